This design comes from an exercise in tuning for a short achievable clock period and few clock cycles on the open sky130 flow, not from production work.
Where RTL was checked, it was by simulation tests only, not by an equivalence proof against the original.
The runs stand in the order in which they began. Some may have run side by side, so a run need not build on the results above it, and the first need not be the original design.
The series may have gaps, and a smaller design here may also do less where the tests do not look.
No functional check of the RTL was part of run 1.
No activity file was given, so power comes from the tool's default toggle rates.

--- design/flow/flow/run.sh ---
#!/bin/bash
# Standard ORFS flow, but with repair_timing aiming well below the target
# period (larger setup margin); everything else as standard.sh.
set -euo pipefail
sed -e 's/SETUP_SLACK_MARGIN=[^ ]*/SETUP_SLACK_MARGIN=9/' standard.sh > my_standard.sh
bash my_standard.sh > flow_make.log 2>&1
--- design/flow/standard.sh ---
#!/bin/bash
# synth_recipe.tcl (not shown) runs the flow's synth.tcl, then flattens the netlist and writes it again
# the make line also repeats each setting of config.mk as NAME=value (left out here)
make -C /OpenROAD-flow-scripts/flow DESIGN_CONFIG=/design/flow/config.mk WORK_HOME=/design/flow/orfs CLKGATE_MAP_FILE= SYNTH_SCRIPT=/design/flow/synth_recipe.tcl "${@:-finish}"
--- design/flow/config.mk ---
export PLATFORM = sky130hd
export DESIGN_NAME = cpu
export DESIGN_NICKNAME = cpu
export VERILOG_FILES = /design/flow/design.v
export SDC_FILE = /design/flow/constraint.sdc
export NUM_CORES = 8
export LEC_CHECK = 0
export CAP_MARGIN = 30
export CORE_MARGIN = 2
export CORE_UTILIZATION = 40
export SETUP_SLACK_MARGIN = 4
export SLEW_MARGIN = 40
--- design/flow/constraint.sdc ---
create_clock -name core_clock -period 11.5 [get_ports {clk}]
set_input_delay 2.3000 -clock core_clock [delete_from_list [all_inputs] [get_ports {clk}]]
set_output_delay 2.3000 -clock core_clock [all_outputs]
set_load 0.01 [all_outputs]
--- design/flow/design.v ---
module control ( input [31:0] idata,     
                 output lui, output auipc, output jal, output jalr, output br,
                 output ld, output st, output opi, output op,
                 output wen,             
                 output usea,            
                 output useb,            
                 output useimm,          
                 output sub,             
                 output sra,             
                 output [2:0] f3,
                 output [4:0] rs1, output [4:0] rs2, output [4:0] rd
               );
    wire [6:0] opc = idata[6:0];
    assign f3  = idata[14:12];
    assign rs1 = idata[19:15];
    assign rs2 = idata[24:20];
    assign rd  = idata[11:7];
    assign lui   = opc == 7'b0110111;
    assign auipc = opc == 7'b0010111;
    assign jal   = opc == 7'b1101111;
    assign jalr  = opc == 7'b1100111;
    assign br    = opc == 7'b1100011 && f3[2:1] != 2'b01;
    assign ld    = opc == 7'b0000011;
    assign st    = opc == 7'b0100011;
    assign opi   = opc == 7'b0010011;
    assign op    = opc == 7'b0110011;
    assign wen    = (lui | auipc | jal | jalr | ld | opi | op) && rd != 5'd0;
    assign usea   = ~(lui | auipc | jal);
    assign useb   = op | br | st;
    assign useimm = ~op;
    assign sub    = op && f3 == 3'd0 && idata[30];
    assign sra    = (op | opi) && f3 == 3'd5 && idata[30];
endmodule
module imm_gen ( input [31:0] idata,      
                 output [31:0] imm,
                 output [31:0] timm
               );
    wire [6:0] opc = idata[6:0];
    wire [31:0] i_imm = {{20{idata[31]}}, idata[31:20]};
    wire [31:0] s_imm = {{20{idata[31]}}, idata[31:25], idata[11:7]};
    wire [31:0] u_imm = {idata[31:12], 12'd0};
    wire [31:0] b_imm = {{20{idata[31]}}, idata[7], idata[30:25], idata[11:8], 1'b0};
    wire [31:0] j_imm = {{12{idata[31]}}, idata[19:12], idata[20], idata[30:21], 1'b0};
    assign imm  = (opc == 7'b0100011) ? s_imm :
                  (opc[4:2] == 3'b101) ? u_imm : i_imm;
    assign timm = (opc[3:2] == 2'b11) ? j_imm :
                  (opc[4:2] == 3'b101) ? u_imm : b_imm;
endmodule
module fslot ( input [31:0] inst,
               input [31:0] pc,
               input [31:0] a,           
               input [31:0] b,           
               output lui, output auipc, output jal, output jalr, output br,
               output ld, output st,
               output wen,               
               output usea, output useb,
               output [4:0] rd,
               output [2:0] f3,
               output taken,             
               output [31:0] asum,       
               output [31:0] tgt,        
               output [31:0] pc4,
               output sel_sum,           
               output [31:0] ea, output [31:0] eb, output ecin,
               output [31:0] cval,       
               output [3:0] smask,       
               output [31:0] sdata       
             );
    wire opi, op, useimm, sub, sra;
    wire [4:0] rs1, rs2;
    wire [31:0] imm, timm;
    control dec (
        .idata(inst),
        .lui(lui), .auipc(auipc), .jal(jal), .jalr(jalr), .br(br),
        .ld(ld), .st(st), .opi(opi), .op(op),
        .wen(wen), .usea(usea), .useb(useb), .useimm(useimm),
        .sub(sub), .sra(sra), .f3(f3), .rs1(rs1), .rs2(rs2), .rd(rd)
    );
    imm_gen ig (.idata(inst), .imm(imm), .timm(timm));
    assign asum = a + imm;
    assign tgt  = pc + timm;
    assign pc4  = pc + 32'd4;
    wire beq, blt, bltu;
    cmp32 bc (.a(a), .b(b), .eq(beq), .lt(blt), .ltu(bltu));
    assign taken = f3[2] ? ((f3[1] ? bltu : blt) ^ f3[0]) : (beq ^ f3[0]);
    wire [31:0] bb = useimm ? imm : b;
    wire seq_, slt, sltu;
    cmp32 sc (.a(a), .b(bb), .eq(seq_), .lt(slt), .ltu(sltu));
    wire [4:0]  sh  = bb[4:0];
    wire [31:0] sll = a << sh;
    wire [63:0] sre = {{32{sra & a[31]}}, a} >> sh;
    reg  [31:0] aluv;
    always @(*) begin
        case (f3)
            3'd1: aluv = sll;
            3'd2: aluv = {31'd0, slt};
            3'd3: aluv = {31'd0, sltu};
            3'd4: aluv = a ^ bb;
            3'd5: aluv = sre[31:0];
            3'd6: aluv = a | bb;
            default: aluv = a & bb;
        endcase
    end
    assign sel_sum = (op | opi) && f3 == 3'd0;
    assign ea   = a;
    assign eb   = sub ? ~b : bb;
    assign ecin = sub;
    assign cval = (op | opi) ? aluv :
                  lui ? imm :
                  auipc ? tgt : pc4;
    assign smask = (f3 == 3'd0) ? (4'b0001 << asum[1:0]) :
                   (f3 == 3'd1) ? ((asum[1:0] == 2'd0) ? 4'b0011 :
                                   (asum[1:0] == 2'd2) ? 4'b1100 : 4'b0000) :
                   (f3 == 3'd2) ? ((asum[1:0] == 2'd0) ? 4'b1111 : 4'b0000) :
                   4'b0000;
    assign sdata = (f3[1:0] == 2'd0) ? {4{b[7:0]}} :
                   (f3[1:0] == 2'd1) ? {2{b[15:0]}} : b;
endmodule
module cmp32 ( input [31:0] a,
               input [31:0] b,
               output eq,
               output lt,      
               output ltu      
             );
    wire [31:0] g0 = a & ~b;
    wire [31:0] e0 = ~(a ^ b);
    wire [15:0] g1, e1;
    wire [7:0]  g2, e2;
    wire [3:0]  g3, e3;
    wire [1:0]  g4, e4;
    genvar i;
    generate
        for (i = 0; i < 16; i = i + 1) begin : l1
            if (i == 15) begin : top
                assign g1[i] = g0[30];
                assign e1[i] = e0[30];
            end else begin : mid
                assign g1[i] = g0[2*i+1] | (e0[2*i+1] & g0[2*i]);
                assign e1[i] = e0[2*i+1] & e0[2*i];
            end
        end
        for (i = 0; i < 8; i = i + 1) begin : l2
            assign g2[i] = g1[2*i+1] | (e1[2*i+1] & g1[2*i]);
            assign e2[i] = e1[2*i+1] & e1[2*i];
        end
        for (i = 0; i < 4; i = i + 1) begin : l3
            assign g3[i] = g2[2*i+1] | (e2[2*i+1] & g2[2*i]);
            assign e3[i] = e2[2*i+1] & e2[2*i];
        end
        for (i = 0; i < 2; i = i + 1) begin : l4
            assign g4[i] = g3[2*i+1] | (e3[2*i+1] & g3[2*i]);
            assign e4[i] = e3[2*i+1] & e3[2*i];
        end
    endgenerate
    wire glo  = g4[1] | (e4[1] & g4[0]);     
    wire elo  = e4[1] & e4[0];               
    wire ltlo = ~glo & ~elo;                 
    wire d31  = a[31] ^ b[31];
    assign eq  = elo & ~d31;
    assign ltu = d31 ? b[31] : ltlo;
    assign lt  = d31 ? a[31] : ltlo;
endmodule
module ldalign ( input [2:0] f3,
                 input [1:0] lo,
                 input [31:0] d,
                 output reg [31:0] v
               );
    always @(*) begin
        case (f3)
            3'd0: case (lo)
                    2'd0: v = {{24{d[7]}},  d[7:0]};
                    2'd1: v = {{24{d[15]}}, d[15:8]};
                    2'd2: v = {{24{d[23]}}, d[23:16]};
                    default: v = {{24{d[31]}}, d[31:24]};
                  endcase
            3'd1: case (lo)
                    2'd0: v = {{16{d[15]}}, d[15:0]};
                    2'd2: v = {{16{d[31]}}, d[31:16]};
                    default: v = 32'd0;
                  endcase
            3'd2: v = d;
            3'd4: case (lo)
                    2'd0: v = {24'd0, d[7:0]};
                    2'd1: v = {24'd0, d[15:8]};
                    2'd2: v = {24'd0, d[23:16]};
                    default: v = {24'd0, d[31:24]};
                  endcase
            3'd5: case (lo)
                    2'd0: v = {16'd0, d[15:0]};
                    2'd2: v = {16'd0, d[31:16]};
                    default: v = 32'd0;
                  endcase
            default: v = 32'd0;
        endcase
    end
endmodule
module regfile ( input [4:0] rs1,      
                 input [4:0] rs2,      
                 input [4:0] rd,       
                 input we,             
                 input clk,            
                 input reset,          
                 input [31:0] wdata,   
                 output [31:0] r1,     
                 output [31:0] r2      
               );
    reg [31:0] regs [0:31];
    integer i;
    always @(posedge clk) begin
        for (i = 1; i < 32; i = i + 1)
            if (reset)
                regs[i] <= 32'd0;
            else if (we && rd == i)
                regs[i] <= wdata;
    end
    wire [31:0] rv [0:31];
    genvar g;
    generate
        for (g = 0; g < 32; g = g + 1) begin : rdv
            if (g == 0) assign rv[g] = 32'd0;
            else assign rv[g] = regs[g];
        end
    endgenerate
    assign r1 = rv[rs1];
    assign r2 = rv[rs2];
endmodule
module cpu ( input clk,              
             input reset,            
             output [31:0] iaddr,    
             input [31:0] idata,     
             output [31:0] daddr,    
             input [31:0] drdata,    
             output [31:0] dwdata,   
             output [3:0] dwe        
           );
    reg         e_redir;            
    reg         e_jalr;
    reg  [31:0] e_pc4, e_tgt, e_jt;
    wire [31:0] pc = e_jalr ? e_jt : e_redir ? e_tgt : e_pc4;
    assign iaddr = pc;
    reg         e_wen, e_sum, e_ld, e_cin;
    reg  [4:0]  e_rd;
    reg  [31:0] e_a, e_b, e_c;
    reg  [31:0] e_addr, e_sdata;
    reg  [3:0]  e_mask;
    reg  [2:0]  e_lf3;
    reg         w_wen;
    reg  [4:0]  w_rd;
    reg  [31:0] w_res;
    wire [4:0] rs1 = idata[19:15];
    wire [4:0] rs2 = idata[24:20];
    wire [31:0] rf_r1, rf_r2;
    regfile rf (
        .clk(clk), .reset(reset),
        .rs1(rs1), .rs2(rs2),
        .rd(w_rd), .we(w_wen), .wdata(w_res),
        .r1(rf_r1), .r2(rf_r2)
    );
    wire [31:0] e_res;
    wire [31:0] ra = (w_wen && w_rd == rs1) ? w_res : rf_r1;
    wire [31:0] rb = (w_wen && w_rd == rs2) ? w_res : rf_r2;
    wire [31:0] opa = (e_wen && e_rd == rs1) ? e_res : ra;
    wire [31:0] opb = (e_wen && e_rd == rs2) ? e_res : rb;
    wire        f_lui, f_auipc, f_jal, f_jalr, f_br, f_ld, f_st, f_wen;
    wire        f_usea, f_useb, f_taken, f_sum, f_cin;
    wire [4:0]  f_rd;
    wire [2:0]  f_f3;
    wire [31:0] f_asum, f_tgt, f_pc4, f_ea, f_eb, f_cval, f_sdata;
    wire [3:0]  f_smask;
    fslot fs (
        .inst(idata), .pc(pc), .a(opa), .b(opb),
        .lui(f_lui), .auipc(f_auipc), .jal(f_jal), .jalr(f_jalr), .br(f_br),
        .ld(f_ld), .st(f_st), .wen(f_wen), .usea(f_usea), .useb(f_useb),
        .rd(f_rd), .f3(f_f3), .taken(f_taken),
        .asum(f_asum), .tgt(f_tgt), .pc4(f_pc4),
        .sel_sum(f_sum), .ea(f_ea), .eb(f_eb), .ecin(f_cin), .cval(f_cval),
        .smask(f_smask), .sdata(f_sdata)
    );
    always @(posedge clk) begin
        if (reset) begin
            e_redir <= 1'b0;
            e_jalr <= 1'b0;
            e_pc4 <= 32'd0;
            e_wen <= 1'b0;
            e_mask <= 4'd0;
            w_wen <= 1'b0;
        end else begin
            e_redir <= f_jal | (f_br & f_taken);
            e_jalr <= f_jalr;
            e_pc4 <= f_pc4;
            e_wen <= f_wen;
            e_mask <= f_st ? f_smask : 4'd0;
            w_wen <= e_wen;
        end
        e_tgt <= f_tgt;
        e_jt <= {f_asum[31:1], 1'b0};
        e_rd <= f_rd;
        e_sum <= f_sum;
        e_ld <= f_ld;
        e_a <= f_ea;
        e_b <= f_eb;
        e_cin <= f_cin;
        e_c <= f_cval;
        e_addr <= f_asum;
        e_sdata <= f_sdata;
        e_lf3 <= f_f3;
        w_rd <= e_rd;
        w_res <= e_res;
    end
    wire [31:0] ldv;
    ldalign la (.f3(e_lf3), .lo(e_addr[1:0]), .d(drdata), .v(ldv));
    wire [31:0] sum = e_a + e_b + {31'd0, e_cin};
    assign e_res = e_sum ? sum : e_ld ? ldv : e_c;
    assign daddr  = e_addr;
    assign dwdata = e_sdata;
    assign dwe    = {4{~reset}} & e_mask;
endmodule
==> flow_metrics.env, run 1 <==
export IMPL_syn_area_per_cell_um2=7.43
export IMPL_synth_seq_cells=1272
export IMPL_die_w_um=430
export IMPL_num_rows=156
export IMPL_synth_area_um2=72500
export IMPL_initial_core_util=0.402
export IMPL_synth_top_area_cell="dfxtp_1"
export IMPL_routabilityCongestion=1.12
export IMPL_clkSinkCount=1272
export IMPL_grt_overflow=1
export IMPL_htree_levels=4
export IMPL_die_y_um=430
export IMPL_yosysWarningCount=5
export IMPL_dp_cells=11700
export IMPL_numCtsBuffers=149
export IMPL_failed_stage="global routing"
export IMPL_outcome="stopped before the end"
export IMPL_ioPinCount=166
export IMPL_synth_fp_nets=10000
export IMPL_netlist_instances=9757
export IMPL_grtUsageTotal=0.631
export IMPL_yosysUniqueCellTypes=122
export IMPL_synth_seq_area_share=0.351
export IMPL_synth_main_ff_cell="dfxtp_1"
export IMPL_grt_max_degree=57
export IMPL_clockRootBuffer="clkbuf_16"
export IMPL_synthArstFlopShare=0
export IMPL_numPortBuffers=165
export IMPL_synth_edf_count=0
export IMPL_place_ws_ns=2.53
export IMPL_synth_area_leaders="dfxtp_1 (35%), nand2_1 (13%), a21oi_1 (8.9%)"
export IMPL_hpwl_mm=346
export IMPL_cts_buffer_depth=3
export IMPL_synth_top_area_share=0.351
export IMPL_tool_error="[ERROR GRT-0232] Routing congestion too high. Check the congestion heatmap in the GUI."
-- power by group through the flow --
stage / clock, uW / combinational (uW) / sequential (uW)
after detailed placement: 0 / 1050 / 4600
after CTS: 5210 / 1750 / 4500
after global placement: 0 / 1030 / 4590
after floorplan: 0 / 697 / 4570
-- worst max path at each step --
stage	startpoint	endpoint	slack, ns
2_1_floorplan	idata[15]	e_addr[30]	4.68
3_3_place_gp	idata[16]	e_redir	2.54
3_5_place_dp	idata[20]	e_c[0]	2.53
4_1_cts	idata[18]	e_addr[30]	4.88
-- metal layers --
metal,global-route usage,overflow
met1,0.735,0
met4,0.472,0
met2,0.765,1
met3,0.450,0
met5,0.145,0
-- cell usage after synthesis, types with 18 or more instances --
cell and instances:
nand2b_1 44, buf_1 60, and3_1 249, a211o_1 19, clkbuf_2 18, nand3_1 166, nor2_1 394, o21ai_0 227
a2111oi_0 76, buf_2 102, and2_1 30, a31oi_1 43, o31ai_1 24, a22o_1 67, a211oi_1 104, xor2_1 43
dfxtp_1 1272, nand4_1 149, nor4_1 47, o211ai_1 40, a21o_1 99, or3_1 35, nor2b_1 43, nand3b_1 19
nor3_1 107, a221o_1 20, clkbuf_1 677, inv_1 159, a22oi_1 680, mux2i_1 123, a222oi_1 24, o22ai_1 33
nand2_1 2426, a221oi_1 67, o21a_1 46, ha_1 218, and4_1 21, xnor2_1 74, mux2_2 33, a21oi_1 1282
-- per-stage QoR --
step	instance area, um2	util	hold WS, ns
2_1_floorplan	82300	-	0.373
3_3_place_gp	82400	0.457	0.394
3_5_place_dp	83400	0.462	0.393
4_1_cts	112000	0.619	0.413
-- kinds of logic after synthesis --
kind of cell,count (synthesis),synth area share
simple gates,3852,0.235
flops,1272,0.351
fa+ha+maj,222,0.0387
mux,161,0.0233
compound gates,3076,0.278
xor+xnor,117,0.0141
buf+inv,1057,0.0594
-- repair_timing --
item / 4_1_cts
hold buffers: 0
gates resized for setup: 2827
setup endpoints to repair: 1339
pin swaps: 539
buffers inserted: 936
gates cloned: 195
==> run 2, diff against run 1 <==
--- a/design/flow/design.v
+++ b/design/flow/design.v
@@ -46,75 +46,30 @@
     assign timm = (opc[3:2] == 2'b11) ? j_imm :
                   (opc[4:2] == 3'b101) ? u_imm : b_imm;
 endmodule
-module fslot ( input [31:0] inst,
-               input [31:0] pc,
-               input [31:0] a,           
-               input [31:0] b,           
-               output lui, output auipc, output jal, output jalr, output br,
-               output ld, output st,
-               output wen,               
-               output usea, output useb,
-               output [4:0] rd,
-               output [2:0] f3,
-               output taken,             
-               output [31:0] asum,       
-               output [31:0] tgt,        
-               output [31:0] pc4,
-               output sel_sum,           
-               output [31:0] ea, output [31:0] eb, output ecin,
-               output [31:0] cval,       
-               output [3:0] smask,       
-               output [31:0] sdata       
-             );
-    wire opi, op, useimm, sub, sra;
-    wire [4:0] rs1, rs2;
-    wire [31:0] imm, timm;
-    control dec (
-        .idata(inst),
-        .lui(lui), .auipc(auipc), .jal(jal), .jalr(jalr), .br(br),
-        .ld(ld), .st(st), .opi(opi), .op(op),
-        .wen(wen), .usea(usea), .useb(useb), .useimm(useimm),
-        .sub(sub), .sra(sra), .f3(f3), .rs1(rs1), .rs2(rs2), .rd(rd)
-    );
-    imm_gen ig (.idata(inst), .imm(imm), .timm(timm));
-    assign asum = a + imm;
-    assign tgt  = pc + timm;
-    assign pc4  = pc + 32'd4;
-    wire beq, blt, bltu;
-    cmp32 bc (.a(a), .b(b), .eq(beq), .lt(blt), .ltu(bltu));
-    assign taken = f3[2] ? ((f3[1] ? bltu : blt) ^ f3[0]) : (beq ^ f3[0]);
-    wire [31:0] bb = useimm ? imm : b;
+module alu ( input [2:0] f3,
+             input sub,
+             input sra,
+             input [31:0] a,
+             input [31:0] b,         
+             output reg [31:0] out
+           );
+    wire [31:0] sum = a + (b ^ {32{sub}}) + {31'd0, sub};
+    wire [31:0] sll = a << b[4:0];
+    wire [63:0] sre = {{32{sra & a[31]}}, a} >> b[4:0];
     wire seq_, slt, sltu;
-    cmp32 sc (.a(a), .b(bb), .eq(seq_), .lt(slt), .ltu(sltu));
-    wire [4:0]  sh  = bb[4:0];
-    wire [31:0] sll = a << sh;
-    wire [63:0] sre = {{32{sra & a[31]}}, a} >> sh;
-    reg  [31:0] aluv;
+    cmp32 sc (.a(a), .b(b), .eq(seq_), .lt(slt), .ltu(sltu));
     always @(*) begin
         case (f3)
-            3'd1: aluv = sll;
-            3'd2: aluv = {31'd0, slt};
-            3'd3: aluv = {31'd0, sltu};
-            3'd4: aluv = a ^ bb;
-            3'd5: aluv = sre[31:0];
-            3'd6: aluv = a | bb;
-            default: aluv = a & bb;
+            3'd0: out = sum;
+            3'd1: out = sll;
+            3'd2: out = {31'd0, slt};
+            3'd3: out = {31'd0, sltu};
+            3'd4: out = a ^ b;
+            3'd5: out = sre[31:0];
+            3'd6: out = a | b;
+            default: out = a & b;
         endcase
     end
-    assign sel_sum = (op | opi) && f3 == 3'd0;
-    assign ea   = a;
-    assign eb   = sub ? ~b : bb;
-    assign ecin = sub;
-    assign cval = (op | opi) ? aluv :
-                  lui ? imm :
-                  auipc ? tgt : pc4;
-    assign smask = (f3 == 3'd0) ? (4'b0001 << asum[1:0]) :
-                   (f3 == 3'd1) ? ((asum[1:0] == 2'd0) ? 4'b0011 :
-                                   (asum[1:0] == 2'd2) ? 4'b1100 : 4'b0000) :
-                   (f3 == 3'd2) ? ((asum[1:0] == 2'd0) ? 4'b1111 : 4'b0000) :
-                   4'b0000;
-    assign sdata = (f3[1:0] == 2'd0) ? {4{b[7:0]}} :
-                   (f3[1:0] == 2'd1) ? {2{b[15:0]}} : b;
 endmodule
 module cmp32 ( input [31:0] a,
                input [31:0] b,
@@ -233,22 +188,50 @@
              output [31:0] dwdata,   
              output [3:0] dwe        
            );
-    reg         e_redir;            
-    reg         e_jalr;
-    reg  [31:0] e_pc4, e_tgt, e_jt;
-    wire [31:0] pc = e_jalr ? e_jt : e_redir ? e_tgt : e_pc4;
-    assign iaddr = pc;
-    reg         e_wen, e_sum, e_ld, e_cin;
-    reg  [4:0]  e_rd;
-    reg  [31:0] e_a, e_b, e_c;
-    reg  [31:0] e_addr, e_sdata;
-    reg  [3:0]  e_mask;
-    reg  [2:0]  e_lf3;
+    localparam BW = 5;                  
+    reg  [31:0] pc;
+    reg         d_valid, d_pred;
+    reg  [31:0] d_inst, d_pc, d_ptgt;
+    reg         e_valid, e_pred, e_tgtok, e_sfb;
+    reg         e_lui, e_auipc, e_jal, e_jalr, e_br, e_ld, e_st, e_alu, e_wen;
+    reg         e_useimm, e_sub, e_sra;
+    reg  [2:0]  e_f3;
+    reg  [4:0]  e_rd, e_rs1, e_rs2;
+    reg  [31:0] e_pc, e_pc4, e_tgt, e_imm, e_c, e_r1, e_r2;
+    reg         e_hit;
+    reg  [1:0]  e_ctr;
+    reg         m_wen, m_ld;
+    reg  [4:0]  m_rd;
+    reg  [2:0]  m_f3;
+    reg  [31:0] m_res, m_addr, m_sdata;
+    reg  [3:0]  m_mask;
     reg         w_wen;
     reg  [4:0]  w_rd;
     reg  [31:0] w_res;
-    wire [4:0] rs1 = idata[19:15];
-    wire [4:0] rs2 = idata[24:20];
+    reg  [31:BW+2] bt_tag [0:(1<<BW)-1];
+    reg  [31:2]    bt_tgt [0:(1<<BW)-1];
+    reg  [1:0]     bt_ctr [0:(1<<BW)-1];
+    reg  [(1<<BW)-1:0] bt_v;
+    assign iaddr = pc;
+    wire [BW-1:0] fi   = pc[BW+1:2];
+    wire          f_hit = bt_v[fi] && bt_tag[fi] == pc[31:BW+2];
+    wire [1:0]    f_ctr = bt_ctr[fi];
+    wire          f_pred = f_hit & f_ctr[1];
+    wire [31:0]   f_ptgt = {bt_tgt[fi], 2'b00};
+    wire [31:0]   f_pc4 = pc + 32'd4;
+    wire        lui, auipc, jal, jalr, br, ld, st, opi, op;
+    wire        wen, usea, useb, useimm, sub, sra;
+    wire [2:0]  f3;
+    wire [4:0]  rs1, rs2, rd;
+    wire [31:0] imm, timm;
+    control dec (
+        .idata(d_inst),
+        .lui(lui), .auipc(auipc), .jal(jal), .jalr(jalr), .br(br),
+        .ld(ld), .st(st), .opi(opi), .op(op),
+        .wen(wen), .usea(usea), .useb(useb), .useimm(useimm),
+        .sub(sub), .sra(sra), .f3(f3), .rs1(rs1), .rs2(rs2), .rd(rd)
+    );
+    imm_gen ig (.idata(d_inst), .imm(imm), .timm(timm));
     wire [31:0] rf_r1, rf_r2;
     regfile rf (
         .clk(clk), .reset(reset),
@@ -256,62 +239,128 @@
         .rd(w_rd), .we(w_wen), .wdata(w_res),
         .r1(rf_r1), .r2(rf_r2)
     );
-    wire [31:0] e_res;
-    wire [31:0] ra = (w_wen && w_rd == rs1) ? w_res : rf_r1;
-    wire [31:0] rb = (w_wen && w_rd == rs2) ? w_res : rf_r2;
-    wire [31:0] opa = (e_wen && e_rd == rs1) ? e_res : ra;
-    wire [31:0] opb = (e_wen && e_rd == rs2) ? e_res : rb;
-    wire        f_lui, f_auipc, f_jal, f_jalr, f_br, f_ld, f_st, f_wen;
-    wire        f_usea, f_useb, f_taken, f_sum, f_cin;
-    wire [4:0]  f_rd;
-    wire [2:0]  f_f3;
-    wire [31:0] f_asum, f_tgt, f_pc4, f_ea, f_eb, f_cval, f_sdata;
-    wire [3:0]  f_smask;
-    fslot fs (
-        .inst(idata), .pc(pc), .a(opa), .b(opb),
-        .lui(f_lui), .auipc(f_auipc), .jal(f_jal), .jalr(f_jalr), .br(f_br),
-        .ld(f_ld), .st(f_st), .wen(f_wen), .usea(f_usea), .useb(f_useb),
-        .rd(f_rd), .f3(f_f3), .taken(f_taken),
-        .asum(f_asum), .tgt(f_tgt), .pc4(f_pc4),
-        .sel_sum(f_sum), .ea(f_ea), .eb(f_eb), .ecin(f_cin), .cval(f_cval),
-        .smask(f_smask), .sdata(f_sdata)
-    );
+    wire [31:0] d_r1 = (w_wen && w_rd == rs1) ? w_res : rf_r1;
+    wire [31:0] d_r2 = (w_wen && w_rd == rs2) ? w_res : rf_r2;
+    wire [31:0] d_tgt = d_pc + timm;
+    wire [31:0] d_pc4 = d_pc + 32'd4;
+    wire stall = e_valid && e_ld && e_wen &&
+                 ((usea && e_rd == rs1) || (useb && e_rd == rs2));
+    reg  [1:0] e_fa, e_fb;
+    wire fa_m = e_fa[1];
+    wire fa_w = e_fa[0];
+    wire fb_m = e_fb[1];
+    wire fb_w = e_fb[0];
+    wire [31:0] a = fa_m ? m_res : fa_w ? w_res : e_r1;
+    wire [31:0] b = fb_m ? m_res : fb_w ? w_res : e_r2;
+    wire [31:0] alu_out;
+    alu alu (.f3(e_f3), .sub(e_sub), .sra(e_sra), .a(a),
+             .b(e_useimm ? e_imm : b), .out(alu_out));
+    wire [31:0] asum = a + e_imm;
+    wire beq, blt, bltu;
+    cmp32 bc (.a(a), .b(b), .eq(beq), .lt(blt), .ltu(bltu));
+    wire cond  = e_f3[2] ? ((e_f3[1] ? bltu : blt) ^ e_f3[0]) : (beq ^ e_f3[0]);
+    wire taken = e_jal | (e_br & cond);
+    wire skip = e_valid & e_sfb & cond & ~e_pred & ~d_pred;
+    wire mis = e_valid & (e_jalr | (taken ? ~(e_pred & e_tgtok) & ~skip : e_pred));
+    wire [31:0] fix = e_jalr ? {asum[31:1], 1'b0} : taken ? e_tgt : e_pc4;
+    wire [31:0] e_res = e_alu ? alu_out : e_c;
+    reg [3:0] smask;
+    always @(*) begin
+        case (e_f3)
+            3'd0: smask = 4'b0001 << asum[1:0];
+            3'd1: smask = (asum[1:0] == 2'd0) ? 4'b0011 :
+                          (asum[1:0] == 2'd2) ? 4'b1100 : 4'b0000;
+            3'd2: smask = (asum[1:0] == 2'd0) ? 4'b1111 : 4'b0000;
+            default: smask = 4'b0000;
+        endcase
+    end
+    wire [31:0] ldv;
+    ldalign la (.f3(m_f3), .lo(m_addr[1:0]), .d(drdata), .v(ldv));
+    assign daddr  = m_addr;
+    assign dwdata = m_sdata;
+    assign dwe    = {4{~reset}} & m_mask;
+    wire [BW-1:0] ei = e_pc[BW+1:2];
+    integer k;
+    reg         u_go, u_tk;
+    reg  [BW-1:0] u_i;
+    reg  [31:BW+2] u_tag;
+    reg  [31:2] u_tgt;
+    reg  [1:0]  u_ctr;
     always @(posedge clk) begin
+        if (reset)
+            pc <= 32'd0;
+        else if (mis)
+            pc <= fix;
+        else if (!stall)
+            pc <= f_pred ? f_ptgt : f_pc4;
+        if (reset || mis)
+            d_valid <= 1'b0;
+        else if (!stall)
+            d_valid <= 1'b1;
+        if (!stall) begin
+            d_inst <= idata;
+            d_pc <= pc;
+            d_pred <= f_pred;
+            d_ptgt <= f_ptgt;
+        end
+        if (reset || mis || stall || skip)
+            e_valid <= 1'b0;
+        else
+            e_valid <= d_valid;
+        e_pred <= d_pred;
+        e_tgtok <= d_ptgt == d_tgt;
+        e_sfb <= br && timm == 32'd8;
+        e_lui <= lui; e_auipc <= auipc; e_jal <= jal; e_jalr <= jalr;
+        e_br <= br; e_ld <= ld; e_st <= st; e_alu <= opi | op; e_wen <= wen;
+        e_useimm <= useimm; e_sub <= sub; e_sra <= sra;
+        e_f3 <= f3; e_rd <= rd; e_rs1 <= rs1; e_rs2 <= rs2;
+        e_pc <= d_pc; e_pc4 <= d_pc4; e_tgt <= d_tgt; e_imm <= imm;
+        e_c <= lui ? imm : auipc ? d_tgt : d_pc4;
+        e_r1 <= d_r1; e_r2 <= d_r2;
+        e_fa[1] <= e_valid && e_wen && e_rd == rs1;
+        e_fa[0] <= !(e_valid && e_wen && e_rd == rs1) && m_wen && m_rd == rs1;
+        e_fb[1] <= e_valid && e_wen && e_rd == rs2;
+        e_fb[0] <= !(e_valid && e_wen && e_rd == rs2) && m_wen && m_rd == rs2;
+        e_hit <= bt_v[d_pc[BW+1:2]] && bt_tag[d_pc[BW+1:2]] == d_pc[31:BW+2];
+        e_ctr <= bt_ctr[d_pc[BW+1:2]];
         if (reset) begin
-            e_redir <= 1'b0;
-            e_jalr <= 1'b0;
-            e_pc4 <= 32'd0;
-            e_wen <= 1'b0;
-            e_mask <= 4'd0;
-            w_wen <= 1'b0;
+            m_wen <= 1'b0;
+            m_mask <= 4'd0;
         end else begin
-            e_redir <= f_jal | (f_br & f_taken);
-            e_jalr <= f_jalr;
-            e_pc4 <= f_pc4;
-            e_wen <= f_wen;
-            e_mask <= f_st ? f_smask : 4'd0;
-            w_wen <= e_wen;
+            m_wen <= e_valid & e_wen;
+            m_mask <= (e_valid & e_st) ? smask : 4'd0;
+        end
+        m_ld <= e_ld;
+        m_rd <= e_rd;
+        m_f3 <= e_f3;
+        m_res <= e_res;
+        m_addr <= asum;
+        m_sdata <= (e_f3[1:0] == 2'd0) ? {4{b[7:0]}} :
+                   (e_f3[1:0] == 2'd1) ? {2{b[15:0]}} : b;
+        if (reset)
+            w_wen <= 1'b0;
+        else
+            w_wen <= m_wen;
+        w_rd <= m_rd;
+        w_res <= m_ld ? ldv : m_res;
+        u_go <= !reset && e_valid && (e_br || e_jal) &&
+                (taken ? (!e_sfb || e_hit) : e_hit);
+        u_tk <= taken;
+        u_i <= ei;
+        u_tag <= e_pc[31:BW+2];
+        u_tgt <= e_tgt[31:2];
+        u_ctr <= !taken ? ((e_ctr == 2'b00) ? 2'b00 : e_ctr - 2'b01) :
+                 !e_hit ? 2'b10 : (e_ctr == 2'b11) ? 2'b11 : e_ctr + 2'b01;
+        for (k = 0; k < (1<<BW); k = k + 1) begin
+            if (reset)
+                bt_v[k] <= 1'b0;
+            else if (u_go && u_tk && u_i == k)
+                bt_v[k] <= 1'b1;
+            if (u_go && u_i == k) begin
+                bt_tag[k] <= u_tag;
+                bt_tgt[k] <= u_tgt;
+                bt_ctr[k] <= u_ctr;
+            end
         end
-        e_tgt <= f_tgt;
-        e_jt <= {f_asum[31:1], 1'b0};
-        e_rd <= f_rd;
-        e_sum <= f_sum;
-        e_ld <= f_ld;
-        e_a <= f_ea;
-        e_b <= f_eb;
-        e_cin <= f_cin;
-        e_c <= f_cval;
-        e_addr <= f_asum;
-        e_sdata <= f_sdata;
-        e_lf3 <= f_f3;
-        w_rd <= e_rd;
-        w_res <= e_res;
     end
-    wire [31:0] ldv;
-    ldalign la (.f3(e_lf3), .lo(e_addr[1:0]), .d(drdata), .v(ldv));
-    wire [31:0] sum = e_a + e_b + {31'd0, e_cin};
-    assign e_res = e_sum ? sum : e_ld ? ldv : e_c;
-    assign daddr  = e_addr;
-    assign dwdata = e_sdata;
-    assign dwe    = {4{~reset}} & e_mask;
 endmodule
==> design/flow/flow/run.sh (replaced) <==
#!/bin/bash
# Standard ORFS flow (standard.sh), with two changes:
#  - repair_timing aims well below the target period (larger setup margin),
#  - the reset and dwe pins are kept together on one edge, so that the
#    reset -> dwe gating path is short.
set -euo pipefail
HERE=$(pwd)
sed -e 's/SETUP_SLACK_MARGIN=[^ ]*/SETUP_SLACK_MARGIN=9/' \
    -e "s|\"\${@:-finish}\"|IO_CONSTRAINTS=$HERE/flow/io.tcl \"\${@:-finish}\"|" \
    standard.sh > my_standard.sh
bash my_standard.sh > flow_make.log 2>&1
==> design/flow/flow/io.tcl (new file) <==
set_io_pin_constraint -group -order -pin_names {dwe[0] dwe[1] reset dwe[2] dwe[3]}
--- a/design/flow/config.mk
+++ b/design/flow/config.mk
@@ -7,6 +7,7 @@
 export LEC_CHECK = 0
 export CAP_MARGIN = 30
 export CORE_MARGIN = 2
-export CORE_UTILIZATION = 40
+export CORE_UTILIZATION = 30
 export SETUP_SLACK_MARGIN = 4
 export SLEW_MARGIN = 40
+export TNS_END_PERCENT = 10
==> run 2 against run 1 <==
Against the previous run: the flow again stops in global routing; area after synthesis up 110%; synthesized cell count up 46%.
==> flow_metrics.env, run 2 <==
export IMPL_grtUsageTotal=0.334
export IMPL_num_rows=261
export IMPL_yosysWarningCount=8
export IMPL_synth_seq_area_share=0.578
export IMPL_yosysUniqueCellTypes=104
export IMPL_htree_levels=5
export IMPL_numCtsBuffers=350
export IMPL_hold_buffers=0
export IMPL_failed_stage="global routing"
export IMPL_cts_buffer_depth=4
export IMPL_tool_error="[ERROR GRT-0232] Routing congestion too high. Check the congestion heatmap in the GUI."
export IMPL_numPortBuffers=165
export IMPL_die_w_um=717
export IMPL_synth_area_leaders="edfxtp_1 (38%), dfxtp_1 (20%), nand2_1 (6.1%)"
export IMPL_clockRootBuffer="clkbuf_16"
export IMPL_grt_max_degree=126
export IMPL_synth_top_cells_by_count="nand2_1 (2481), edfxtp_1 (1919), dfxtp_1 (1519)"
export IMPL_syn_area_per_cell_um2=10.7
export IMPL_synth_main_ff_cell="edfxtp_1"
export IMPL_initial_core_util=0.302
export IMPL_synth_area_um2=152000
export IMPL_clkSinkCount=3438
export IMPL_synth_edf_count=1919
export IMPL_ioPinCount=166
export IMPL_synth_top_area_share=0.378
export IMPL_yosys_cell_count_top_type="nand2_1"
export IMPL_outcome="stopped before the end"
export IMPL_grt_overflow=1
export IMPL_dpl_cell_area_um2=166000
export IMPL_synth_fp_nets=14600
export IMPL_synthArstFlopShare=0
export IMPL_die_y_um=717
export IMPL_routabilityCongestion=1.04
export IMPL_synth_top_area_cell="edfxtp_1"
export IMPL_netlist_instances=14300
export IMPL_synth_seq_cells=3438
export IMPL_hpwl_mm=503
==> run 2: cells by family after synthesis <==
logic type	Yosys count	synth area share
simple gates	4140	0.119
buf+inv	1384	0.0355
mux	447	0.0323
flops	3438	0.578
xor+xnor	257	0.0149
compound gates	4376	0.202
fa+ha+maj	232	0.0192
==> run 2: timing repair <==
| action | CTS |
|---|---|
| setup endpoints to repair | 2588 |
| gates cloned | 86 |
| gates resized for setup | 1790 |
| buffers inserted | 523 |
| pin swaps | 357 |
==> run 2: metrics by stage <==
step	hold WS [ns]	instances	setup slack, ns	utilization
2_1_floorplan	0.310	14300	6.49	-
3_3_place_gp	0.310	20400	4.79	0.325
3_5_place_dp	0.312	20500	4.95	0.328
4_1_cts	0.324	21700	6.56	0.378
==> run 2: worst min path at each step <==
stage	slack [ns]	to	startpoint	cells after the start
3_3_place_gp	0.31	u_tag[17]	e_pc[17]	0
2_1_floorplan	0.31	u_i[0]	e_pc[2]	0
3_5_place_dp	0.31	u_tag[28]	e_pc[28]	0
4_1_cts	0.32	u_i[1]	e_pc[3]	0
==> run 2: power groups by stage <==
stage                     sequential (uW)  combinational, uW  clock, uW
after global placement              13600               1660          0
after detailed placement            13600               1680          0
after floorplan                     13500                869          0
after CTS                           13300               2210      11900
==> run 2: routing by layer <==
metal,global-route usage,GRT overflow
met3,0.190,0
met2,0.443,1
met1,0.394,0
met4,0.252,0
met5,0.0202,0
Testbench counts for the RTL of run 2, summed over its fixed seeds: cycles 1,190,817.
==> run 3, diff against run 2 <==
==> design/flow/design.v (replaced) <==
module control ( input [31:0] idata,     
                 output lui, output auipc, output jal, output jalr, output br,
                 output ld, output st, output opi, output op,
                 output wen,             
                 output usea,            
                 output useb,            
                 output useimm,          
                 output sub,             
                 output sra,             
                 output [2:0] f3,
                 output [4:0] rs1, output [4:0] rs2, output [4:0] rd
               );
    wire [6:0] opc = idata[6:0];
    assign f3  = idata[14:12];
    assign rs1 = idata[19:15];
    assign rs2 = idata[24:20];
    assign rd  = idata[11:7];
    assign lui   = opc == 7'b0110111;
    assign auipc = opc == 7'b0010111;
    assign jal   = opc == 7'b1101111;
    assign jalr  = opc == 7'b1100111;
    assign br    = opc == 7'b1100011 && f3[2:1] != 2'b01;
    assign ld    = opc == 7'b0000011;
    assign st    = opc == 7'b0100011;
    assign opi   = opc == 7'b0010011;
    assign op    = opc == 7'b0110011;
    assign wen    = (lui | auipc | jal | jalr | ld | opi | op) && rd != 5'd0;
    assign usea   = ~(lui | auipc | jal);
    assign useb   = op | br | st;
    assign useimm = ~op;
    assign sub    = op && f3 == 3'd0 && idata[30];
    assign sra    = (op | opi) && f3 == 3'd5 && idata[30];
endmodule
module imm_gen ( input [31:0] idata,      
                 output [31:0] imm,
                 output [31:0] timm
               );
    wire [6:0] opc = idata[6:0];
    wire [31:0] i_imm = {{20{idata[31]}}, idata[31:20]};
    wire [31:0] s_imm = {{20{idata[31]}}, idata[31:25], idata[11:7]};
    wire [31:0] u_imm = {idata[31:12], 12'd0};
    wire [31:0] b_imm = {{20{idata[31]}}, idata[7], idata[30:25], idata[11:8], 1'b0};
    wire [31:0] j_imm = {{12{idata[31]}}, idata[19:12], idata[20], idata[30:21], 1'b0};
    assign imm  = (opc == 7'b0100011) ? s_imm :
                  (opc[4:2] == 3'b101) ? u_imm : i_imm;
    assign timm = (opc[3:2] == 2'b11) ? j_imm :
                  (opc[4:2] == 3'b101) ? u_imm : b_imm;
endmodule
module alu ( input [8:0] sel,       
             input sub,
             input sra,
             input [31:0] a,
             input [31:0] b,         
             input [31:0] c,         
             output [31:0] out,
             output [31:0] sum
           );
    add32c ad (.a(a), .b(b ^ {32{sub}}), .c(sub), .s(sum));
    wire [31:0] sll = a << b[4:0];
    wire [63:0] sre = {{32{sra & a[31]}}, a} >> b[4:0];
    wire seq_, slt, sltu;
    cmp32 sc (.a(a), .b(b), .eq(seq_), .lt(slt), .ltu(sltu));
    assign out = ({32{sel[0]}} & sum) | ({32{sel[1]}} & sll) |
                 {31'd0, (sel[2] & slt) | (sel[3] & sltu)} |
                 ({32{sel[4]}} & (a ^ b)) | ({32{sel[5]}} & sre[31:0]) |
                 ({32{sel[6]}} & (a | b)) | ({32{sel[7]}} & (a & b)) |
                 ({32{sel[8]}} & c);
endmodule
module cmp32 ( input [31:0] a,
               input [31:0] b,
               output eq,
               output lt,      
               output ltu      
             );
    wire [31:0] g0 = a & ~b;
    wire [31:0] e0 = ~(a ^ b);
    wire [15:0] g1, e1;
    wire [7:0]  g2, e2;
    wire [3:0]  g3, e3;
    wire [1:0]  g4, e4;
    genvar i;
    generate
        for (i = 0; i < 16; i = i + 1) begin : l1
            if (i == 15) begin : top
                assign g1[i] = g0[30];
                assign e1[i] = e0[30];
            end else begin : mid
                assign g1[i] = g0[2*i+1] | (e0[2*i+1] & g0[2*i]);
                assign e1[i] = e0[2*i+1] & e0[2*i];
            end
        end
        for (i = 0; i < 8; i = i + 1) begin : l2
            assign g2[i] = g1[2*i+1] | (e1[2*i+1] & g1[2*i]);
            assign e2[i] = e1[2*i+1] & e1[2*i];
        end
        for (i = 0; i < 4; i = i + 1) begin : l3
            assign g3[i] = g2[2*i+1] | (e2[2*i+1] & g2[2*i]);
            assign e3[i] = e2[2*i+1] & e2[2*i];
        end
        for (i = 0; i < 2; i = i + 1) begin : l4
            assign g4[i] = g3[2*i+1] | (e3[2*i+1] & g3[2*i]);
            assign e4[i] = e3[2*i+1] & e3[2*i];
        end
    endgenerate
    wire glo  = g4[1] | (e4[1] & g4[0]);     
    wire elo  = e4[1] & e4[0];               
    wire ltlo = ~glo & ~elo;                 
    wire d31  = a[31] ^ b[31];
    assign eq  = elo & ~d31;
    assign ltu = d31 ? b[31] : ltlo;
    assign lt  = d31 ? a[31] : ltlo;
endmodule
module ldalign ( input [2:0] f3,
                 input [1:0] lo,
                 input [31:0] d,
                 output reg [31:0] v
               );
    always @(*) begin
        case (f3)
            3'd0: case (lo)
                    2'd0: v = {{24{d[7]}},  d[7:0]};
                    2'd1: v = {{24{d[15]}}, d[15:8]};
                    2'd2: v = {{24{d[23]}}, d[23:16]};
                    default: v = {{24{d[31]}}, d[31:24]};
                  endcase
            3'd1: case (lo)
                    2'd0: v = {{16{d[15]}}, d[15:0]};
                    2'd2: v = {{16{d[31]}}, d[31:16]};
                    default: v = 32'd0;
                  endcase
            3'd2: v = d;
            3'd4: case (lo)
                    2'd0: v = {24'd0, d[7:0]};
                    2'd1: v = {24'd0, d[15:8]};
                    2'd2: v = {24'd0, d[23:16]};
                    default: v = {24'd0, d[31:24]};
                  endcase
            3'd5: case (lo)
                    2'd0: v = {16'd0, d[15:0]};
                    2'd2: v = {16'd0, d[31:16]};
                    default: v = 32'd0;
                  endcase
            default: v = 32'd0;
        endcase
    end
endmodule
module add32 ( input [31:0] a, input [31:0] b, output [31:0] s );
    assign s = a + b;
endmodule
module add32c ( input [31:0] a, input [31:0] b, input c, output [31:0] s );
    assign s = a + b + {31'd0, c};
endmodule
module regfile ( input clk,            
                 input reset,          
                 input [4:0] ra0, input [4:0] rb0,    
                 input [4:0] ra1, input [4:0] rb1,    
                 output [31:0] va0, output [31:0] vb0,
                 output [31:0] va1, output [31:0] vb1,
                 input we0, input [4:0] rd0, input [31:0] wd0,
                 input we1, input [4:0] rd1, input [31:0] wd1
               );
    reg [31:0] regs [0:31];
    integer i;
    always @(posedge clk) begin
        for (i = 1; i < 32; i = i + 1)
            if (reset)
                regs[i] <= 32'd0;
            else if (we1 && rd1 == i)
                regs[i] <= wd1;
            else if (we0 && rd0 == i)
                regs[i] <= wd0;
    end
    wire [31:0] rv [0:31];
    genvar g;
    generate
        for (g = 0; g < 32; g = g + 1) begin : rdv
            if (g == 0) assign rv[g] = 32'd0;
            else assign rv[g] = regs[g];
        end
    endgenerate
    assign va0 = rv[ra0];
    assign vb0 = rv[rb0];
    assign va1 = rv[ra1];
    assign vb1 = rv[rb1];
endmodule
module cpu ( input clk,              
             input reset,            
             output [31:0] iaddr,    
             input [31:0] idata,     
             output [31:0] daddr,    
             input [31:0] drdata,    
             output [31:0] dwdata,   
             output [3:0] dwe        
           );
    localparam BW = 5;                  
    localparam CW = 6;                  
    reg  [31:0] pc;
    reg         d_v0, d_v1, d_pred0, d_pred1, d_hit0, d_hit1;
    reg  [1:0]  d_ctr0, d_ctr1;
    reg         d_fold;
    reg  [31:0] d_inst0, d_inst1, d_pc, d_pc1, d_ptgt, d_ptgt0, d_ptgt1;
    reg  [31:0] d_pc4r, d_pc14r;       
    reg         e_v0, e_v1, e_pred0, e_pred1, e_sfb;
    reg         e_hit0, e_hit1;
    reg  [1:0]  e_ctr0, e_ctr1;
    reg         e_jal0, e_jalr0, e_br0, e_ld0, e_st0, e_alu0, e_wen0;
    reg         e_jal1, e_jalr1, e_br1, e_ld1, e_st1, e_alu1, e_wen1;
    reg         e_useimm0, e_sub0, e_sra0, e_useimm1, e_sub1, e_sra1;
    reg  [2:0]  e_f30, e_f31;
    reg  [4:0]  e_rd0, e_rd1;
    reg  [31:0] e_pc, e_pc4, e_pc1, e_pc14, e_tgt0, e_tgt1, e_imm0, e_imm1, e_inst1;
    reg         e_fold;
    reg  [31:0] e_ptgt, e_ptgt0, e_ptgt1;
    reg  [31:0] e_tgt04, e_tgt14, e_pc8, e_pc18;
    reg  [31:0] e_c0, e_c1, e_ra0, e_rb0, e_ra1, e_rb1;
    reg  [1:0]  e_fa0, e_fb0, e_fa1, e_fb1;
    reg  [3:0]  e_fi0, e_fi1;
    reg  [8:0]  e_sel0, e_sel1;
    reg         m_wen0, m_wen1, m_ld0, m_ld1;
    reg  [4:0]  m_rd0, m_rd1;
    reg  [2:0]  m_f3;
    reg  [31:0] m_res0, m_res1, m_addr, m_sdata;
    reg  [3:0]  m_mask;
    reg  [31:0] m_res0n, m_res1n;        
    reg  [31:BW+2] bt_tag [0:(1<<BW)-1];
    reg  [31:2]    bt_tgt [0:(1<<BW)-1];
    reg  [31:2]    bt_tgt4 [0:(1<<BW)-1];   
    reg  [31:0]    bt_ti [0:(1<<BW)-1];     
    reg  [(1<<BW)-1:0] bt_tiv;
    reg  [1:0]     bt_ctr [0:(1<<BW)-1];
    reg  [(1<<BW)-1:0] bt_v;
    reg  [31:0]        ic_d [0:(1<<CW)-1];
    reg  [31:CW+2]     ic_t [0:(1<<CW)-1];
    reg  [(1<<CW)-1:0] ic_v;
    reg  [31:0] pcn;
    assign iaddr = ~pcn;
    wire [31:0] f_pc4 = pc + 32'd4;
    wire [31:0] f_pc8 = pc + 32'd8;
    reg  [(1<<CW)-1:0] coh;
    reg  [(1<<BW)-1:0] boh;
    wire [(1<<BW)-1:0] boh1 = {boh[(1<<BW)-2:0], boh[(1<<BW)-1]};    
    wire [(1<<CW)-1:0] coh1 = {coh[(1<<CW)-2:0], coh[(1<<CW)-1]};    
    reg  [(1<<CW)-1:0] cm, cm1;
    reg  [(1<<BW)-1:0] bm, bm1;
    reg         f_c1, f_c2, f_hit0, f_hit1, f_pred0, f_pred1, f_tiv, f_tiv1;
    reg  [31:0] f_i1, f_i2;
    reg  [1:0]  f_ctr0, f_ctr1;
    reg  [31:2] f_btgt0, f_btgt1, f_btgt04;
    reg  [31:0] f_ti, f_ti1;
    integer j;
    always @(*) begin
        for (j = 0; j < (1<<CW); j = j + 1) begin
            cm[j]  = ic_v[j] && ic_t[j] == pc[31:CW+2];
            cm1[j] = ic_v[j] && ic_t[j] == (j == 0 ? f_pc4[31:CW+2] : pc[31:CW+2]);
        end
        for (j = 0; j < (1<<BW); j = j + 1) begin
            bm[j]  = bt_v[j] && bt_tag[j] == pc[31:BW+2];
            bm1[j] = bt_v[j] && bt_tag[j] == (j == 0 ? f_pc4[31:BW+2] : pc[31:BW+2]);
        end
        f_c1 = |(coh & cm);
        f_c2 = |(coh1 & cm1);
        f_i1 = 32'd0; f_i2 = 32'd0;
        for (j = 0; j < (1<<CW); j = j + 1) begin
            f_i1 = f_i1 | ({32{coh[j]}} & ic_d[j]);
            f_i2 = f_i2 | ({32{coh1[j]}} & ic_d[j]);
        end
        f_hit0 = |(boh & bm);
        f_hit1 = |(boh1 & bm1);
        f_pred0 = 1'b0; f_pred1 = 1'b0; f_tiv = 1'b0; f_tiv1 = 1'b0;
        f_ctr0 = 2'd0; f_ctr1 = 2'd0;
        f_btgt0 = 30'd0; f_btgt1 = 30'd0; f_btgt04 = 30'd0; f_ti = 32'd0; f_ti1 = 32'd0;
        for (j = 0; j < (1<<BW); j = j + 1) begin
            f_pred0 = f_pred0 | (boh[j] & bm[j] & bt_ctr[j][1]);
            f_pred1 = f_pred1 | (boh1[j] & bm1[j] & bt_ctr[j][1]);
            f_tiv = f_tiv | (boh[j] & bt_tiv[j]);
            f_tiv1 = f_tiv1 | (boh1[j] & bt_tiv[j]);
            f_ctr0 = f_ctr0 | ({2{boh[j]}} & bt_ctr[j]);
            f_ctr1 = f_ctr1 | ({2{boh1[j]}} & bt_ctr[j]);
            f_btgt0 = f_btgt0 | ({30{boh[j]}} & bt_tgt[j]);
            f_btgt1 = f_btgt1 | ({30{boh1[j]}} & bt_tgt[j]);
            f_btgt04 = f_btgt04 | ({30{boh[j]}} & bt_tgt4[j]);
            f_ti = f_ti | ({32{boh[j]}} & bt_ti[j]);
            f_ti1 = f_ti1 | ({32{boh1[j]}} & bt_ti[j]);
        end
    end
    wire        f_tok = f_tiv && f_ti[6:0] != 7'b1101111 &&
                        f_ti[6:0] != 7'b1100111 && f_ti[6:0] != 7'b1100011;
    wire [31:0] f_s1  = f_pred0 ? f_ti : f_i1;
    wire [6:0] op0 = idata[6:0];
    wire [6:0] op1 = f_s1[6:0];
    wire f_wen0 = (op0 == 7'b0110111 || op0 == 7'b0010111 || op0 == 7'b1101111 ||
                   op0 == 7'b1100111 || op0 == 7'b0000011 || op0 == 7'b0010011 ||
                   op0 == 7'b0110011) && idata[11:7] != 5'd0;
    wire f_mem0 = op0 == 7'b0000011 || op0 == 7'b0100011;
    wire f_mem1 = op1 == 7'b0000011 || op1 == 7'b0100011;
    wire f_usea1 = !(op1 == 7'b0110111 || op1 == 7'b0010111 || op1 == 7'b1101111);
    wire f_useb1 = op1 == 7'b0110011 || op1 == 7'b1100011 || op1 == 7'b0100011;
    wire f_dep = f_wen0 && ((f_usea1 && idata[11:7] == f_s1[19:15]) ||
                            (f_useb1 && idata[11:7] == f_s1[24:20]));
    wire f_p1 = (f_pred0 ? f_tok : f_c1) & ~f_dep & ~(f_mem0 & f_mem1);
    wire [31:0] f_bt0 = {f_btgt0, 2'b00};
    wire [31:0] f_bt1 = {f_btgt1, 2'b00};
    wire [31:0] f_bt04 = {f_btgt04, 2'b00};
    wire [31:0] f_nx1 = f_pred0 ? f_bt04 : f_pred1 ? f_bt1 : f_pc8;    
    wire [31:0] f_nx0 = f_pred0 ? f_bt0 : f_pc4;                       
    wire [31:0] f_next = f_p1 ? f_nx1 : f_nx0;
    wire        lui0, auipc0, jal0, jalr0, br0, ld0, st0, opi0, opr0;
    wire        wen0, usea0, useb0, useimm0, sub0, sra0;
    wire [2:0]  f30;
    wire [4:0]  rs10, rs20, rd0;
    wire [31:0] imm0, timm0;
    control dec0 (
        .idata(d_inst0),
        .lui(lui0), .auipc(auipc0), .jal(jal0), .jalr(jalr0), .br(br0),
        .ld(ld0), .st(st0), .opi(opi0), .op(opr0),
        .wen(wen0), .usea(usea0), .useb(useb0), .useimm(useimm0),
        .sub(sub0), .sra(sra0), .f3(f30), .rs1(rs10), .rs2(rs20), .rd(rd0)
    );
    imm_gen ig0 (.idata(d_inst0), .imm(imm0), .timm(timm0));
    wire        lui1, auipc1, jal1, jalr1, br1, ld1, st1, opi1, opr1;
    wire        wen1, usea1, useb1, useimm1, sub1, sra1;
    wire [2:0]  f31;
    wire [4:0]  rs11, rs21, rd1;
    wire [31:0] imm1, timm1;
    control dec1 (
        .idata(d_inst1),
        .lui(lui1), .auipc(auipc1), .jal(jal1), .jalr(jalr1), .br(br1),
        .ld(ld1), .st(st1), .opi(opi1), .op(opr1),
        .wen(wen1), .usea(usea1), .useb(useb1), .useimm(useimm1),
        .sub(sub1), .sra(sra1), .f3(f31), .rs1(rs11), .rs2(rs21), .rd(rd1)
    );
    imm_gen ig1 (.idata(d_inst1), .imm(imm1), .timm(timm1));
    wire [31:0] rv_a0, rv_b0, rv_a1, rv_b1;
    regfile rf (
        .clk(clk), .reset(reset),
        .ra0(rs10), .rb0(rs20), .ra1(rs11), .rb1(rs21),
        .va0(rv_a0), .vb0(rv_b0), .va1(rv_a1), .vb1(rv_b1),
        .we0(m_wen0), .rd0(m_rd0), .wd0(m_val0),
        .we1(m_wen1), .rd1(m_rd1), .wd1(m_val1)
    );
    wire [31:0] m_val0 = m_ld0 ? ldv : ~m_res0n;
    wire [31:0] m_val1 = m_ld1 ? ldv : ~m_res1n;
    function [31:0] wbyp(input [4:0] rs, input [31:0] rv);
        wbyp = (m_wen1 && m_rd1 == rs) ? m_val1 :
               (m_wen0 && m_rd0 == rs) ? m_val0 : rv;
    endfunction
    function [1:0] fsel(input [4:0] rs);
        fsel[1] = x1 && e_wen1 && e_rd1 == rs;
        fsel[0] = !fsel[1] && e_v0 && e_wen0 && e_rd0 == rs;
    endfunction
    wire [1:0]  fs_b0 = fsel(rs20);
    wire [1:0]  fs_b1 = fsel(rs21);
    wire [31:0] d_pc4  = d_pc4r;
    wire [31:0] d_pc14 = d_pc14r;
    wire [31:0] d_tgt0, d_tgt1;
    add32 ad_t0 (.a(d_pc), .b(timm0), .s(d_tgt0));
    add32 ad_t1 (.a(d_pc1), .b(timm1), .s(d_tgt1));
    wire [31:0] d_tgt04, d_tgt14;
    add32 ad_t04 (.a(d_pc4r), .b(timm0), .s(d_tgt04));
    add32 ad_t14 (.a(d_pc14r), .b(timm1), .s(d_tgt14));
    function uses(input [4:0] r);
        uses = r != 5'd0 && ((d_v0 && ((usea0 && rs10 == r) || (useb0 && rs20 == r))) ||
                             (d_v1 && ((usea1 && rs11 == r) || (useb1 && rs21 == r))));
    endfunction
    wire stall = (e_v0 && e_ld0 && e_wen0 && uses(e_rd0)) ||
                 (e_v1 && e_ld1 && e_wen1 && uses(e_rd1));
    function [31:0] fwd(input [1:0] s, input [31:0] rv);
        fwd = ({32{s[1]}} & m_res1) | ({32{s[0]}} & m_res0) |
              ({32{s == 2'd0}} & rv);
    endfunction
    wire [31:0] a0 = fwd(e_fa0, e_ra0);
    wire [31:0] b0 = fwd(e_fb0, e_rb0);
    wire [31:0] a1 = fwd(e_fa1, e_ra1);
    wire [31:0] b1 = fwd(e_fb1, e_rb1);
    function [31:0] fwdi(input [3:0] s, input [31:0] rv, input [31:0] iv);
        fwdi = ({32{s[3]}} & m_res1) | ({32{s[2]}} & m_res0) |
               ({32{s[1]}} & rv) | ({32{s[0]}} & iv);
    endfunction
    wire [31:0] bi0 = fwdi(e_fi0, e_rb0, e_imm0);
    wire [31:0] bi1 = fwdi(e_fi1, e_rb1, e_imm1);
    wire [31:0] alu0, alu1;
    alu alu_0 (.sel(e_sel0), .sub(e_sub0), .sra(e_sra0), .a(a0),
               .b(bi0), .c(e_c0), .out(alu0), .sum(as0));
    alu alu_1 (.sel(e_sel1), .sub(e_sub1), .sra(e_sra1), .a(a1),
               .b(bi1), .c(e_c1), .out(alu1), .sum(as1));
    wire [31:0] as0, as1;
    wire eq0, lt0, ltu0, eq1, lt1, ltu1;
    cmp32 bc0 (.a(a0), .b(b0), .eq(eq0), .lt(lt0), .ltu(ltu0));
    cmp32 bc1 (.a(a1), .b(b1), .eq(eq1), .lt(lt1), .ltu(ltu1));
    wire cond0 = e_f30[2] ? ((e_f30[1] ? ltu0 : lt0) ^ e_f30[0]) : (eq0 ^ e_f30[0]);
    wire cond1 = e_f31[2] ? ((e_f31[1] ? ltu1 : lt1) ^ e_f31[0]) : (eq1 ^ e_f31[0]);
    wire tk0 = e_jal0 | (e_br0 & cond0);
    wire tk1 = e_jal1 | (e_br1 & cond1);
    wire skip = e_v0 & e_v1 & e_sfb & cond0 & ~e_pred0 & ~e_pred1;
    wire e_tgtok0 = e_ptgt0 == e_tgt0;       
    wire e_tgtok1 = e_ptgt == e_tgt1;        
    wire e_bt1ok  = e_ptgt1 == e_tgt1;       
    wire jr0  = e_v0 & e_jalr0;
    wire mb0  = e_v0 & ~e_jalr0 & (tk0 ? ~(e_pred0 & e_tgtok0) & ~skip : e_pred0);
    wire mis0 = jr0 | mb0;
    wire x1   = e_v1 & ~mis0 & ~skip;             
    wire jr1  = x1 & e_jalr1;
    wire mb1  = x1 & ~e_jalr1 & (tk1 ? ~(e_pred1 & e_tgtok1) : e_pred1);
    wire mis  = mb0 | mb1;
    wire jr   = jr0 | jr1;
    wire [31:0] fix = mb0 ? (tk0 ? e_tgt0 : e_pc4) : (tk1 ? e_tgt1 : e_pc14);
    wire [32:0] fixi = mb0 ? (tk0 ? {e_at0[32] & e_tgtok0, e_at0[31:0]} : e_an0) :
                             (tk1 ? {e_at1[32] & e_bt1ok, e_at1[31:0]} : e_an1);
    wire        inj  = fixi[32];
    wire [31:0] fix4 = mb0 ? (tk0 ? e_tgt04 : e_pc8) : (tk1 ? e_tgt14 : e_pc18);
    wire [31:0] res0 = alu0;
    wire [31:0] res1 = alu1;
    wire        mem0  = e_ld0 | e_st0;
    wire [31:0] asm   = mem0 ? as0 : as1;
    wire [2:0]  mf3   = mem0 ? e_f30 : e_f31;
    wire [31:0] sb    = mem0 ? b0 : b1;
    wire        st_go = (e_v0 & e_st0) | (x1 & e_st1);
    reg  [3:0]  smask;
    always @(*) begin
        case (mf3)
            3'd0: smask = 4'b0001 << asm[1:0];
            3'd1: smask = (asm[1:0] == 2'd0) ? 4'b0011 :
                          (asm[1:0] == 2'd2) ? 4'b1100 : 4'b0000;
            3'd2: smask = (asm[1:0] == 2'd0) ? 4'b1111 : 4'b0000;
            default: smask = 4'b0000;
        endcase
    end
    wire [31:0] ldv;
    ldalign la (.f3(m_f3), .lo(m_addr[1:0]), .d(drdata), .v(ldv));
    assign daddr  = m_addr;
    assign dwdata = m_sdata;
    assign dwe    = {4{~reset}} & m_mask;
    function [(1<<CW)-1:0] cdec(input [CW-1:0] x);
        cdec = {{((1<<CW)-1){1'b0}}, 1'b1} << x;
    endfunction
    function [(1<<BW)-1:0] bdec(input [BW-1:0] x);
        bdec = {{((1<<BW)-1){1'b0}}, 1'b1} << x;
    endfunction
    wire [(1<<CW)-1:0] coh_f  = cdec(fix[CW+1:2]);
    wire [(1<<CW)-1:0] coh_f4 = cdec(fix4[CW+1:2]);
    wire [(1<<CW)-1:0] coh_n1 = f_pred0 ? cdec(f_bt04[CW+1:2]) : f_pred1 ? cdec(f_bt1[CW+1:2]) :
                                {coh[(1<<CW)-3:0], coh[(1<<CW)-1:(1<<CW)-2]};
    wire [(1<<CW)-1:0] coh_n0 = f_pred0 ? cdec(f_bt0[CW+1:2]) : coh1;
    wire [(1<<BW)-1:0] boh_f  = bdec(fix[BW+1:2]);
    wire [(1<<BW)-1:0] boh_f4 = bdec(fix4[BW+1:2]);
    wire [(1<<BW)-1:0] boh_n1 = f_pred0 ? bdec(f_bt04[BW+1:2]) : f_pred1 ? bdec(f_bt1[BW+1:2]) :
                                {boh[(1<<BW)-3:0], boh[(1<<BW)-1:(1<<BW)-2]};
    wire [(1<<BW)-1:0] boh_n0 = f_pred0 ? bdec(f_bt0[BW+1:2]) : boh1;
    wire [(1<<CW)-1:0] coh_j  = cdec(jr_tgt[CW+1:2]);
    wire [(1<<BW)-1:0] boh_j  = bdec(jr_tgt[BW+1:2]);
    integer k;
    reg         jr_pend;
    reg  [32:0] d_at0, d_at1, d_an0, d_an1, e_at0, e_at1, e_an0, e_an1;
    reg         cw_v;
    reg  [(1<<CW)-1:0] cw_oh;
    reg  [31:CW+2] cw_t;
    reg  [31:0] cw_d;
    reg  [31:0] jr_tgt;
    reg         u0, u1, u_tk0, u_tk1;
    reg  [BW-1:0] u_i0, u_i1;
    reg  [31:BW+2] u_tag0, u_tag1;
    reg  [31:2] u_tgt0, u_tgt1;
    reg  [1:0]  u_ctr0, u_ctr1;
    reg         u_tiv0, u_tiv1;
    reg  [31:0] u_ti0, u_ti1;
    wire [BW-1:0] ei0 = e_pc[BW+1:2];
    wire [BW-1:0] ei1 = e_pc1[BW+1:2];
    wire upd0 = e_v0 && (e_br0 || e_jal0);
    wire upd1 = x1 && (e_br1 || e_jal1);
    always @(posedge clk) begin
        jr_pend <= ~reset & jr;
        jr_tgt <= jr0 ? {as0[31:1], 1'b0} : {as1[31:1], 1'b0};
        if (reset) begin
            pc <= 32'd0;
            pcn <= ~32'd0;
            coh <= 1;
            boh <= 1;
        end else if (jr_pend) begin
            pc <= jr_tgt;
            pcn <= ~jr_tgt;
            coh <= coh_j;
            boh <= boh_j;
        end else if (mis) begin
            pc <= inj ? fix4 : fix;
            pcn <= inj ? ~fix4 : ~fix;
            coh <= inj ? coh_f4 : coh_f;
            boh <= inj ? boh_f4 : boh_f;
        end else if (!stall) begin
            pc <= f_next;
            pcn <= ~f_next;
            coh <= f_p1 ? coh_n1 : coh_n0;
            boh <= f_p1 ? boh_n1 : boh_n0;
        end
        cw_v <= ~reset;
        cw_oh <= {coh[0], coh[(1<<CW)-1:1]};
        cw_t <= coh[0] ? pc[31:CW+2] - 1'b1 : pc[31:CW+2];
        cw_d <= idata;
        for (k = 0; k < (1<<CW); k = k + 1) begin
            if (reset)
                ic_v[k] <= 1'b0;
            else if (cw_v && cw_oh[k])
                ic_v[k] <= 1'b1;
            if (cw_oh[k]) begin
                ic_d[k] <= cw_d;
                ic_t[k] <= cw_t;
            end
        end
        if (reset || jr_pend) begin
            d_v0 <= 1'b0;
            d_v1 <= 1'b0;
        end else if (mis) begin
            d_v0 <= inj;
            d_v1 <= 1'b0;
        end else if (!stall) begin
            d_v0 <= 1'b1;
            d_v1 <= f_p1;
        end
        if (mis) begin
            d_inst0 <= fixi[31:0];
            d_pc <= fix;
            d_pc1 <= fix4;
            d_pc4r <= fix4;
            d_pc14r <= fix4;
            d_fold <= 1'b0;
            d_ptgt0 <= fix4;
            d_ptgt1 <= fix4;
            d_pred0 <= 1'b0;
            d_pred1 <= 1'b0;
            d_hit0 <= 1'b0;
            d_hit1 <= 1'b0;
            d_ptgt <= fix4;
            d_at0 <= 33'd0; d_at1 <= 33'd0; d_an0 <= 33'd0; d_an1 <= 33'd0;
        end else if (!stall) begin
            d_at0 <= {f_hit0 & f_tiv, f_ti};
            d_an0 <= {f_c1, f_i1};
            d_at1 <= {~f_pred0 & f_hit1 & f_tiv1, f_ti1};
            d_an1 <= {~f_pred0 & f_c2, f_i2};
            d_inst0 <= idata;
            d_inst1 <= f_s1;
            d_pc <= pc;
            d_pc1 <= f_pred0 ? f_bt0 : f_pc4;
            d_pc4r <= f_pc4;
            d_pc14r <= f_pred0 ? f_bt04 : f_pc8;
            d_fold <= f_pred0;
            d_ptgt0 <= f_bt0;
            d_ptgt1 <= f_bt1;
            d_pred0 <= f_pred0;
            d_pred1 <= ~f_pred0 & f_p1 & f_pred1;
            d_hit0 <= f_hit0;
            d_hit1 <= f_hit1;
            d_ctr0 <= f_ctr0;
            d_ctr1 <= f_ctr1;
            d_ptgt <= f_next;
        end
        if (reset || mis || jr || jr_pend || stall) begin
            e_v0 <= 1'b0;
            e_v1 <= 1'b0;
        end else begin
            e_v0 <= d_v0;
            e_v1 <= d_v1;
        end
        e_pred0 <= d_pred0;
        e_pred1 <= d_pred1;
        e_ptgt <= d_ptgt;
        e_ptgt0 <= d_ptgt0;
        e_ptgt1 <= d_ptgt1;
        e_sfb <= br0 && timm0 == 32'd8;
        e_hit0 <= d_hit0; e_hit1 <= d_hit1;
        e_ctr0 <= d_ctr0; e_ctr1 <= d_ctr1;
        e_jal0 <= jal0; e_jalr0 <= jalr0; e_br0 <= br0; e_ld0 <= ld0; e_st0 <= st0;
        e_alu0 <= opi0 | opr0; e_wen0 <= wen0;
        e_sel0 <= (opi0 | opr0) ? {1'b0, 8'b1 << f30} : auipc0 ? 9'b000000001 : 9'b100000000;
        e_sel1 <= (opi1 | opr1) ? {1'b0, 8'b1 << f31} : auipc1 ? 9'b000000001 : 9'b100000000;
        e_jal1 <= jal1; e_jalr1 <= jalr1; e_br1 <= br1; e_ld1 <= ld1; e_st1 <= st1;
        e_alu1 <= opi1 | opr1; e_wen1 <= wen1;
        e_useimm0 <= useimm0; e_sub0 <= sub0; e_sra0 <= sra0;
        e_useimm1 <= useimm1; e_sub1 <= sub1; e_sra1 <= sra1;
        e_f30 <= f30; e_f31 <= f31;
        e_rd0 <= rd0; e_rd1 <= rd1;
        e_pc <= d_pc; e_pc4 <= d_pc4; e_pc1 <= d_pc1; e_pc14 <= d_pc14;
        e_fold <= d_fold; e_inst1 <= d_inst1;
        e_tgt04 <= d_tgt04; e_tgt14 <= d_tgt14;
        e_at0 <= d_at0; e_at1 <= d_at1; e_an0 <= d_an0; e_an1 <= d_an1;
        e_pc8 <= d_pc4r + 32'd4; e_pc18 <= d_pc14r + 32'd4;
        e_tgt0 <= d_tgt0; e_tgt1 <= d_tgt1;
        e_imm0 <= imm0; e_imm1 <= imm1;
        e_c0 <= lui0 ? imm0 : d_pc4;
        e_c1 <= lui1 ? imm1 : d_pc14;
        e_ra0 <= auipc0 ? d_pc : wbyp(rs10, rv_a0);
        e_rb0 <= wbyp(rs20, rv_b0);
        e_ra1 <= auipc1 ? d_pc1 : wbyp(rs11, rv_a1);
        e_rb1 <= wbyp(rs21, rv_b1);
        e_fa0 <= auipc0 ? 2'd0 : fsel(rs10);
        e_fb0 <= fsel(rs20);
        e_fi0 <= useimm0 ? 4'b0001 : {fs_b0, fs_b0 == 2'd0, 1'b0};
        e_fi1 <= useimm1 ? 4'b0001 : {fs_b1, fs_b1 == 2'd0, 1'b0};
        e_fa1 <= auipc1 ? 2'd0 : fsel(rs11);
        e_fb1 <= fsel(rs21);
        if (reset) begin
            m_wen0 <= 1'b0;
            m_wen1 <= 1'b0;
            m_mask <= 4'd0;
        end else begin
            m_wen0 <= e_v0 & e_wen0;
            m_wen1 <= x1 & e_wen1;
            m_mask <= st_go ? smask : 4'd0;
        end
        m_ld0 <= e_ld0; m_ld1 <= e_ld1;
        m_rd0 <= e_rd0; m_rd1 <= e_rd1;
        m_res0 <= res0; m_res1 <= res1;
        m_res0n <= ~res0; m_res1n <= ~res1;
        m_f3 <= mf3;
        m_addr <= asm;
        m_sdata <= (mf3[1:0] == 2'd0) ? {4{sb[7:0]}} :
                   (mf3[1:0] == 2'd1) ? {2{sb[15:0]}} : sb;
        u0 <= !reset && upd0 && (tk0 ? !(e_sfb && e_br0 && !e_hit0) : e_hit0);
        u1 <= !reset && upd1 && (tk1 || e_hit1);
        u_tk0 <= tk0; u_tk1 <= tk1;
        u_i0 <= ei0; u_i1 <= ei1;
        u_tag0 <= e_pc[31:BW+2]; u_tag1 <= e_pc1[31:BW+2];
        u_tiv0 <= (e_fold && e_v1) || (d_v0 && d_pc == e_tgt0);
        u_ti0 <= (e_fold && e_v1) ? e_inst1 : d_inst0;
        u_tiv1 <= d_v0 && d_pc == e_tgt1;
        u_ti1 <= d_inst0;
        u_tgt0 <= e_tgt0[31:2]; u_tgt1 <= e_tgt1[31:2];
        u_ctr0 <= !tk0 ? ((e_ctr0 == 2'b00) ? 2'b00 : e_ctr0 - 2'b01) :
                  !e_hit0 ? 2'b10 : (e_ctr0 == 2'b11) ? 2'b11 : e_ctr0 + 2'b01;
        u_ctr1 <= !tk1 ? ((e_ctr1 == 2'b00) ? 2'b00 : e_ctr1 - 2'b01) :
                  !e_hit1 ? 2'b10 : (e_ctr1 == 2'b11) ? 2'b11 : e_ctr1 + 2'b01;
        for (k = 0; k < (1<<BW); k = k + 1) begin
            if (reset)
                bt_v[k] <= 1'b0;
            else if ((u0 && u_tk0 && u_i0 == k) || (u1 && u_tk1 && u_i1 == k))
                bt_v[k] <= 1'b1;
            if (reset)
                bt_tiv[k] <= 1'b0;
            else if (u1 && u_tk1 && u_i1 == k)
                bt_tiv[k] <= u_tiv1;
            else if (u0 && u_tk0 && u_i0 == k)
                bt_tiv[k] <= u_tiv0;
            if (u1 && u_i1 == k) begin
                bt_tag[k] <= u_tag1;
                bt_tgt[k] <= u_tgt1;
                bt_ctr[k] <= u_ctr1;
                if (u_tk1) begin
                    bt_tgt4[k] <= u_tgt1 + 30'd1;
                    bt_ti[k] <= u_ti1;
                end
            end else if (u0 && u_i0 == k) begin
                bt_tag[k] <= u_tag0;
                bt_tgt[k] <= u_tgt0;
                bt_ctr[k] <= u_ctr0;
                if (u_tk0) begin
                    bt_tgt4[k] <= u_tgt0 + 30'd1;
                    bt_ti[k] <= u_ti0;
                end
            end
        end
    end
endmodule
==> design/flow/flow/run.sh (replaced) <==
#!/bin/bash
# Standard ORFS flow (standard.sh), with these changes:
#  - repair_timing aims well below the target period (larger setup margin),
#  - the reset and dwe pins are kept together on one edge, so that the
#    reset -> dwe gating path is short,
#  - if global routing fails on congestion after its timing repair, it is
#    run again without that repair.
set -euo pipefail
HERE=$(pwd)
sed -e 's/SETUP_SLACK_MARGIN=[^ ]*/SETUP_SLACK_MARGIN=6/' \
    -e "s|\"\${@:-finish}\"|IO_CONSTRAINTS=$HERE/flow/io.tcl \"\${@:-finish}\"|" \
    standard.sh > my_standard.sh
if ! bash my_standard.sh > flow_make.log 2>&1; then
    sed -i -e "s|IO_CONSTRAINTS=|SKIP_INCREMENTAL_REPAIR=1 IO_CONSTRAINTS=|" my_standard.sh
    bash my_standard.sh > flow_make2.log 2>&1
fi
--- a/design/flow/config.mk
+++ b/design/flow/config.mk
@@ -6,8 +6,11 @@
 export NUM_CORES = 8
 export LEC_CHECK = 0
 export CAP_MARGIN = 30
+export CELL_PAD_IN_SITES_DETAIL_PLACEMENT = 1
+export CELL_PAD_IN_SITES_GLOBAL_PLACEMENT = 1
 export CORE_MARGIN = 2
 export CORE_UTILIZATION = 30
+export PLACE_DENSITY = 0.45
 export SETUP_SLACK_MARGIN = 4
 export SLEW_MARGIN = 40
-export TNS_END_PERCENT = 10
+export TNS_END_PERCENT = 25
==> run 3 against run 2 <==
Against the previous run: the layout now fails its checks (antenna violations); area after synthesis increased to 3.4 times the previous value; synthesized cell count rose to 3.6 times the previous value.
==> flow_metrics.env, run 3 <==
export IMPL_setup_tns_final_ns=0
export IMPL_antenna_found_initial=628
export IMPL_grtUsageTotal=0.460
export IMPL_power_leakage_uw=0.220
export IMPL_syn_area_per_cell_um2=10.1
export IMPL_rsz0062_at_grt="yes"
export IMPL_dieArea_um2=1740000
export IMPL_hpwl_mm=2630
export IMPL_multi_input_area_um2=224000
export IMPL_routed_wl_met3_mm=486
export IMPL_wl_per_cell_um=55.0
export IMPL_nets=52100
export IMPL_synth_area_leaders="edfxtp_1 (44%), dfxtp_1 (11%), nand2_1 (8.1%)"
export IMPL_fin_cells=76400
export IMPL_drive_gt1_frac=0.140
export IMPL_wl_met1_mm=1560
export IMPL_power_per_cell_area_nw_per_um2=148
export IMPL_nFillCells=187000
export IMPL_outcome="failed layout checks"
export IMPL_wl_met2_mm=1750
export IMPL_worstPathArrival_ns=7.26
export IMPL_yosys_cell_count_top_type="nand2_1"
export IMPL_final_setup_viol_count=0
export IMPL_post_route_min_period_ns=6.01
export IMPL_die_w_mm=1.32
export IMPL_ioPinCount=166
export IMPL_core_um2=1730000
export IMPL_synth_edf_count=7680
export IMPL_critPathRequiredTime_ns=12.75
export IMPL_drtAntennaViolNets=3
export IMPL_drv_slew=0
export IMPL_cp_end_kind="flop"
export IMPL_clkLatencyLatePin_ns=1.45
export IMPL_mostFrequentLayoutCells="nand2_1 (11.1k), edfxtp_1 (7680), nor2_1 (3080)"
export IMPL_syn_to_final_growth_pct=20.7
export IMPL_finalCritPeriodShare=0.523
export IMPL_synth_seq_area_share=0.553
export IMPL_synth_mux_area_frac=0.0107
export IMPL_synth_top_area_cell="edfxtp_1"
export IMPL_routed_wl_mm=4210
export IMPL_clkSinkCount=10500
export IMPL_ff_latch_area_um2=289000
export IMPL_top_layer_used="met5"
export IMPL_final_util=0.363
export IMPL_peakVddDrop_uv=134
export IMPL_slew_headroom=0.241
export IMPL_num_vias=525000
export IMPL_largest_reg_flops=2048
export IMPL_finalHoldViolations=0
export IMPL_cts_buffer_depth=6
export IMPL_hold_buffers=0
export IMPL_vias_per_cell=6.87
export IMPL_yosysUniqueCellTypes=109
export IMPL_synth_fp_nets=52000
export IMPL_final_setup_skew_ns=0.131
export IMPL_htree_levels=7
export IMPL_grt_overflow=0
export IMPL_synthAdderAreaFrac=0.0108
export IMPL_routabilityCongestion=0.978
export IMPL_yosys_area_share_xor_xnor=0.0510
export IMPL_num_rows=483
export IMPL_total_power_uw=93000
export IMPL_cp_start_kind="flop"
export IMPL_dpl_cell_area_um2=565000
export IMPL_synth_top_area_share=0.443
export IMPL_netlist_instances=51500
export IMPL_synth_area_um2=520000
export IMPL_design_area_um2=628000
export IMPL_top_regs="ic_d (2048), ic_t (1536), bt_ti (1024)"
export IMPL_synth_compound_area_frac=0.182
export IMPL_yosysWarningCount=11
export IMPL_cap_viol_max_count=0
export IMPL_numPortBuffers=165
export IMPL_dp_cells=72500
export IMPL_tritoncts="yes"
export IMPL_synth_top_cells_by_count="nand2_1 (11.2k), edfxtp_1 (7680), clkbuf_1 (3570)"
export IMPL_initial_core_util=0.301
export IMPL_synth_main_ff_cell="edfxtp_1"
export IMPL_first_iter_violations=97100
export IMPL_grt_max_degree=150
export IMPL_path_class="flop to flop"
export IMPL_numCtsBuffers=1372
export IMPL_so_violations="antenna violations"
export IMPL_first_pass_iters=15
export IMPL_clock_fmax_mhz=166
export IMPL_clkSlewWorstSetupHoldPaths_ns=0.06
export IMPL_tightest_slew_ns=1.14
export IMPL_drt_drc_violations_left=0
export IMPL_holdCritPathClass="flop to flop"
export IMPL_regMostFlops="ic_d"
export IMPL_yosys_area_share_simple=0.153
export IMPL_layout_commonest_cell="nand2_1"
export IMPL_grt_pass1_wl_mm=5310
export IMPL_synthArstFlopShare=0
export IMPL_die_y_mm=1.32
export IMPL_critical_path_max_fanout=27
export IMPL_synth_top_family_by_area="compound AO/OA/AOI/OAI gates"
export IMPL_clockRootBuffer="clkbuf_16"
export IMPL_synth_seq_cells=10500
export IMPL_grt_pass1_vias=487000
run 3: timing repair:
item,4_1_cts,5_1_grt
gates resized for setup,961,569
buffers inserted,369,229
endpoints found under the setup margin,1067,624
cloned,97,30
pin swaps,191,202
run 3: stage by stage:
| step | hold WS (ns) | setup slack [ns] |
|---|---|---|
| 2_1_floorplan | 0.310 | 5.33 |
| 3_3_place_gp | 0.311 | 2.24 |
| 3_5_place_dp | 0.313 | 2.73 |
| 4_1_cts | 0.280 | 5.51 |
| 5_1_grt | 0.280 | 5.69 |
| 6_report | 0.294 | 5.49 |
run 3: area by class of cell:
type,instances,area share
diodes,766,0.00305
repair buffers,3456,0.0617
repair inverters,3,0.0000419
clock buffers,1834,0.0603
flip-flops and latches,10500,0.461
multi-input cells,35800,0.357
inverters,428,0.00275
clock inverters,579,0.00886
well taps,23000,0.0459
run 3: logic make-up (layout without fill, tap and decap cells):
group | after synthesis | after routing
buf+inv | 5213 | 6300
compound gates | 13000 | 13000
xor+xnor | 3024 | 3024
other cells | 0 | 766
simple gates | 18800 | 18800
fa+ha+maj | 445 | 445
mux | 538 | 538
flops | 10500 | 10500
run 3: report_power, final:
group / leakage (uW) / switching (uW) / internal, uW
sequential: 0.0937 / 750 / 41200
combinational: 0.106 / 5510 / 1630
clock: 0.0212 / 18700 / 25200
total: 0.220 / 25000 / 68100
run 3: final timing paths:
path | slack [ns] | depth (start not counted) | end | from
min reg2reg | 0.29 | 0 | u_tag0[24] | e_pc[24]
max | 5.49 | 13 | pcn[26] | boh[28]
max reg2reg | 5.49 | 13 | pcn[26] | boh[28]
min | 0.29 | 0 | u_tag0[24] | e_pc[24]
run 3: critical path: stages, from the launching register on:
cell     delay (ns)
dfxtp_4        0.80
buf_4          0.36
buf_4          0.59
buf_4          0.66
buf_4          0.77
a22oi_1        0.15
nand4_1        0.19
or4_4          0.51
nor2_1         0.13
a21oi_2        0.29
a21oi_1        0.11
or3_4          0.37
a311o_2        0.50
a21o_1         0.18
run 3: metal layers:
layer | global-route usage | vias to the layer above
li1 | - | 192000
met1 | 0.568 | 273000
met2 | 0.670 | 46100
met3 | 0.140 | 13500
met4 | 0.358 | 182
met5 | 0.00833 | -
Testbench counts for the RTL of run 3, summed over its fixed seeds: cycles 748,237.
==> run 4, diff against run 3 <==
--- a/design/flow/design.v
+++ b/design/flow/design.v
@@ -110,39 +110,16 @@
     assign ltu = d31 ? b[31] : ltlo;
     assign lt  = d31 ? a[31] : ltlo;
 endmodule
-module ldalign ( input [2:0] f3,
-                 input [1:0] lo,
+module ldalign ( input [12:0] sel,
                  input [31:0] d,
-                 output reg [31:0] v
+                 output [31:0] v
                );
-    always @(*) begin
-        case (f3)
-            3'd0: case (lo)
-                    2'd0: v = {{24{d[7]}},  d[7:0]};
-                    2'd1: v = {{24{d[15]}}, d[15:8]};
-                    2'd2: v = {{24{d[23]}}, d[23:16]};
-                    default: v = {{24{d[31]}}, d[31:24]};
-                  endcase
-            3'd1: case (lo)
-                    2'd0: v = {{16{d[15]}}, d[15:0]};
-                    2'd2: v = {{16{d[31]}}, d[31:16]};
-                    default: v = 32'd0;
-                  endcase
-            3'd2: v = d;
-            3'd4: case (lo)
-                    2'd0: v = {24'd0, d[7:0]};
-                    2'd1: v = {24'd0, d[15:8]};
-                    2'd2: v = {24'd0, d[23:16]};
-                    default: v = {24'd0, d[31:24]};
-                  endcase
-            3'd5: case (lo)
-                    2'd0: v = {16'd0, d[15:0]};
-                    2'd2: v = {16'd0, d[31:16]};
-                    default: v = 32'd0;
-                  endcase
-            default: v = 32'd0;
-        endcase
-    end
+    wire sgn = (sel[2] & d[7]) | (sel[3] & d[15]) | (sel[4] & d[23]) | (sel[5] & d[31]);
+    assign v[7:0]   = ({8{sel[9]}} & d[7:0]) | ({8{sel[10]}} & d[15:8]) |
+                      ({8{sel[11]}} & d[23:16]) | ({8{sel[12]}} & d[31:24]);
+    assign v[15:8]  = ({8{sel[7]}} & d[15:8]) | ({8{sel[8]}} & d[31:24]) |
+                      {8{sel[1] & sgn}};
+    assign v[31:16] = ({16{sel[6]}} & d[31:16]) | {16{sel[0] & sgn}};
 endmodule
 module add32 ( input [31:0] a, input [31:0] b, output [31:0] s );
     assign s = a + b;
@@ -213,12 +190,12 @@
     reg  [31:0] e_ptgt, e_ptgt0, e_ptgt1;
     reg  [31:0] e_tgt04, e_tgt14, e_pc8, e_pc18;
     reg  [31:0] e_c0, e_c1, e_ra0, e_rb0, e_ra1, e_rb1;
-    reg  [1:0]  e_fa0, e_fb0, e_fa1, e_fb1;
-    reg  [3:0]  e_fi0, e_fi1;
+    reg  [2:0]  e_fa0, e_fb0, e_fa1, e_fb1;
+    reg  [4:0]  e_fi0, e_fi1;
     reg  [8:0]  e_sel0, e_sel1;
     reg         m_wen0, m_wen1, m_ld0, m_ld1;
     reg  [4:0]  m_rd0, m_rd1;
-    reg  [2:0]  m_f3;
+    reg  [12:0] m_lsel;      
     reg  [31:0] m_res0, m_res1, m_addr, m_sdata;
     reg  [3:0]  m_mask;
     reg  [31:0] m_res0n, m_res1n;        
@@ -344,12 +321,18 @@
         wbyp = (m_wen1 && m_rd1 == rs) ? m_val1 :
                (m_wen0 && m_rd0 == rs) ? m_val0 : rv;
     endfunction
-    function [1:0] fsel(input [4:0] rs);
-        fsel[1] = x1 && e_wen1 && e_rd1 == rs;
-        fsel[0] = !fsel[1] && e_v0 && e_wen0 && e_rd0 == rs;
+    function [2:0] fsel(input [4:0] rs);
+        reg h1, h0;
+        begin
+            h1 = x1 && e_wen1 && e_rd1 == rs;
+            h0 = !h1 && e_v0 && e_wen0 && e_rd0 == rs;
+            fsel[2] = h1 && !e_ld1;
+            fsel[1] = h0 && !e_ld0;
+            fsel[0] = (h1 && e_ld1) || (h0 && e_ld0);    
+        end
     endfunction
-    wire [1:0]  fs_b0 = fsel(rs20);
-    wire [1:0]  fs_b1 = fsel(rs21);
+    wire [2:0]  fs_b0 = fsel(rs20);
+    wire [2:0]  fs_b1 = fsel(rs21);
     wire [31:0] d_pc4  = d_pc4r;
     wire [31:0] d_pc14 = d_pc14r;
     wire [31:0] d_tgt0, d_tgt1;
@@ -358,22 +341,30 @@
     wire [31:0] d_tgt04, d_tgt14;
     add32 ad_t04 (.a(d_pc4r), .b(timm0), .s(d_tgt04));
     add32 ad_t14 (.a(d_pc14r), .b(timm1), .s(d_tgt14));
-    function uses(input [4:0] r);
-        uses = r != 5'd0 && ((d_v0 && ((usea0 && rs10 == r) || (useb0 && rs20 == r))) ||
-                             (d_v1 && ((usea1 && rs11 == r) || (useb1 && rs21 == r))));
+    function ldu(input [4:0] r);
+        ldu = r != 5'd0 && ((d_v0 && br0 && (rs10 == r || rs20 == r)) ||
+                            (d_v1 && br1 && (rs11 == r || rs21 == r)));
     endfunction
-    wire stall = (e_v0 && e_ld0 && e_wen0 && uses(e_rd0)) ||
-                 (e_v1 && e_ld1 && e_wen1 && uses(e_rd1));
-    function [31:0] fwd(input [1:0] s, input [31:0] rv);
-        fwd = ({32{s[1]}} & m_res1) | ({32{s[0]}} & m_res0) |
-              ({32{s == 2'd0}} & rv);
+    wire stall = (e_v0 && e_ld0 && e_wen0 && ldu(e_rd0)) ||
+                 (e_v1 && e_ld1 && e_wen1 && ldu(e_rd1));
+    function [31:0] fwd(input [2:0] s, input [31:0] rv);
+        fwd = ({32{s[2]}} & m_res1) | ({32{s[1]}} & m_res0) | ({32{s[0]}} & ldv) |
+              ({32{s == 3'd0}} & rv);
     endfunction
     wire [31:0] a0 = fwd(e_fa0, e_ra0);
     wire [31:0] b0 = fwd(e_fb0, e_rb0);
     wire [31:0] a1 = fwd(e_fa1, e_ra1);
     wire [31:0] b1 = fwd(e_fb1, e_rb1);
-    function [31:0] fwdi(input [3:0] s, input [31:0] rv, input [31:0] iv);
-        fwdi = ({32{s[3]}} & m_res1) | ({32{s[2]}} & m_res0) |
+    function [31:0] fwdb(input [2:0] s, input [31:0] rv);
+        fwdb = ({32{s[2]}} & m_res1) | ({32{s[1]}} & m_res0) |
+               ({32{s == 3'd0}} & rv);
+    endfunction
+    wire [31:0] ca0 = fwdb(e_fa0, e_ra0);
+    wire [31:0] cb0 = fwdb(e_fb0, e_rb0);
+    wire [31:0] ca1 = fwdb(e_fa1, e_ra1);
+    wire [31:0] cb1 = fwdb(e_fb1, e_rb1);
+    function [31:0] fwdi(input [4:0] s, input [31:0] rv, input [31:0] iv);
+        fwdi = ({32{s[4]}} & m_res1) | ({32{s[3]}} & m_res0) | ({32{s[2]}} & ldv) |
                ({32{s[1]}} & rv) | ({32{s[0]}} & iv);
     endfunction
     wire [31:0] bi0 = fwdi(e_fi0, e_rb0, e_imm0);
@@ -385,8 +376,8 @@
                .b(bi1), .c(e_c1), .out(alu1), .sum(as1));
     wire [31:0] as0, as1;
     wire eq0, lt0, ltu0, eq1, lt1, ltu1;
-    cmp32 bc0 (.a(a0), .b(b0), .eq(eq0), .lt(lt0), .ltu(ltu0));
-    cmp32 bc1 (.a(a1), .b(b1), .eq(eq1), .lt(lt1), .ltu(ltu1));
+    cmp32 bc0 (.a(ca0), .b(cb0), .eq(eq0), .lt(lt0), .ltu(ltu0));
+    cmp32 bc1 (.a(ca1), .b(cb1), .eq(eq1), .lt(lt1), .ltu(ltu1));
     wire cond0 = e_f30[2] ? ((e_f30[1] ? ltu0 : lt0) ^ e_f30[0]) : (eq0 ^ e_f30[0]);
     wire cond1 = e_f31[2] ? ((e_f31[1] ? ltu1 : lt1) ^ e_f31[0]) : (eq1 ^ e_f31[0]);
     wire tk0 = e_jal0 | (e_br0 & cond0);
@@ -412,6 +403,22 @@
     wire [31:0] res1 = alu1;
     wire        mem0  = e_ld0 | e_st0;
     wire [31:0] asm   = mem0 ? as0 : as1;
+    function [12:0] ldsel(input [2:0] f3, input [1:0] lo);
+        reg bt, hf, sg;
+        begin
+            bt = f3 == 3'd0 || f3 == 3'd4;
+            hf = (f3 == 3'd1 || f3 == 3'd5) && !lo[0];
+            sg = f3 == 3'd0 || f3 == 3'd1;
+            ldsel[12:9] = bt ? (4'b0001 << lo) : hf ? (lo[1] ? 4'b0100 : 4'b0001) :
+                          (f3 == 3'd2) ? 4'b0001 : 4'b0000;
+            ldsel[8:7]  = hf ? (lo[1] ? 2'b10 : 2'b01) : (f3 == 3'd2) ? 2'b01 : 2'b00;
+            ldsel[6]    = f3 == 3'd2;
+            ldsel[5:2]  = (bt && sg) ? (4'b0001 << lo) :
+                          (hf && sg) ? (lo[1] ? 4'b1000 : 4'b0010) : 4'b0000;
+            ldsel[1]    = bt && sg;
+            ldsel[0]    = (bt || hf) && sg;
+        end
+    endfunction
     wire [2:0]  mf3   = mem0 ? e_f30 : e_f31;
     wire [31:0] sb    = mem0 ? b0 : b1;
     wire        st_go = (e_v0 & e_st0) | (x1 & e_st1);
@@ -426,7 +433,7 @@
         endcase
     end
     wire [31:0] ldv;
-    ldalign la (.f3(m_f3), .lo(m_addr[1:0]), .d(drdata), .v(ldv));
+    ldalign la (.sel(m_lsel), .d(drdata), .v(ldv));
     assign daddr  = m_addr;
     assign dwdata = m_sdata;
     assign dwe    = {4{~reset}} & m_mask;
@@ -590,11 +597,11 @@
         e_rb0 <= wbyp(rs20, rv_b0);
         e_ra1 <= auipc1 ? d_pc1 : wbyp(rs11, rv_a1);
         e_rb1 <= wbyp(rs21, rv_b1);
-        e_fa0 <= auipc0 ? 2'd0 : fsel(rs10);
+        e_fa0 <= auipc0 ? 3'd0 : fsel(rs10);
         e_fb0 <= fsel(rs20);
-        e_fi0 <= useimm0 ? 4'b0001 : {fs_b0, fs_b0 == 2'd0, 1'b0};
-        e_fi1 <= useimm1 ? 4'b0001 : {fs_b1, fs_b1 == 2'd0, 1'b0};
-        e_fa1 <= auipc1 ? 2'd0 : fsel(rs11);
+        e_fi0 <= useimm0 ? 5'b00001 : {fs_b0, fs_b0 == 3'd0, 1'b0};
+        e_fi1 <= useimm1 ? 5'b00001 : {fs_b1, fs_b1 == 3'd0, 1'b0};
+        e_fa1 <= auipc1 ? 3'd0 : fsel(rs11);
         e_fb1 <= fsel(rs21);
         if (reset) begin
             m_wen0 <= 1'b0;
@@ -609,7 +616,7 @@
         m_rd0 <= e_rd0; m_rd1 <= e_rd1;
         m_res0 <= res0; m_res1 <= res1;
         m_res0n <= ~res0; m_res1n <= ~res1;
-        m_f3 <= mf3;
+        m_lsel <= ldsel(mf3, asm[1:0]);
         m_addr <= asm;
         m_sdata <= (mf3[1:0] == 2'd0) ? {4{sb[7:0]}} :
                    (mf3[1:0] == 2'd1) ? {2{sb[15:0]}} : sb;
==> design/flow/flow/run.sh (replaced) <==
#!/bin/bash
# Standard ORFS flow (standard.sh), with these changes:
#  - repair_timing aims well below the target period (larger setup margin),
#  - the reset and dwe pins are kept together on one edge, so that the
#    reset -> dwe gating path is short,
#  - antenna repair after detailed routing may take up to 20 rounds,
#  - if global routing fails on congestion after its timing repair, it is
#    run again without that repair.
set -euo pipefail
HERE=$(pwd)
sed -e 's/SETUP_SLACK_MARGIN=[^ ]*/SETUP_SLACK_MARGIN=6/' \
    -e "s|\"\${@:-finish}\"|MAX_REPAIR_ANTENNAS_ITER_DRT=20 IO_CONSTRAINTS=$HERE/flow/io.tcl \"\${@:-finish}\"|" \
    standard.sh > my_standard.sh
if ! bash my_standard.sh > flow_make.log 2>&1; then
    sed -i -e "s|IO_CONSTRAINTS=|SKIP_INCREMENTAL_REPAIR=1 IO_CONSTRAINTS=|" my_standard.sh
    bash my_standard.sh > flow_make2.log 2>&1
fi
==> run 4 against run 3 <==
Against the previous run: the run now finishes clean; via count is 3.3% higher; critical path depth is 2 higher; die area is 1.2% higher; fmax is 1.9% lower; design area is 1.3% higher; combinational power is 9.7% higher; count of clock-buffer cells in the layout is 23 higher; area after synthesis is 1.2% higher; non-clock buffer count is 226 higher; global-route usage is 0.76 points higher; highest routed layer unchanged.
==> flow_metrics.env, run 4 <==
export IMPL_synth_top_area_cell="edfxtp_1"
export IMPL_num_rows=486
export IMPL_synthArstFlopShare=0
export IMPL_peakVddDrop_uv=127
export IMPL_path_delay_family="buffers and inverters"
export IMPL_largest_reg_flops=2048
export IMPL_holdWs_ns=0.317
export IMPL_grt_pass1_vias=500000
export IMPL_drtAntennaViolNets=0
export IMPL_synth_top_cells_by_count="nand2_1 (11.1k), edfxtp_1 (7680), clkbuf_1 (3651)"
export IMPL_syn_to_final_growth_pct=20.8
export IMPL_final_setup_viol_count=0
export IMPL_reg2reg_from="boh[14]"
export IMPL_place_ws_ns=2.84
export IMPL_power_leakage_uw=0.222
export IMPL_worstHoldPathCells=0
export IMPL_synth_seq_cells=10600
export IMPL_core_um2=1750000
export IMPL_nets=53200
export IMPL_path_class="flop to flop"
export IMPL_synth_main_ff_cell="edfxtp_1"
export IMPL_rr_worst_depth=15
export IMPL_worstPathArrival_ns=7.46
export IMPL_setup_slack_ns=5.37
export IMPL_grt_overflow=0
export IMPL_min_from="e_pc1[22]"
export IMPL_finalCritPeriodShare=0.533
export IMPL_yosysUniqueCellTypes=109
export IMPL_numPortBuffers=165
export IMPL_antenna_found_initial=671
export IMPL_clockRootBuffer="clkbuf_16"
export IMPL_hold_buffers=0
export IMPL_critPathBufInv=4
export IMPL_nFillCells=190000
export IMPL_slew_headroom=0.172
export IMPL_cp_start_kind="flop"
export IMPL_rsz0062_at_grt="yes"
export IMPL_first_iter_violations=102000
export IMPL_first_pass_iters=14
export IMPL_dieArea_um2=1760000
export IMPL_synth_seq_area_share=0.548
export IMPL_cp_end_kind="flop"
export IMPL_outcome="complete, no violations"
export IMPL_fin_cells=77500
export IMPL_top_regs="ic_d (2048), ic_t (1536), bt_ti (1024)"
export IMPL_clkSlewWorstSetupHoldPaths_ns=0.07
export IMPL_hpwl_mm=2730
export IMPL_initial_core_util=0.301
export IMPL_grt_pass1_wl_mm=5450
export IMPL_synth_fp_nets=53000
export IMPL_grtUsageTotal=0.468
export IMPL_drive_gt1_frac=0.145
export IMPL_clock_fmax_mhz=163
export IMPL_tightest_slew_ns=1.24
export IMPL_cts_buffer_depth=6
export IMPL_holdCritPathClass="flop to flop"
export IMPL_crit_top_cell="buf_4"
export IMPL_die_w_mm=1.33
export IMPL_yosys_cell_count_top_type="nand2_1"
export IMPL_clkSinkCount=10600
export IMPL_ioPinCount=166
export IMPL_path_cells="buf_4, buf_4, buf_4, a22o_1, a221oi_1, nand3_1, or4_1, buf_4, nor2b_1, nand2_1, nor2_1, nand2_1, nand3_1, a32oi_1, a221oi_2"
export IMPL_critPathRequiredTime_ns=12.84
export IMPL_drv_slew=0
export IMPL_clkLatencyLatePin_ns=1.48
export IMPL_synth_top_area_share=0.438
export IMPL_cp_slowest_stage_delay_ns=0.67
export IMPL_cap_viol_max_count=0
export IMPL_grt_max_degree=158
export IMPL_synth_area_leaders="edfxtp_1 (44%), dfxtp_1 (11%), nand2_1 (7.9%)"
export IMPL_drt_drc_violations_left=0
export IMPL_finalHoldViolations=0
export IMPL_synth_edf_count=7680
export IMPL_routed_wl_mm=4330
export IMPL_htree_levels=7
export IMPL_dp_cells=73600
export IMPL_synth_area_um2=526000
export IMPL_critical_path_max_fanout=25
export IMPL_routabilityCongestion=0.989
export IMPL_numCtsBuffers=1388
export IMPL_power_per_cell_area_nw_per_um2=148
export IMPL_crit_cells=15
export IMPL_cp_slowest_cell="buf_4"
export IMPL_final_setup_skew_ns=0.153
export IMPL_tritoncts="yes"
export IMPL_mostFrequentLayoutCells="nand2_1 (10.9k), edfxtp_1 (7680), nor2_1 (3223)"
export IMPL_vias_per_cell=6.99
export IMPL_crit_path_start="boh[14]"
export IMPL_num_vias=542000
export IMPL_layout_commonest_cell="nand2_1"
export IMPL_yosysWarningCount=10
export IMPL_setup_tns_final_ns=0
export IMPL_syn_area_per_cell_um2=10.0
export IMPL_regMostFlops="ic_d"
export IMPL_post_route_min_period_ns=6.13
export IMPL_wl_per_cell_um=55.9
export IMPL_netlist_instances=52500
export IMPL_die_y_mm=1.33
## run 4: changes by cell type after synthesis, sizes merged, moves of 192 or more
cell / previous run / this run
a21oi: 1632 / 2019
a22o: 2167 / 1923
a22oi: 2554 / 2892
nand4: 1523 / 1837
nor4: 316 / 508
o21ai: 2015 / 1816
## run 4: final cells by class
cell class	count	area, um2	area share
Sequential cell	10600	289000	0.455
Multi-Input combinational cell	36600	230000	0.362
Timing Repair Buffer	3682	40500	0.0637
Clock buffer	1857	38300	0.0603
Tap cell	23200	29000	0.0456
Clock inverter	566	5090	0.00801
Antenna cell	649	1620	0.00255
Inverter	405	1610	0.00253
Timing Repair inverter	5	43.8	0.0000689
## run 4: layer usage
metal | GRT usage | vias up | share of wire
li1 | - | 196000 | -
met1 | 0.582 | 282000 | 0.37
met2 | 0.664 | 48700 | 0.41
met3 | 0.155 | 14300 | 0.12
met4 | 0.368 | 254 | 0.097
met5 | 0.00279 | - | 0.00056
## run 4: timing repair
action / in CTS / in global routing
buffers inserted: 456 / 294
gates cloned: 78 / 32
pin swaps: 264 / 268
gates resized for setup: 1160 / 603
endpoints found under the hold margin: 0 / 0
endpoints found under the setup margin: 1101 / 872
## run 4: final timing paths
check	endpoint	slack, ns
worst max-delay path	coh[56]	5.37
worst max register to register	coh[56]	5.37
worst min register to register	u_tag1[22]	0.32
worst min-delay path	u_tag1[22]	0.32
## run 4: stage by stage
stage / instance area, um2 / power, uW / utilization
after CTS: 628000 / 93600 / 0.359
after detailed placement: 573000 / 50000 / 0.327
after floorplan: 527000 / 45600 / -
final: 636000 / 94100 / 0.363
after global placement: 565000 / 49800 / 0.323
after global routing: 635000 / 95400 / 0.363
## run 4: power breakdown
part / internal (uW) / switching [uW]
registers: 41300 / 851
logic: 1880 / 5950
clock network: 25200 / 19000
total: 68300 / 25800
## run 4: kinds of logic after synthesis
logic type / after synthesis / synth area share
simple gates: 19300 / 0.158
fa+ha+maj: 445 / 0.0107
buf+inv: 5302 / 0.0388
flops: 10600 / 0.548
compound gates: 13300 / 0.183
xor+xnor: 3035 / 0.0506
mux: 588 / 0.0116
Testbench counts for the RTL of run 4, summed over its fixed seeds: cycles 723,595.
==> run 5, diff against run 4 <==
--- a/design/flow/config.mk
+++ b/design/flow/config.mk
@@ -9,8 +9,8 @@
 export CELL_PAD_IN_SITES_DETAIL_PLACEMENT = 1
 export CELL_PAD_IN_SITES_GLOBAL_PLACEMENT = 1
 export CORE_MARGIN = 2
-export CORE_UTILIZATION = 30
-export PLACE_DENSITY = 0.45
+export CORE_UTILIZATION = 35
+export PLACE_DENSITY = 0.5
 export SETUP_SLACK_MARGIN = 4
 export SLEW_MARGIN = 40
 export TNS_END_PERCENT = 25
==> run 5 against run 4 <==
Against the previous run: area after synthesis is the same; largest cell class unchanged; clock skew shrank 0.030 ns; highest routed layer unchanged; still clean; fmax shrank 6.2%; design area shrank 1.2%.
==> flow_metrics.env, run 5 <==
export IMPL_outcome="complete, no violations"
export IMPL_first_iter_violations=110000
export IMPL_ioPinCount=166
export IMPL_vias_per_cell=7.44
export IMPL_cp_start_kind="flop"
export IMPL_num_vias=551000
export IMPL_critPathRequiredTime_ns=12.78
export IMPL_synth_fp_nets=53000
export IMPL_reg2reg_from="boh[28]"
export IMPL_yosys_area_share_xor_xnor=0.0506
export IMPL_timing_critical_path_to="boh[21]"
export IMPL_synthAdderAreaFrac=0.0107
export IMPL_initial_core_util=0.351
export IMPL_grt_max_degree=131
export IMPL_synth_area_um2=526000
export IMPL_slew_headroom=0.177
export IMPL_nets=53000
export IMPL_path_class="flop to flop"
export IMPL_routed_wl_mm=4130
export IMPL_grt_pass1_wl_mm=5230
export IMPL_die_y_mm=1.23
export IMPL_numPortBuffers=165
export IMPL_final_setup_viol_count=0
export IMPL_critical_path_max_fanout=22
export IMPL_antenna_found_initial=643
export IMPL_synth_seq_cells=10600
export IMPL_grtUsageTotal=0.519
export IMPL_cp_slowest_cell="or4_1"
export IMPL_htree_levels=7
export IMPL_numCtsBuffers=1344
export IMPL_rr_worst_depth=15
export IMPL_wl_per_cell_um=55.7
export IMPL_synthArstFlopShare=0
export IMPL_final_setup_skew_ns=0.123
export IMPL_regMostFlops="ic_d"
export IMPL_hold_buffers=0
export IMPL_cp_end_kind="flop"
export IMPL_num_rows=450
export IMPL_clkSinkCount=10600
export IMPL_rsz0062_at_grt="yes"
export IMPL_setup_slack_ns=4.97
export IMPL_synth_main_ff_cell="edfxtp_1"
export IMPL_place_ws_ns=2.58
export IMPL_synth_area_leaders="edfxtp_1 (44%), dfxtp_1 (11%), nand2_1 (7.9%)"
export IMPL_synth_top_family_by_area="compound AO/OA/AOI/OAI gates"
export IMPL_cp_slowest_stage_delay_ns=0.79
export IMPL_clkSlewWorstSetupHoldPaths_ns=0.07
export IMPL_synth_top_cells_by_count="nand2_1 (11.1k), edfxtp_1 (7680), clkbuf_1 (3651)"
export IMPL_synth_seq_area_share=0.548
export IMPL_drv_slew=0
export IMPL_worstPathArrival_ns=7.81
export IMPL_r2r_end="boh[21]"
export IMPL_synth_top_area_cell="edfxtp_1"
export IMPL_yosys_cell_count_top_type="nand2_1"
export IMPL_netlist_instances=52500
export IMPL_final_util=0.419
export IMPL_dieArea_um2=1510000
export IMPL_clock_fmax_mhz=153
export IMPL_cap_viol_max_count=0
export IMPL_grt_overflow=0
export IMPL_core_um2=1500000
export IMPL_synth_compound_area_frac=0.183
export IMPL_syn_area_per_cell_um2=10.0
export IMPL_crit_path_start="boh[28]"
export IMPL_clkLatencyLatePin_ns=1.44
export IMPL_yosys_area_share_simple=0.158
export IMPL_layout_commonest_cell="nand2_1"
export IMPL_yosysWarningCount=10
export IMPL_cts_buffer_depth=6
export IMPL_synth_mux_area_frac=0.0116
export IMPL_hpwl_mm=2570
export IMPL_peakVddDrop_uv=125
export IMPL_tightest_slew_ns=1.23
export IMPL_path_cells="buf_4, buf_6, buf_4, buf_4, a22oi_1, nand4_1, or4_1, nand2b_1, nor2_1, clkinvlp_4, nor3_1, a21oi_1, a211oi_1, a21oi_2, o21ai_1"
export IMPL_nFillCells=161000
export IMPL_finalHoldViolations=0
export IMPL_dp_cells=70200
export IMPL_drtAntennaViolNets=0
export IMPL_syn_to_final_growth_pct=19.4
export IMPL_grt_pass1_vias=502000
export IMPL_drt_drc_violations_left=0
export IMPL_drive_gt1_frac=0.141
export IMPL_synth_edf_count=7680
export IMPL_fin_cells=74100
export IMPL_crit_top_cell="buf_4"
export IMPL_die_w_mm=1.23
export IMPL_multi_input_area_um2=230000
export IMPL_ff_latch_area_um2=289000
export IMPL_post_route_min_period_ns=6.53
export IMPL_power_leakage_uw=0.220
export IMPL_power_per_cell_area_nw_per_um2=149
export IMPL_clockRootBuffer="clkbuf_16"
export IMPL_largest_reg_flops=2048
export IMPL_routabilityCongestion=1.02
export IMPL_regToRegSetupSlack_ns=4.97
export IMPL_tritoncts="yes"
export IMPL_first_pass_iters=20
export IMPL_yosysUniqueCellTypes=109
export IMPL_finalCritPeriodShare=0.568
export IMPL_mostFrequentLayoutCells="nand2_1 (10.9k), edfxtp_1 (7680), nor2_1 (3244)"
export IMPL_top_regs="ic_d (2048), ic_t (1536), bt_ti (1024)"
export IMPL_holdCritPathClass="flop to flop"
export IMPL_setup_tns_final_ns=0
export IMPL_synth_top_area_share=0.438
run 5: routing by layer:
metal  track usage  wire length [um]  up-vias
met5       0.00940              3270        -
met4         0.422            423000      254
met3         0.208            596000    16200
met2         0.711           1630000    56100
met1         0.640           1480000   283000
li1              -                 -   196000
run 5: metrics by stage:
stage | hold slack [ns] | instance area, um2 | power, uW
after detailed placement | 0.313 | 566000 | 49800
after floorplan | 0.310 | 527000 | 45600
after global routing | 0.289 | 627000 | 94300
final | 0.266 | 628000 | 93400
after CTS | 0.266 | 620000 | 92500
after global placement | 0.315 | 560000 | 49700
run 5: power by group:
group / internal [uW] / switching, uW / total [uW]
logic: 1790 / 5840 / 7630
clock network: 25000 / 18500 / 43500
registers: 41300 / 947 / 42200
run 5: kinds of logic (layout without fill, tap and decap cells):
| group | Yosys count | after routing |
|---|---|---|
| and+or+nand+nor | 19300 | 19300 |
| AOI/OAI and AO/OA | 13300 | 13300 |
| DFF | 10600 | 10600 |
| buffers and inverters | 5302 | 6292 |
| xor gates and xnor gates | 3035 | 3035 |
| muxes | 588 | 588 |
| adders and majority gates | 445 | 445 |
| other | 0 | 722 |
run 5: timing repair:
item | in CTS | in global routing
gates cloned | 118 | 34
gates resized for setup | 941 | 646
endpoints found under the setup margin | 1131 | 1104
pin swaps | 194 | 257
buffers inserted | 434 | 227
run 5: area by class of cell:
class | instances | share of cell area
Clock buffer | 1798 | 0.0591
Inverter | 405 | 0.00257
Multi-Input combinational cell | 36600 | 0.365
Timing Repair Buffer | 3523 | 0.0605
Sequential cell | 10600 | 0.461
Tap cell | 19900 | 0.0396
Timing Repair inverter | 4 | 0.0000856
Clock inverter | 562 | 0.00921
Antenna cell | 722 | 0.00288
run 5: worst min-delay path by stage:
stage / from / end / slack (ns) / cells after the start
final: e_pc[22] / u_tag0[22] / 0.27 / 0
after global routing: e_pc[22] / u_tag0[22] / 0.29 / 0
after CTS: e_pc[22] / u_tag0[22] / 0.27 / 0
after detailed placement: e_pc[20] / u_tag0[20] / 0.31 / 0
after global placement: e_pc1[4] / u_i1[2] / 0.31 / 0
after floorplan: e_pc[2] / u_i0[0] / 0.31 / 0
run 5: worst max-delay path: cells and delay by family, from the launching register on:
| kind | cells | cell delay [ns] |
|---|---|---|
| AO/OA/AOI/OAI | 5 | 0.78 |
| buffers and inverters | 5 | 2.87 |
| flip-flops | 1 | 0.66 |
| AND/OR/NAND/NOR | 5 | 1.87 |
==> run 6, diff against run 5 <==
--- a/design/flow/design.v
+++ b/design/flow/design.v
@@ -213,10 +213,12 @@
     assign iaddr = ~pcn;
     wire [31:0] f_pc4 = pc + 32'd4;
     wire [31:0] f_pc8 = pc + 32'd8;
-    reg  [(1<<CW)-1:0] coh;
-    reg  [(1<<BW)-1:0] boh;
-    wire [(1<<BW)-1:0] boh1 = {boh[(1<<BW)-2:0], boh[(1<<BW)-1]};    
-    wire [(1<<CW)-1:0] coh1 = {coh[(1<<CW)-2:0], coh[(1<<CW)-1]};    
+    reg  [(1<<CW)-1:0] coh, cohn;
+    reg  [(1<<BW)-1:0] boh, bohn;
+    wire [(1<<CW)-1:0] cohb = ~cohn;
+    wire [(1<<BW)-1:0] bohb = ~bohn;
+    wire [(1<<BW)-1:0] boh1 = {bohb[(1<<BW)-2:0], bohb[(1<<BW)-1]};    
+    wire [(1<<CW)-1:0] coh1 = {cohb[(1<<CW)-2:0], cohb[(1<<CW)-1]};    
     reg  [(1<<CW)-1:0] cm, cm1;
     reg  [(1<<BW)-1:0] bm, bm1;
     reg         f_c1, f_c2, f_hit0, f_hit1, f_pred0, f_pred1, f_tiv, f_tiv1;
@@ -481,22 +483,30 @@
             pc <= 32'd0;
             pcn <= ~32'd0;
             coh <= 1;
+            cohn <= ~(1);
             boh <= 1;
+            bohn <= ~(1);
         end else if (jr_pend) begin
             pc <= jr_tgt;
             pcn <= ~jr_tgt;
             coh <= coh_j;
+            cohn <= ~(coh_j);
             boh <= boh_j;
+            bohn <= ~(boh_j);
         end else if (mis) begin
             pc <= inj ? fix4 : fix;
             pcn <= inj ? ~fix4 : ~fix;
             coh <= inj ? coh_f4 : coh_f;
+            cohn <= ~(inj ? coh_f4 : coh_f);
             boh <= inj ? boh_f4 : boh_f;
+            bohn <= ~(inj ? boh_f4 : boh_f);
         end else if (!stall) begin
             pc <= f_next;
             pcn <= ~f_next;
             coh <= f_p1 ? coh_n1 : coh_n0;
+            cohn <= ~(f_p1 ? coh_n1 : coh_n0);
             boh <= f_p1 ? boh_n1 : boh_n0;
+            bohn <= ~(f_p1 ? boh_n1 : boh_n0);
         end
         cw_v <= ~reset;
         cw_oh <= {coh[0], coh[(1<<CW)-1:1]};
--- a/design/flow/config.mk
+++ b/design/flow/config.mk
@@ -9,8 +9,8 @@
 export CELL_PAD_IN_SITES_DETAIL_PLACEMENT = 1
 export CELL_PAD_IN_SITES_GLOBAL_PLACEMENT = 1
 export CORE_MARGIN = 2
-export CORE_UTILIZATION = 35
-export PLACE_DENSITY = 0.5
+export CORE_UTILIZATION = 30
+export PLACE_DENSITY = 0.45
 export SETUP_SLACK_MARGIN = 4
 export SLEW_MARGIN = 40
 export TNS_END_PERCENT = 25
==> run 6 against run 5 <==
Against the previous run: still clean on timing, DRC and antenna; clock skew up 0.024 ns; worst setup slack better by 0.32 ns; first-iteration DRC count up 4.5%; clock power increased by 3%; design area rose by 2.0%; die area increased by 17%; fmax rose by 5.2%; non-clock buffer count up 327; register-to-register slack better by 0.32 ns; count of clock-buffer cells in the layout grew 125.
==> flow_metrics.env, run 6 <==
export IMPL_outcome="complete, no violations"
export IMPL_htree_levels=7
export IMPL_power_leakage_uw=0.229
export IMPL_post_route_min_period_ns=6.21
export IMPL_syn_area_per_cell_um2=10.1
export IMPL_synth_seq_cells=10700
export IMPL_synth_area_leaders="edfxtp_1 (44%), dfxtp_1 (11%), nand2_1 (7.8%)"
export IMPL_fin_cells=78500
export IMPL_drive_gt1_frac=0.149
export IMPL_path_cells="buf_4, nand2b_2, nor2_4, buf_4, buf_4, a22oi_1, nand3_1, a2111oi_0, nand4_1, nand2_1, o21ai_0"
export IMPL_power_per_cell_area_nw_per_um2=150
export IMPL_crit_path_start="d_inst0[24]"
export IMPL_crit_top_cell="buf_4"
export IMPL_synth_main_ff_cell="edfxtp_1"
export IMPL_clkSinkCount=10700
export IMPL_cts_buffer_depth=6
export IMPL_die_y_mm=1.33
export IMPL_setup_tns_final_ns=0
export IMPL_finalCritPeriodShare=0.540
export IMPL_cp_start_kind="flop"
export IMPL_netlist_instances=52300
export IMPL_grt_overflow=0
export IMPL_regMostFlops="ic_d"
export IMPL_holdWs_ns=0.302
export IMPL_hold_buffers=0
export IMPL_hpwl_mm=2970
export IMPL_largest_reg_flops=2048
export IMPL_first_iter_violations=115000
export IMPL_numPortBuffers=165
export IMPL_rsz0062_at_grt="yes"
export IMPL_yosys_cell_count_top_type="nand2_1"
export IMPL_path_delay_family="simple AND/OR/NAND/NOR gates"
export IMPL_cp_slowest_stage_delay_ns=0.88
export IMPL_routabilityCongestion=1.01
export IMPL_peakVddDrop_uv=224
export IMPL_slew_headroom=0.245
export IMPL_clkLatencyLatePin_ns=1.47
export IMPL_synth_top_area_cell="edfxtp_1"
export IMPL_routed_wl_mm=4670
export IMPL_first_pass_iters=13
export IMPL_grt_pass1_vias=500000
export IMPL_synth_edf_count=7680
export IMPL_critPathRequiredTime_ns=12.70
export IMPL_regToRegSetupSlack_ns=5.29
export IMPL_drtAntennaViolNets=0
export IMPL_synth_fp_nets=52800
export IMPL_synth_top_area_share=0.437
export IMPL_initial_core_util=0.300
export IMPL_worstPathArrival_ns=7.41
export IMPL_layout_commonest_cell="nand2_1"
export IMPL_antenna_found_initial=911
export IMPL_tritoncts="yes"
export IMPL_clkSlewWorstSetupHoldPaths_ns=0.06
export IMPL_final_setup_skew_ns=0.147
export IMPL_num_vias=567000
export IMPL_dp_cells=74000
export IMPL_grtUsageTotal=0.504
export IMPL_critPathBufInv=3
export IMPL_grt_max_degree=159
export IMPL_clock_fmax_mhz=161
export IMPL_path_class="flop to flop"
export IMPL_drv_slew=0
export IMPL_ioPinCount=166
export IMPL_finalHoldViolations=0
export IMPL_cap_viol_max_count=0
export IMPL_mostFrequentLayoutCells="nand2_1 (10.8k), edfxtp_1 (7680), nor2_1 (3165)"
export IMPL_clockRootBuffer="clkbuf_16"
export IMPL_top_regs="ic_d (2048), ic_t (1536), bt_ti (1024)"
export IMPL_dieArea_um2=1770000
export IMPL_synth_area_um2=527000
export IMPL_critical_path_max_fanout=16
export IMPL_num_rows=487
export IMPL_tightest_slew_ns=1.13
export IMPL_synth_seq_area_share=0.550
export IMPL_wl_per_cell_um=59.5
export IMPL_die_w_mm=1.33
export IMPL_min_from="d_ctr1[0]"
export IMPL_nFillCells=190000
export IMPL_synthArstFlopShare=0
export IMPL_synth_top_cells_by_count="nand2_1 (10.9k), edfxtp_1 (7680), clkbuf_1 (3649)"
export IMPL_holdCritPathClass="flop to flop"
export IMPL_vias_per_cell=7.23
export IMPL_reg2reg_from="d_inst0[24]"
export IMPL_cp_end_kind="flop"
export IMPL_numCtsBuffers=1410
export IMPL_cp_slowest_cell="nor2_4"
export IMPL_yosysUniqueCellTypes=114
export IMPL_yosysWarningCount=10
export IMPL_drt_drc_violations_left=0
export IMPL_core_um2=1760000
export IMPL_syn_to_final_growth_pct=21.5
export IMPL_grt_pass1_wl_mm=5790
export IMPL_final_setup_viol_count=0
export IMPL_nets=53200
## run 6: final timing paths
check | to | cells past startpoint
min | e_ctr1[0] | 0
max | e_rb0[24] | 11
max reg2reg | e_rb0[24] | 11
min reg2reg | e_ctr1[0] | 0
## run 6: cell type report
class,count,area [um2],area share
Antenna cell,1203,3010,0.00470
Clock buffer,1923,39100,0.0611
Clock inverter,556,4720,0.00737
Inverter,551,2470,0.00386
Multi-Input combinational cell,36300,229000,0.358
Sequential cell,10700,291000,0.455
Tap cell,23500,29400,0.0459
Timing Repair Buffer,3850,41300,0.0645
Timing Repair inverter,3,26.3,0.0000410
## run 6: metal layers
metal | up-vias | GRT usage | routed length (um)
li1 | 196000 | - | -
met1 | 293000 | 0.620 | 1720000
met2 | 59500 | 0.693 | 1860000
met3 | 17700 | 0.208 | 641000
met4 | 254 | 0.395 | 446000
met5 | - | 0.00505 | 3770
## run 6: through the flow
stage          utilization  total power, uW  cell area (um2)  setup slack [ns]
6_report             0.365            96200           640000              5.29
5_1_grt              0.364            97200           638000              5.71
4_1_cts              0.359            95300           631000              5.78
3_5_place_dp         0.328            51400           577000              3.08
3_3_place_gp         0.324            51200           569000              2.84
2_1_floorplan            -            46200           528000              3.84
## run 6: kinds of logic (layout without fill, tap and decap cells)
kind of cell,count (synthesis),in the layout,synth area share
AND/OR/NAND/NOR,18800,18800,0.152
adder cells (fa/ha/maj),445,445,0.0106
multiplexers,630,630,0.0124
XOR/XNOR,3006,3006,0.0500
other,0,1203,0
AO/OA/AOI/OAI,13400,13400,0.185
flip-flops,10700,10700,0.550
buffers and inverters,5368,6883,0.0397
## run 6: repair_timing
item / in CTS / in global routing
pin swaps: 266 / 282
buffers inserted: 405 / 240
gates resized for setup: 995 / 637
endpoints found under the setup margin: 1205 / 1051
cloned: 73 / 26
## run 6: power by group
part           internal (uW)  total [uW]  switching [uW]
clock network          25300       44700           19400
logic                   2020        8830            6810
registers              41700       42700            1060
total                  69000       96200           27300
## run 6: worst reg2reg max path, delay by kind of cell (launching register included)
kind	cells	cell delay, ns
AO/OA/AOI/OAI	3	1.09
buffers and inverters	3	2.00
flip-flops	1	0.64
AND/OR/NAND/NOR	5	2.25
Testbench counts for the RTL of run 6, summed over its fixed seeds: cycles 723,595.
==> run 7, diff against run 6 <==
--- a/design/flow/design.v
+++ b/design/flow/design.v
@@ -213,12 +213,13 @@
     assign iaddr = ~pcn;
     wire [31:0] f_pc4 = pc + 32'd4;
     wire [31:0] f_pc8 = pc + 32'd8;
-    reg  [(1<<CW)-1:0] coh, cohn;
-    reg  [(1<<BW)-1:0] boh, bohn;
+    reg  [(1<<CW)-1:0] coh, cohn, cohr;
+    reg  [(1<<BW)-1:0] boh, bohn, bohr, bohrn;
     wire [(1<<CW)-1:0] cohb = ~cohn;
     wire [(1<<BW)-1:0] bohb = ~bohn;
-    wire [(1<<BW)-1:0] boh1 = {bohb[(1<<BW)-2:0], bohb[(1<<BW)-1]};    
-    wire [(1<<CW)-1:0] coh1 = {cohb[(1<<CW)-2:0], cohb[(1<<CW)-1]};    
+    wire [(1<<BW)-1:0] boh1 = bohr;                  
+    wire [(1<<BW)-1:0] boh1d = ~bohrn;               
+    wire [(1<<CW)-1:0] coh1 = cohr;                  
     reg  [(1<<CW)-1:0] cm, cm1;
     reg  [(1<<BW)-1:0] bm, bm1;
     reg         f_c1, f_c2, f_hit0, f_hit1, f_pred0, f_pred1, f_tiv, f_tiv1;
@@ -240,26 +241,26 @@
         f_c2 = |(coh1 & cm1);
         f_i1 = 32'd0; f_i2 = 32'd0;
         for (j = 0; j < (1<<CW); j = j + 1) begin
-            f_i1 = f_i1 | ({32{coh[j]}} & ic_d[j]);
+            f_i1 = f_i1 | ({32{cohb[j]}} & ic_d[j]);
             f_i2 = f_i2 | ({32{coh1[j]}} & ic_d[j]);
         end
         f_hit0 = |(boh & bm);
-        f_hit1 = |(boh1 & bm1);
+        f_hit1 = |(boh1d & bm1);
         f_pred0 = 1'b0; f_pred1 = 1'b0; f_tiv = 1'b0; f_tiv1 = 1'b0;
         f_ctr0 = 2'd0; f_ctr1 = 2'd0;
         f_btgt0 = 30'd0; f_btgt1 = 30'd0; f_btgt04 = 30'd0; f_ti = 32'd0; f_ti1 = 32'd0;
         for (j = 0; j < (1<<BW); j = j + 1) begin
             f_pred0 = f_pred0 | (boh[j] & bm[j] & bt_ctr[j][1]);
             f_pred1 = f_pred1 | (boh1[j] & bm1[j] & bt_ctr[j][1]);
-            f_tiv = f_tiv | (boh[j] & bt_tiv[j]);
-            f_tiv1 = f_tiv1 | (boh1[j] & bt_tiv[j]);
-            f_ctr0 = f_ctr0 | ({2{boh[j]}} & bt_ctr[j]);
-            f_ctr1 = f_ctr1 | ({2{boh1[j]}} & bt_ctr[j]);
+            f_tiv = f_tiv | (bohb[j] & bt_tiv[j]);
+            f_tiv1 = f_tiv1 | (boh1d[j] & bt_tiv[j]);
+            f_ctr0 = f_ctr0 | ({2{bohb[j]}} & bt_ctr[j]);
+            f_ctr1 = f_ctr1 | ({2{boh1d[j]}} & bt_ctr[j]);
             f_btgt0 = f_btgt0 | ({30{boh[j]}} & bt_tgt[j]);
             f_btgt1 = f_btgt1 | ({30{boh1[j]}} & bt_tgt[j]);
             f_btgt04 = f_btgt04 | ({30{boh[j]}} & bt_tgt4[j]);
-            f_ti = f_ti | ({32{boh[j]}} & bt_ti[j]);
-            f_ti1 = f_ti1 | ({32{boh1[j]}} & bt_ti[j]);
+            f_ti = f_ti | ({32{bohb[j]}} & bt_ti[j]);
+            f_ti1 = f_ti1 | ({32{boh1d[j]}} & bt_ti[j]);
         end
     end
     wire        f_tok = f_tiv && f_ti[6:0] != 7'b1101111 &&
@@ -442,6 +443,12 @@
     function [(1<<CW)-1:0] cdec(input [CW-1:0] x);
         cdec = {{((1<<CW)-1){1'b0}}, 1'b1} << x;
     endfunction
+    function [(1<<CW)-1:0] rotc(input [(1<<CW)-1:0] x);
+        rotc = {x[(1<<CW)-2:0], x[(1<<CW)-1]};
+    endfunction
+    function [(1<<BW)-1:0] rotb(input [(1<<BW)-1:0] x);
+        rotb = {x[(1<<BW)-2:0], x[(1<<BW)-1]};
+    endfunction
     function [(1<<BW)-1:0] bdec(input [BW-1:0] x);
         bdec = {{((1<<BW)-1){1'b0}}, 1'b1} << x;
     endfunction
@@ -457,6 +464,16 @@
     wire [(1<<BW)-1:0] boh_n0 = f_pred0 ? bdec(f_bt0[BW+1:2]) : boh1;
     wire [(1<<CW)-1:0] coh_j  = cdec(jr_tgt[CW+1:2]);
     wire [(1<<BW)-1:0] boh_j  = bdec(jr_tgt[BW+1:2]);
+    wire [(1<<CW)-1:0] cohr_j  = rotc(coh_j);
+    wire [(1<<CW)-1:0] cohr_f  = rotc(coh_f);
+    wire [(1<<CW)-1:0] cohr_f4 = rotc(coh_f4);
+    wire [(1<<CW)-1:0] cohr_n1 = rotc(coh_n1);
+    wire [(1<<CW)-1:0] cohr_n0 = rotc(coh_n0);
+    wire [(1<<BW)-1:0] bohr_j  = rotb(boh_j);
+    wire [(1<<BW)-1:0] bohr_f  = rotb(boh_f);
+    wire [(1<<BW)-1:0] bohr_f4 = rotb(boh_f4);
+    wire [(1<<BW)-1:0] bohr_n1 = rotb(boh_n1);
+    wire [(1<<BW)-1:0] bohr_n0 = rotb(boh_n0);
     integer k;
     reg         jr_pend;
     reg  [32:0] d_at0, d_at1, d_an0, d_an1, e_at0, e_at1, e_an0, e_an1;
@@ -483,29 +500,41 @@
             pc <= 32'd0;
             pcn <= ~32'd0;
             coh <= 1;
+            cohr <= 2;
             cohn <= ~(1);
             boh <= 1;
+            bohr <= 2;
+            bohrn <= ~2;
             bohn <= ~(1);
         end else if (jr_pend) begin
             pc <= jr_tgt;
             pcn <= ~jr_tgt;
             coh <= coh_j;
+            cohr <= cohr_j;
             cohn <= ~(coh_j);
             boh <= boh_j;
+            bohr <= bohr_j;
+            bohrn <= ~bohr_j;
             bohn <= ~(boh_j);
         end else if (mis) begin
             pc <= inj ? fix4 : fix;
             pcn <= inj ? ~fix4 : ~fix;
             coh <= inj ? coh_f4 : coh_f;
+            cohr <= inj ? cohr_f4 : cohr_f;
             cohn <= ~(inj ? coh_f4 : coh_f);
             boh <= inj ? boh_f4 : boh_f;
+            bohr <= inj ? bohr_f4 : bohr_f;
+            bohrn <= ~(inj ? bohr_f4 : bohr_f);
             bohn <= ~(inj ? boh_f4 : boh_f);
         end else if (!stall) begin
             pc <= f_next;
             pcn <= ~f_next;
             coh <= f_p1 ? coh_n1 : coh_n0;
+            cohr <= f_p1 ? cohr_n1 : cohr_n0;
             cohn <= ~(f_p1 ? coh_n1 : coh_n0);
             boh <= f_p1 ? boh_n1 : boh_n0;
+            bohr <= f_p1 ? bohr_n1 : bohr_n0;
+            bohrn <= ~(f_p1 ? bohr_n1 : bohr_n0);
             bohn <= ~(f_p1 ? boh_n1 : boh_n0);
         end
         cw_v <= ~reset;
==> run 7 against run 6 <==
Against the previous run: largest power group unchanged; wire length shrank 3.1%; utilization hardly changed; cell count about the same; area after synthesis increased by 0.31%; hold slack lost 0.090 ns; register-to-register slack worse by 0.07 ns; synthesized cell count increased by 0.90%; flip-flop and latch count is the same; sequential share of layout area about the same; combinational power up 29%; die area grew 0.31%; still clean; critical endpoint is now pcn[23]; clock skew up 0.15 ns.
==> flow_metrics.env, run 7 <==
export IMPL_synth_seq_cells=10700
export IMPL_numCtsBuffers=1398
export IMPL_critPathRequiredTime_ns=12.72
export IMPL_multi_input_area_um2=230000
export IMPL_clkSinkCount=10700
export IMPL_yosysWarningCount=10
export IMPL_synth_top_cells_by_count="nand2_1 (11.1k), edfxtp_1 (7680), clkbuf_1 (3645)"
export IMPL_ff_latch_area_um2=291000
export IMPL_dpl_cell_area_um2=576000
export IMPL_htree_levels=7
export IMPL_path_class="flop to flop"
export IMPL_grt_pass1_wl_mm=5670
export IMPL_wl_per_cell_um=57.7
export IMPL_cp_end_kind="flop"
export IMPL_syn_area_per_cell_um2=10.0
export IMPL_finalHoldViolations=0
export IMPL_grt_use_met3=0.168
export IMPL_clkSlewWorstSetupHoldPaths_ns=0.06
export IMPL_yosysUniqueCellTypes=118
export IMPL_design_area_um2=641000
export IMPL_grt_pass1_vias=502000
export IMPL_tritoncts="yes"
export IMPL_die_y_mm=1.33
export IMPL_syn_to_final_growth_pct=21.2
export IMPL_outcome="complete, no violations"
export IMPL_cp_start_kind="flop"
export IMPL_grt_use_met2=0.675
export IMPL_cap_viol_max_count=0
export IMPL_first_pass_iters=11
export IMPL_grt_overflow=0
export IMPL_synth_top_area_share=0.436
export IMPL_nFillCells=191000
export IMPL_total_power_uw=99600
export IMPL_num_vias=557000
export IMPL_drtAntennaViolNets=0
export IMPL_num_rows=487
export IMPL_initial_core_util=0.301
export IMPL_rsz0062_at_grt="yes"
export IMPL_vias_per_cell=7.10
export IMPL_synth_top_area_cell="edfxtp_1"
export IMPL_antenna_found_initial=847
export IMPL_dieArea_um2=1770000
export IMPL_grt_max_degree=178
export IMPL_hold_buffers=0
export IMPL_clockRootBuffer="clkbuf_16"
export IMPL_drt_drc_violations_left=0
export IMPL_cts_buffer_depth=6
export IMPL_post_route_min_period_ns=6.28
export IMPL_drive_gt1_frac=0.150
export IMPL_mostFrequentLayoutCells="nand2_1 (10.9k), edfxtp_1 (7680), nor2_1 (3057)"
export IMPL_synthArstFlopShare=0
export IMPL_finalCritPeriodShare=0.546
export IMPL_top_regs="ic_d (2048), ic_t (1536), bt_ti (1024)"
export IMPL_routed_wl_mm=4530
export IMPL_final_util=0.365
export IMPL_power_leakage_uw=0.227
export IMPL_yosys_cell_count_top_type="nand2_1"
export IMPL_top_usage_layer="met2"
export IMPL_final_setup_skew_ns=0.296
export IMPL_synth_area_um2=529000
export IMPL_setup_tns_final_ns=0
export IMPL_clock_fmax_mhz=159
export IMPL_slew_headroom=0.250
export IMPL_holdCritPathClass="flop to flop"
export IMPL_grt_util_met1=0.617
export IMPL_die_w_mm=1.33
export IMPL_numPortBuffers=165
export IMPL_critical_path_max_fanout=17
export IMPL_drv_slew=0
export IMPL_worstPathArrival_ns=7.50
export IMPL_synth_fp_nets=53300
export IMPL_clkLatencyLatePin_ns=1.56
export IMPL_hpwl_mm=2880
export IMPL_synth_edf_count=7680
export IMPL_netlist_instances=52700
export IMPL_regMostFlops="ic_d"
export IMPL_holdWs_ns=0.212
export IMPL_synth_area_leaders="edfxtp_1 (44%), dfxtp_1 (11%), nand2_1 (7.9%)"
export IMPL_tightest_slew_ns=1.13
export IMPL_ioPinCount=166
export IMPL_power_per_cell_area_nw_per_um2=155
export IMPL_layout_commonest_cell="nand2_1"
export IMPL_first_iter_violations=114000
export IMPL_synth_seq_area_share=0.548
export IMPL_core_um2=1760000
export IMPL_routabilityCongestion=1.01
export IMPL_grtUsageTotal=0.487
export IMPL_nets=53600
export IMPL_final_setup_viol_count=0
export IMPL_synth_main_ff_cell="edfxtp_1"
export IMPL_peakVddDrop_uv=153
export IMPL_largest_reg_flops=2048
[run 7: cell types whose count changed after synthesis, sizes merged, moves of 105 or more]
cell and delta:
a221oi +251, a22oi -413, inv +474, nand2 +177
nand4 -114, nor2 -105, o22ai +366, xnor2 +257
xor2 -225
[run 7: logic make-up after synthesis]
family | count (synthesis) | synth area share
mux | 698 | 0.0138
simple gates | 18800 | 0.153
flops | 10700 | 0.548
compound gates | 13300 | 0.182
fa+ha+maj | 445 | 0.0106
buf+inv | 5799 | 0.0424
xor+xnor | 3037 | 0.0503
[run 7: per-layer routing]
layer | up-vias | share of wire
met2 | 55300 | 0.40
met1 | 290000 | 0.37
met3 | 15500 | 0.13
met5 | - | 0.00069
li1 | 197000 | -
met4 | 253 | 0.094
[run 7: what timing repair did]
item                                    4_1_cts  5_1_grt
buffers inserted                            551      162
pin swaps                                   341      198
cloned                                       92        9
endpoints found under the setup margin     1194      884
resized for setup                          1444      440
[run 7: worst paths after layout]
kind	startpoint	to	slack [ns]	depth (start not counted)
worst max-delay path	cohn[23]	pcn[23]	5.22	18
worst min-delay path	e_pc[13]	u_tag0[13]	0.21	0
worst max register to register	cohn[23]	pcn[23]	5.22	18
worst min register to register	e_pc[13]	u_tag0[13]	0.21	0
[run 7: metrics by stage]
| stage | instances | setup WS (ns) |
|---|---|---|
| 2_1_floorplan | 52700 | 5.27 |
| 3_3_place_gp | 74100 | 1.54 |
| 3_5_place_dp | 74300 | 2.75 |
| 4_1_cts | 77400 | 5.57 |
| 5_1_grt | 77900 | 5.45 |
| 6_report | 78500 | 5.22 |
[run 7: area by class of cell]
class / instances / area share
flip-flops and latches: 10700 / 0.455
multi-input cells: 36300 / 0.359
repair buffers: 3717 / 0.0622
clock buffers: 1895 / 0.0604
well taps: 23500 / 0.0458
clock inverters: 569 / 0.00830
inverters: 983 / 0.00620
diodes: 935 / 0.00365
repair inverters: 4 / 0.0000547
[run 7: worst max-delay path, stage by stage, from the launching register on]
cell	delay [ns]
dfxtp_1	0.69
inv_2	0.27
buf_4	0.45
a22o_1	0.37
a221o_1	0.28
nor4_1	0.65
nand3_2	0.43
nand2_1	0.22
nor3_1	0.07
buf_4	0.20
mux2i_1	0.26
nor2b_1	0.16
a21o_1	0.30
nor3_4	0.26
buf_12	0.20
buf_12	0.17
mux2i_4	0.32
a211oi_4	0.15
a2111o_1	0.41
[run 7: report_power, final]
group,total (uW),switching (uW),leakage (uW),internal (uW)
clock,44700,19200,0.0216,25500
combinational,11400,8730,0.111,2670
sequential,43500,1570,0.0938,41900
total,99600,29500,0.227,70100
Testbench counts for the RTL of run 7, summed over its fixed seeds: cycles 723,595.

[port drivers added, routing unchanged]
Ports are ideal in the flow. The routed layouts listed here were re-timed in OpenROAD. Step 1: set_driving_cell puts a clkbuf_16 on clk and a buf_2 on each other input, an assumption about the parent block. Step 2 moves the port delays by t, midway between the first and last clock arrival at a register: inputs arrive t later, outputs are due t later. That takes back most of the time a late clock gives input paths. Three values: no drivers, after step 1, after step 2; two values: the first two.
| run | t, ns | setup WS [ns] | worst hold slack (ns) | worst setup path at the end | slew at the worst register clock pin (ns) |
|---|---|---|---|---|---|
| run 3 | 1.624 | 5.491 / 5.491 / 4.472 | 0.294 / 0.294 / 0.294 | input to register | 0.08 / 0.08 |
| run 4 | 1.607 | 5.372 / 5.372 / 4.366 | 0.317 / 0.317 / 0.317 | input to register | 0.07 / 0.07 |
| run 5 | 1.601 | 4.966 / 4.966 / 4.293 | 0.266 / 0.266 / 0.266 | input to register | 0.07 / 0.07 |
| run 6 | 1.624 | 5.290 / 5.290 / 4.511 | 0.302 / 0.302 / 0.302 | input to register | 0.07 / 0.07 |
| run 7 | 1.615 | 5.220 / 5.220 / 4.232 | 0.212 / 0.212 / 0.212 | input to register | 0.08 / 0.08 |
For run 3, which loses most, drivers alone change the setup slack by 0.000 ns; drivers and shift together by -1.019 ns.
